From an optimization exercise on the open Yosys and OpenROAD flow, aimed at small area; shortcuts taken in it are not production practice. RTL that was checked went through simulation tests only; none was proved equivalent to the original. Runs are listed by start time; runs that overlapped did not see each other's results, and the first one shown may already differ from the original design. Some runs may be left out. An edit can pass the tests and still lose a function that they never use. Function not checked in runs 2 to 4: the RTL went through the layout flow alone.

--- design/flow/constraint.sdc ---
create_clock -name core_clock -period 20.0 [get_ports {clk_50M}]
set_input_delay 4.0000 -clock core_clock [delete_from_list [all_inputs] [get_ports {clk_50M}]]
set_output_delay 4.0000 -clock core_clock [all_outputs]
set_load 0.01 [all_outputs]
--- design/flow/config.mk ---
export PLATFORM = sky130hd
export DESIGN_NAME = ov5640_cfg_top
export DESIGN_NICKNAME = ov5640_cfg_top
export VERILOG_FILES = /design/flow/design.v
export SDC_FILE = /design/flow/constraint.sdc
export NUM_CORES = 4
export LEC_CHECK = 0
export CAP_MARGIN = 20
export CORE_MARGIN = 2
export CORE_UTILIZATION = 40
export SLEW_MARGIN = 20
--- design/flow/design.v ---
module ov5640_powerup(
    input               sysclk      ,        
    input               rst_n       ,
    output              cmos_pwdn   ,
    output              cmos_reset  ,
    output              done        
);
localparam      delay_6ms   =   300_000     ;
localparam      delay_2ms   =   100_000     ;
localparam      delay_21ms  =   1_050_000   ;
reg     [20:0]  delay_cnt   ;
always @(posedge sysclk or negedge rst_n) begin
    if (rst_n == 1'b0) begin
        delay_cnt   <=  1'b0    ;
    end else if (delay_cnt == delay_21ms+delay_2ms+delay_6ms-1) begin
        delay_cnt   <=  delay_cnt   ;
    end else begin
        delay_cnt   <=  delay_cnt + 1'b1    ;
    end
end
assign cmos_pwdn    = (delay_cnt < delay_6ms) ? 1'b1 : 1'b0             ;
assign cmos_reset   = (delay_cnt < delay_6ms+delay_2ms) ? 1'b0 : 1'b1   ;
assign done         = (delay_cnt < delay_21ms+delay_2ms+delay_6ms-2) ? 1'b0 : 1'b1;
endmodule
`timescale 1ns/1ns
module ov5640_sccb(
    input                   sysclk      ,    
    input                   rst_n       ,
    input                   srst        ,    
    input                   ce_pos      ,    
    input                   ce_neg      ,    
    input                   start       ,
    input       [31:0]      cfg_data    ,
    output reg  [ 7:0]      rd_data     ,
    output reg              busy        ,
    output reg              done        ,
    output reg              cmos_sclk   ,
    output                  cmos_sdat_o ,
    output                  cmos_sdat_oe,
    input                   cmos_sdat_i 
);
localparam                  READ_JUMP_FROM  =   55  ;
localparam                  READ_JUMP_TO    =   76  ;
localparam                  WRITE_END_CNT   =   75  ;
localparam                  READ_END_CNT    =   117 ;
reg         [6:0]           cnt         ;
wire                        read        ;
reg                         cmos_sdat_r ;
reg         [31:0]          cfg_data_r  ;
reg                         sdat_dir    ;    
always @(posedge sysclk or negedge rst_n) begin
    if (rst_n == 1'b0) begin
        cfg_data_r <=  32'd0 ;
    end else if (srst == 1'b1) begin
        cfg_data_r <=  32'd0 ;
    end else if (ce_pos == 1'b1) begin
        if (start == 1'b1) begin
            cfg_data_r <=  cfg_data ;
        end
    end
end
always @(posedge sysclk or negedge rst_n) begin
    if (rst_n == 1'b0) begin
        busy    <=  1'b0    ;
    end else if (srst == 1'b1) begin
        busy    <=  1'b0    ;
    end else if (ce_pos == 1'b1) begin
        if (start == 1'b1) begin
            busy    <=  1'b1    ;
        end else if (cnt == WRITE_END_CNT || cnt == READ_END_CNT) begin
            busy    <=  1'b0    ;
        end
    end
end
always @(posedge sysclk or negedge rst_n) begin
    if (rst_n == 1'b0) begin
        done    <=  1'b0    ;
    end else if (srst == 1'b1) begin
        done    <=  1'b0    ;
    end else if (ce_pos == 1'b1) begin
        if (cnt == WRITE_END_CNT || cnt == READ_END_CNT) begin
            done    <=  1'b1    ;
        end else begin
            done    <=  1'b0    ;
        end
    end
end
always @(posedge sysclk or negedge rst_n) begin
    if (rst_n == 1'b0) begin
        cnt     <=  7'd0    ;
    end else if (srst == 1'b1) begin
        cnt     <=  7'd0    ;
    end else if (ce_pos == 1'b1) begin
        if (cnt == WRITE_END_CNT || cnt == READ_END_CNT) begin
            cnt     <=  7'd0    ;
        end else if (read == 1'b1 && cnt == READ_JUMP_FROM) begin
            cnt     <=  READ_JUMP_TO    ;
        end else if (busy   == 1'b1) begin
            cnt     <=  cnt + 1'd1  ;
        end
    end
end
assign read = cfg_data_r[24] ;
always @(posedge sysclk or negedge rst_n) begin
    if (rst_n == 1'b0) begin
        cmos_sclk   <=  1'b1    ;
    end else if (srst == 1'b1) begin
        cmos_sclk   <=  1'b1    ;
    end else if (ce_neg == 1'b1) begin
        if (cnt >= READ_JUMP_TO+1 && cnt <= READ_JUMP_TO + 3) begin
            cmos_sclk   <=  1'b1    ;
        end else if (cnt >= 2) begin
            cmos_sclk   <=  ~cmos_sclk  ;
        end else begin
            cmos_sclk   <=  1'b1    ;
        end
    end
end
always @(posedge sysclk or negedge rst_n) begin
    if (rst_n == 1'b0) begin
        cmos_sdat_r   <=  1'b1    ;
    end else if (srst == 1'b1) begin
        cmos_sdat_r   <=  1'b1    ;
    end else if (ce_pos == 1'b1) begin
        if (busy == 1'b1) begin
            case (cnt[6:1])
                  0:    cmos_sdat_r     <=  ~cnt[0]     ;   
                  1:    cmos_sdat_r     <=  cfg_data_r[31] ;   
                  2:    cmos_sdat_r     <=  cfg_data_r[30] ; 
                  3:    cmos_sdat_r     <=  cfg_data_r[29] ; 
                  4:    cmos_sdat_r     <=  cfg_data_r[28] ; 
                  5:    cmos_sdat_r     <=  cfg_data_r[27] ; 
                  6:    cmos_sdat_r     <=  cfg_data_r[26] ; 
                  7:    cmos_sdat_r     <=  cfg_data_r[25] ; 
                  8:    cmos_sdat_r     <=  1'b0        ; 
                 10:    cmos_sdat_r     <=  cfg_data_r[23] ;   
                 11:    cmos_sdat_r     <=  cfg_data_r[22] ; 
                 12:    cmos_sdat_r     <=  cfg_data_r[21] ; 
                 13:    cmos_sdat_r     <=  cfg_data_r[20] ; 
                 14:    cmos_sdat_r     <=  cfg_data_r[19] ; 
                 15:    cmos_sdat_r     <=  cfg_data_r[18] ; 
                 16:    cmos_sdat_r     <=  cfg_data_r[17] ; 
                 17:    cmos_sdat_r     <=  cfg_data_r[16] ; 
                 19:    cmos_sdat_r     <=  cfg_data_r[15] ;   
                 20:    cmos_sdat_r     <=  cfg_data_r[14] ; 
                 21:    cmos_sdat_r     <=  cfg_data_r[13] ; 
                 22:    cmos_sdat_r     <=  cfg_data_r[12] ; 
                 23:    cmos_sdat_r     <=  cfg_data_r[11] ; 
                 24:    cmos_sdat_r     <=  cfg_data_r[10] ; 
                 25:    cmos_sdat_r     <=  cfg_data_r[09] ; 
                 26:    cmos_sdat_r     <=  cfg_data_r[08] ; 
                 28:    cmos_sdat_r     <=  cfg_data_r[07] ;   
                 29:    cmos_sdat_r     <=  cfg_data_r[06] ; 
                 30:    cmos_sdat_r     <=  cfg_data_r[05] ; 
                 31:    cmos_sdat_r     <=  cfg_data_r[04] ; 
                 32:    cmos_sdat_r     <=  cfg_data_r[03] ; 
                 33:    cmos_sdat_r     <=  cfg_data_r[02] ; 
                 34:    cmos_sdat_r     <=  cfg_data_r[01] ; 
                 35:    cmos_sdat_r     <=  cfg_data_r[00] ; 
                 37:    cmos_sdat_r     <=  cnt[0]      ;   
                 38:    cmos_sdat_r     <=  cnt[0]      ;   
                 39:    cmos_sdat_r     <=  ~cnt[0]     ;   
                 40:    cmos_sdat_r     <=  cfg_data_r[31] ;   
                 41:    cmos_sdat_r     <=  cfg_data_r[30] ; 
                 42:    cmos_sdat_r     <=  cfg_data_r[29] ; 
                 43:    cmos_sdat_r     <=  cfg_data_r[28] ; 
                 44:    cmos_sdat_r     <=  cfg_data_r[27] ; 
                 45:    cmos_sdat_r     <=  cfg_data_r[26] ; 
                 46:    cmos_sdat_r     <=  cfg_data_r[25] ; 
                 47:    cmos_sdat_r     <=  1'b1        ; 
                 58:    cmos_sdat_r     <=  cnt[0]      ;   
                default: cmos_sdat_r    <=  1'b1        ;
            endcase
        end else begin
            cmos_sdat_r <=  1'b1    ;
        end
    end
end
always @(posedge sysclk or negedge rst_n) begin
    if (rst_n == 1'b0) begin
        sdat_dir    <=  1'b0    ;
    end else if (srst == 1'b1) begin
        sdat_dir    <=  1'b0    ;
    end else if (ce_pos == 1'b1) begin
        begin
            case (cnt[6:1])
                9, 18, 27, 36, 48, 49, 50, 51, 52, 53, 54, 55, 56:   sdat_dir    <=  1'b1    ; 
                default: sdat_dir   <=  1'b0    ;
            endcase
        end
    end
end
assign cmos_sdat_o  = cmos_sdat_r  ;
assign cmos_sdat_oe = ~sdat_dir    ;
always @(posedge sysclk or negedge rst_n) begin
    if (rst_n == 1'b0) begin
        rd_data <=  8'd0    ;
    end else if (srst == 1'b1) begin
        rd_data <=  8'd0    ;
    end else if (ce_pos == 1'b1) begin
        if (sdat_dir == 1'b1 && cmos_sclk == 1'b1) begin
            rd_data <=  {rd_data[6:0], cmos_sdat_i} ;
        end
    end
end
endmodule
`timescale 1ns/1ns
module ov5640_cfg(
    input                   sysclk          ,   
    input                   rst_n           ,
    input                   srst            ,   
    input                   ce_pos          ,   
    input                   ce_neg          ,   
    output                  cmos_sclk       ,
    output                  cmos_sdat_o     ,
    output                  cmos_sdat_oe    ,
    input                   cmos_sdat_i     ,
    output reg              cfg_done        ,
    output      [7:0]       rd_data         
);
localparam          CFG_REG_NUM =   304 ;
wire    [31:0]      cfg_reg[0:CFG_REG_NUM-1]    ;
reg     [ 8:0]      cfg_reg_addr                ;
wire                busy    ;
reg                 busy_r  ;
wire                done    ;
reg                 start   ;
always @(posedge sysclk) begin
    if (ce_pos == 1'b1)
        busy_r  <=  busy    ;
end
always @(posedge sysclk or negedge rst_n) begin
    if (rst_n == 1'b0) begin
        start   <=  1'b0    ;
    end else if (srst == 1'b1) begin
        start   <=  1'b0    ;
    end else if (ce_pos == 1'b1) begin
        if (busy_r == 1'b0 && cfg_done == 1'b0) begin
            start   <=  1'b1    ;
        end else begin
            start   <=  1'b0    ;
        end
    end
end
always @(posedge sysclk or negedge rst_n) begin
    if (rst_n == 1'b0) begin
        cfg_reg_addr    <=  9'd0    ;
    end else if (srst == 1'b1) begin
        cfg_reg_addr    <=  9'd0    ;
    end else if (ce_pos == 1'b1) begin
        if (cfg_reg_addr == CFG_REG_NUM-1) begin
            cfg_reg_addr    <=  cfg_reg_addr    ;
        end else if (done == 1'b1) begin
            cfg_reg_addr    <=  cfg_reg_addr + 9'd1 ;
        end
    end
end
always @(posedge sysclk or negedge rst_n) begin
    if (rst_n == 1'b0) begin
        cfg_done    <=  1'b0    ;
    end else if (srst == 1'b1) begin
        cfg_done    <=  1'b0    ;
    end else if (ce_pos == 1'b1) begin
        if (cfg_reg_addr == CFG_REG_NUM-1 && done == 1'b1) begin
            cfg_done    <=  1'b1    ;
        end
    end
end
ov5640_sccb u_ov5640_sccb(
    .sysclk                 (   sysclk                      ),
    .rst_n                  (   rst_n                       ),
    .srst                   (   srst                        ),
    .ce_pos                 (   ce_pos                      ),
    .ce_neg                 (   ce_neg                      ),
    .start                  (   start                       ),
    .cfg_data               (   cfg_reg[cfg_reg_addr]       ),
    .cmos_sclk              (   cmos_sclk                   ),
    .cmos_sdat_o            (   cmos_sdat_o                 ),
    .cmos_sdat_oe           (   cmos_sdat_oe                ),
    .cmos_sdat_i            (   cmos_sdat_i                 ),
    .done                   (   done                        ),
    .busy                   (   busy                        ),
    .rd_data                (   rd_data                     ) 
);
assign  cfg_reg[000]  =       {8'h78, 16'h3103, 8'h11};
assign  cfg_reg[001]  =       {8'h78, 16'h3008, 8'h82};
assign  cfg_reg[002]  =       {8'h78, 16'h3008, 8'h42};
assign  cfg_reg[003]  =       {8'h78, 16'h3103, 8'h03};
assign  cfg_reg[004]  =       {8'h78, 16'h3017, 8'hff};
assign  cfg_reg[005]  =       {8'h78, 16'h3018, 8'hff};
assign  cfg_reg[006]  =       {8'h78, 16'h3034, 8'h1A};
assign  cfg_reg[007]  =       {8'h78, 16'h3037, 8'h13};        
assign  cfg_reg[008]  =       {8'h78, 16'h3108, 8'h01};        
assign  cfg_reg[009]  =       {8'h78, 16'h3630, 8'h36};
assign  cfg_reg[010]  =       {8'h78, 16'h3631, 8'h0e};
assign  cfg_reg[011]  =       {8'h78, 16'h3632, 8'he2};
assign  cfg_reg[012]  =       {8'h78, 16'h3633, 8'h12};
assign  cfg_reg[013]  =       {8'h78, 16'h3621, 8'he0};
assign  cfg_reg[014]  =       {8'h78, 16'h3704, 8'ha0};
assign  cfg_reg[015]  =       {8'h78, 16'h3703, 8'h5a};
assign  cfg_reg[016]  =       {8'h78, 16'h3715, 8'h78};
assign  cfg_reg[017]  =       {8'h78, 16'h3717, 8'h01};
assign  cfg_reg[018]  =       {8'h78, 16'h370b, 8'h60};
assign  cfg_reg[019]  =       {8'h78, 16'h3705, 8'h1a};
assign  cfg_reg[020]  =       {8'h78, 16'h3905, 8'h02};
assign  cfg_reg[021]  =       {8'h78, 16'h3906, 8'h10};
assign  cfg_reg[022]  =       {8'h78, 16'h3901, 8'h0a};
assign  cfg_reg[023]  =       {8'h78, 16'h3731, 8'h12};
assign  cfg_reg[024]  =       {8'h78, 16'h3600, 8'h08};
assign  cfg_reg[025]  =       {8'h78, 16'h3601, 8'h33};
assign  cfg_reg[026]  =       {8'h78, 16'h302d, 8'h60};
assign  cfg_reg[027]  =       {8'h78, 16'h3620, 8'h52};
assign  cfg_reg[028]  =       {8'h78, 16'h371b, 8'h20};
assign  cfg_reg[029]  =       {8'h78, 16'h471c, 8'h50};
assign  cfg_reg[030]  =       {8'h78, 16'h3a13, 8'h43};
assign  cfg_reg[031]  =       {8'h78, 16'h3a18, 8'h00};
assign  cfg_reg[032]  =       {8'h78, 16'h3a19, 8'hf8};
assign  cfg_reg[033]  =       {8'h78, 16'h3635, 8'h13};
assign  cfg_reg[034]  =       {8'h78, 16'h3636, 8'h03};
assign  cfg_reg[035]  =       {8'h78, 16'h3634, 8'h40};
assign  cfg_reg[036]  =       {8'h78, 16'h3622, 8'h01};
assign  cfg_reg[037]  =       {8'h78, 16'h3c01, 8'h34};
assign  cfg_reg[038]  =       {8'h78, 16'h3c04, 8'h28};
assign  cfg_reg[039]  =       {8'h78, 16'h3c05, 8'h98};     
assign  cfg_reg[040]  =       {8'h78, 16'h3c06, 8'h00};
assign  cfg_reg[041]  =       {8'h78, 16'h3c07, 8'h08};
assign  cfg_reg[042]  =       {8'h78, 16'h3c08, 8'h00};
assign  cfg_reg[043]  =       {8'h78, 16'h3c09, 8'h1c};
assign  cfg_reg[044]  =       {8'h78, 16'h3c0a, 8'h9c};
assign  cfg_reg[045]  =       {8'h78, 16'h3c0b, 8'h40};
assign  cfg_reg[046]  =       {8'h78, 16'h3810, 8'h00};
assign  cfg_reg[047]  =       {8'h78, 16'h3811, 8'h10};
assign  cfg_reg[048]  =       {8'h78, 16'h3812, 8'h00};
assign  cfg_reg[049]  =       {8'h78, 16'h3708, 8'h64};
assign  cfg_reg[050]  =       {8'h78, 16'h4001, 8'h02};
assign  cfg_reg[051]  =       {8'h78, 16'h4005, 8'h1a};
assign  cfg_reg[052]  =       {8'h78, 16'h3000, 8'h00};
assign  cfg_reg[053]  =       {8'h78, 16'h3004, 8'hff};
assign  cfg_reg[054]  =       {8'h78, 16'h300e, 8'h58};
assign  cfg_reg[055]  =       {8'h78, 16'h302e, 8'h00};
assign  cfg_reg[056]  =       {8'h78, 16'h4300, 8'h61};   
assign  cfg_reg[057]  =       {8'h78, 16'h501f, 8'h01};
assign  cfg_reg[058]  =       {8'h78, 16'h440e, 8'h00};
assign  cfg_reg[059]  =       {8'h78, 16'h5000, 8'ha7};    
assign  cfg_reg[060]  =       {8'h78, 16'h3a0f, 8'h30};
assign  cfg_reg[061]  =       {8'h78, 16'h3a10, 8'h28};
assign  cfg_reg[062]  =       {8'h78, 16'h3a1b, 8'h30};
assign  cfg_reg[063]  =       {8'h78, 16'h3a1e, 8'h26};
assign  cfg_reg[064]  =       {8'h78, 16'h3a11, 8'h60};
assign  cfg_reg[065]  =       {8'h78, 16'h3a1f, 8'h14};
assign  cfg_reg[066]  =       {8'h78, 16'h5800, 8'h23};
assign  cfg_reg[067]  =       {8'h78, 16'h5801, 8'h14};
assign  cfg_reg[068]  =       {8'h78, 16'h5802, 8'h0f};
assign  cfg_reg[069]  =       {8'h78, 16'h5803, 8'h0f};  
assign  cfg_reg[070]  =       {8'h78, 16'h5804, 8'h12};
assign  cfg_reg[071]  =       {8'h78, 16'h5805, 8'h26};
assign  cfg_reg[072]  =       {8'h78, 16'h5806, 8'h0c};
assign  cfg_reg[073]  =       {8'h78, 16'h5807, 8'h08};
assign  cfg_reg[074]  =       {8'h78, 16'h5808, 8'h05};
assign  cfg_reg[075]  =       {8'h78, 16'h5809, 8'h05};
assign  cfg_reg[076]  =       {8'h78, 16'h580a, 8'h08};
assign  cfg_reg[077]  =       {8'h78, 16'h580b, 8'h0d};
assign  cfg_reg[078]  =       {8'h78, 16'h580c, 8'h08};
assign  cfg_reg[079]  =       {8'h78, 16'h580d, 8'h03};    
assign  cfg_reg[080]  =       {8'h78, 16'h580e, 8'h00};
assign  cfg_reg[081]  =       {8'h78, 16'h580f, 8'h00};
assign  cfg_reg[082]  =       {8'h78, 16'h5810, 8'h03};
assign  cfg_reg[083]  =       {8'h78, 16'h5811, 8'h09};
assign  cfg_reg[084]  =       {8'h78, 16'h5812, 8'h07};
assign  cfg_reg[085]  =       {8'h78, 16'h5813, 8'h03};
assign  cfg_reg[086]  =       {8'h78, 16'h5814, 8'h00};
assign  cfg_reg[087]  =       {8'h78, 16'h5815, 8'h01};
assign  cfg_reg[088]  =       {8'h78, 16'h5816, 8'h03};
assign  cfg_reg[089]  =       {8'h78, 16'h5817, 8'h08};  
assign  cfg_reg[090]  =       {8'h78, 16'h5818, 8'h0d};
assign  cfg_reg[091]  =       {8'h78, 16'h5819, 8'h08};
assign  cfg_reg[092]  =       {8'h78, 16'h581a, 8'h05};
assign  cfg_reg[093]  =       {8'h78, 16'h581b, 8'h06};
assign  cfg_reg[094]  =       {8'h78, 16'h581c, 8'h08};
assign  cfg_reg[095]  =       {8'h78, 16'h581d, 8'h0e};
assign  cfg_reg[096]  =       {8'h78, 16'h581e, 8'h29};
assign  cfg_reg[097]  =       {8'h78, 16'h581f, 8'h17};
assign  cfg_reg[098]  =       {8'h78, 16'h5820, 8'h11};
assign  cfg_reg[099]  =       {8'h78, 16'h5821, 8'h11};     
assign  cfg_reg[100]  =       {8'h78, 16'h5822, 8'h15};
assign  cfg_reg[101]  =       {8'h78, 16'h5823, 8'h28};
assign  cfg_reg[102]  =       {8'h78, 16'h5824, 8'h46};
assign  cfg_reg[103]  =       {8'h78, 16'h5825, 8'h26};
assign  cfg_reg[104]  =       {8'h78, 16'h5826, 8'h08};
assign  cfg_reg[105]  =       {8'h78, 16'h5827, 8'h26};
assign  cfg_reg[106]  =       {8'h78, 16'h5828, 8'h64};
assign  cfg_reg[107]  =       {8'h78, 16'h5829, 8'h26};
assign  cfg_reg[108]  =       {8'h78, 16'h582a, 8'h24};
assign  cfg_reg[109]  =       {8'h78, 16'h582b, 8'h22};       
assign  cfg_reg[110]  =       {8'h78, 16'h582c, 8'h24};
assign  cfg_reg[111]  =       {8'h78, 16'h582d, 8'h24};
assign  cfg_reg[112]  =       {8'h78, 16'h582e, 8'h06};
assign  cfg_reg[113]  =       {8'h78, 16'h582f, 8'h22};
assign  cfg_reg[114]  =       {8'h78, 16'h5830, 8'h40};
assign  cfg_reg[115]  =       {8'h78, 16'h5831, 8'h42};
assign  cfg_reg[116]  =       {8'h78, 16'h5832, 8'h24};
assign  cfg_reg[117]  =       {8'h78, 16'h5833, 8'h26};
assign  cfg_reg[118]  =       {8'h78, 16'h5834, 8'h24};
assign  cfg_reg[119]  =       {8'h78, 16'h5835, 8'h22};        
assign  cfg_reg[120]  =       {8'h78, 16'h5836, 8'h22};
assign  cfg_reg[121]  =       {8'h78, 16'h5837, 8'h26};
assign  cfg_reg[122]  =       {8'h78, 16'h5838, 8'h44};
assign  cfg_reg[123]  =       {8'h78, 16'h5839, 8'h24};
assign  cfg_reg[124]  =       {8'h78, 16'h583a, 8'h26};
assign  cfg_reg[125]  =       {8'h78, 16'h583b, 8'h28};
assign  cfg_reg[126]  =       {8'h78, 16'h583c, 8'h42};
assign  cfg_reg[127]  =       {8'h78, 16'h583d, 8'hce};
assign  cfg_reg[128]  =       {8'h78, 16'h5180, 8'hff};
assign  cfg_reg[129]  =       {8'h78, 16'h5181, 8'hf2};   
assign  cfg_reg[130]  =       {8'h78, 16'h5182, 8'h00};
assign  cfg_reg[131]  =       {8'h78, 16'h5183, 8'h14};
assign  cfg_reg[132]  =       {8'h78, 16'h5184, 8'h25};
assign  cfg_reg[133]  =       {8'h78, 16'h5185, 8'h24};
assign  cfg_reg[134]  =       {8'h78, 16'h5186, 8'h09};
assign  cfg_reg[135]  =       {8'h78, 16'h5187, 8'h09};
assign  cfg_reg[136]  =       {8'h78, 16'h5188, 8'h09};
assign  cfg_reg[137]  =       {8'h78, 16'h5189, 8'h75};
assign  cfg_reg[138]  =       {8'h78, 16'h518a, 8'h54};
assign  cfg_reg[139]  =       {8'h78, 16'h518b, 8'he0};   
assign  cfg_reg[140]  =       {8'h78, 16'h518c, 8'hb2};
assign  cfg_reg[141]  =       {8'h78, 16'h518d, 8'h42};
assign  cfg_reg[142]  =       {8'h78, 16'h518e, 8'h3d};
assign  cfg_reg[143]  =       {8'h78, 16'h518f, 8'h56};
assign  cfg_reg[144]  =       {8'h78, 16'h5190, 8'h46};
assign  cfg_reg[145]  =       {8'h78, 16'h5191, 8'hf8};
assign  cfg_reg[146]  =       {8'h78, 16'h5192, 8'h04};
assign  cfg_reg[147]  =       {8'h78, 16'h5193, 8'h70};
assign  cfg_reg[148]  =       {8'h78, 16'h5194, 8'hf0};
assign  cfg_reg[149]  =       {8'h78, 16'h5195, 8'hf0};   
assign  cfg_reg[150]  =       {8'h78, 16'h5196, 8'h03};
assign  cfg_reg[151]  =       {8'h78, 16'h5197, 8'h01};
assign  cfg_reg[152]  =       {8'h78, 16'h5198, 8'h04};
assign  cfg_reg[153]  =       {8'h78, 16'h5199, 8'h12};
assign  cfg_reg[154]  =       {8'h78, 16'h519a, 8'h04};
assign  cfg_reg[155]  =       {8'h78, 16'h519b, 8'h00};
assign  cfg_reg[156]  =       {8'h78, 16'h519c, 8'h06};
assign  cfg_reg[157]  =       {8'h78, 16'h519d, 8'h82};
assign  cfg_reg[158]  =       {8'h78, 16'h519e, 8'h38};
assign  cfg_reg[159]  =       {8'h78, 16'h5480, 8'h01};   
assign  cfg_reg[160]  =       {8'h78, 16'h5481, 8'h08};
assign  cfg_reg[161]  =       {8'h78, 16'h5482, 8'h14};
assign  cfg_reg[162]  =       {8'h78, 16'h5483, 8'h28};
assign  cfg_reg[163]  =       {8'h78, 16'h5484, 8'h51};
assign  cfg_reg[164]  =       {8'h78, 16'h5485, 8'h65};
assign  cfg_reg[165]  =       {8'h78, 16'h5486, 8'h71};
assign  cfg_reg[166]  =       {8'h78, 16'h5487, 8'h7d};
assign  cfg_reg[167]  =       {8'h78, 16'h5488, 8'h87};
assign  cfg_reg[168]  =       {8'h78, 16'h5489, 8'h91};
assign  cfg_reg[169]  =       {8'h78, 16'h548a, 8'h9a};   
assign  cfg_reg[170]  =       {8'h78, 16'h548b, 8'haa};
assign  cfg_reg[171]  =       {8'h78, 16'h548c, 8'hb8};
assign  cfg_reg[172]  =       {8'h78, 16'h548d, 8'hcd};
assign  cfg_reg[173]  =       {8'h78, 16'h548e, 8'hdd};
assign  cfg_reg[174]  =       {8'h78, 16'h548f, 8'hea};
assign  cfg_reg[175]  =       {8'h78, 16'h5490, 8'h1d};
assign  cfg_reg[176]  =       {8'h78, 16'h5381, 8'h1e};
assign  cfg_reg[177]  =       {8'h78, 16'h5382, 8'h5b};
assign  cfg_reg[178]  =       {8'h78, 16'h5383, 8'h08};
assign  cfg_reg[179]  =       {8'h78, 16'h5384, 8'h0a};  
assign  cfg_reg[180]  =       {8'h78, 16'h5385, 8'h7e};
assign  cfg_reg[181]  =       {8'h78, 16'h5386, 8'h88};
assign  cfg_reg[182]  =       {8'h78, 16'h5387, 8'h7c};
assign  cfg_reg[183]  =       {8'h78, 16'h5388, 8'h6c};
assign  cfg_reg[184]  =       {8'h78, 16'h5389, 8'h10};
assign  cfg_reg[185]  =       {8'h78, 16'h538a, 8'h01};
assign  cfg_reg[186]  =       {8'h78, 16'h538b, 8'h98};
assign  cfg_reg[187]  =       {8'h78, 16'h5580, 8'h06};
assign  cfg_reg[188]  =       {8'h78, 16'h5583, 8'h40};
assign  cfg_reg[189]  =       {8'h78, 16'h5584, 8'h10};  
assign  cfg_reg[190]  =       {8'h78, 16'h5589, 8'h10};
assign  cfg_reg[191]  =       {8'h78, 16'h558a, 8'h00};
assign  cfg_reg[192]  =       {8'h78, 16'h558b, 8'hf8};
assign  cfg_reg[193]  =       {8'h78, 16'h501d, 8'h40};
assign  cfg_reg[194]  =       {8'h78, 16'h5300, 8'h08};
assign  cfg_reg[195]  =       {8'h78, 16'h5301, 8'h30};
assign  cfg_reg[196]  =       {8'h78, 16'h5302, 8'h10};
assign  cfg_reg[197]  =       {8'h78, 16'h5303, 8'h00};
assign  cfg_reg[198]  =       {8'h78, 16'h5304, 8'h08};
assign  cfg_reg[199]  =       {8'h78, 16'h5305, 8'h30};  
assign  cfg_reg[200]  =       {8'h78, 16'h5306, 8'h08};
assign  cfg_reg[201]  =       {8'h78, 16'h5307, 8'h16};
assign  cfg_reg[202]  =       {8'h78, 16'h5309, 8'h08};
assign  cfg_reg[203]  =       {8'h78, 16'h530a, 8'h30};
assign  cfg_reg[204]  =       {8'h78, 16'h530b, 8'h04};
assign  cfg_reg[205]  =       {8'h78, 16'h530c, 8'h06};
assign  cfg_reg[206]  =       {8'h78, 16'h5025, 8'h00};
assign  cfg_reg[207]  =       {8'h78, 16'h3008, 8'h02};
assign  cfg_reg[208]  =       {8'h78, 16'h3035, 8'h11};
assign  cfg_reg[209]  =       {8'h78, 16'h3036, 8'h46}; 
assign  cfg_reg[210]  =       {8'h78, 16'h3c07, 8'h08};
assign  cfg_reg[211]  =       {8'h78, 16'h3820, 8'h41};
assign  cfg_reg[212]  =       {8'h78, 16'h3821, 8'h07};
assign  cfg_reg[213]  =       {8'h78, 16'h3814, 8'h31};
assign  cfg_reg[214]  =       {8'h78, 16'h3815, 8'h31};
assign  cfg_reg[215]  =       {8'h78, 16'h3800, 8'h00};
assign  cfg_reg[216]  =       {8'h78, 16'h3801, 8'h00};
assign  cfg_reg[217]  =       {8'h78, 16'h3802, 8'h00};
assign  cfg_reg[218]  =       {8'h78, 16'h3803, 8'h04};
assign  cfg_reg[219]  =       {8'h78, 16'h3804, 8'h0a};  
assign  cfg_reg[220]  =       {8'h78, 16'h3805, 8'h3f};
assign  cfg_reg[221]  =       {8'h78, 16'h3806, 8'h07};
assign  cfg_reg[222]  =       {8'h78, 16'h3807, 8'h9b};
assign  cfg_reg[223]  =       {8'h78, 16'h3808, 8'h03};
assign  cfg_reg[224]  =       {8'h78, 16'h3809, 8'h20};
assign  cfg_reg[225]  =       {8'h78, 16'h380a, 8'h02};
assign  cfg_reg[226]  =       {8'h78, 16'h380b, 8'h58};
assign  cfg_reg[227]  =       {8'h78, 16'h380c, 8'h07};
assign  cfg_reg[228]  =       {8'h78, 16'h380d, 8'h68};
assign  cfg_reg[229]  =       {8'h78, 16'h380e, 8'h03}; 
assign  cfg_reg[230]  =       {8'h78, 16'h380f, 8'hd8};
assign  cfg_reg[231]  =       {8'h78, 16'h3813, 8'h06};
assign  cfg_reg[232]  =       {8'h78, 16'h3618, 8'h00};
assign  cfg_reg[233]  =       {8'h78, 16'h3612, 8'h29};
assign  cfg_reg[234]  =       {8'h78, 16'h3709, 8'h52};
assign  cfg_reg[235]  =       {8'h78, 16'h370c, 8'h03};
assign  cfg_reg[236]  =       {8'h78, 16'h3a02, 8'h17};
assign  cfg_reg[237]  =       {8'h78, 16'h3a03, 8'h10};
assign  cfg_reg[238]  =       {8'h78, 16'h3a14, 8'h17};
assign  cfg_reg[239]  =       {8'h78, 16'h3a15, 8'h10}; 
assign  cfg_reg[240]  =       {8'h78, 16'h4004, 8'h02};
assign  cfg_reg[241]  =       {8'h78, 16'h3002, 8'h1c};
assign  cfg_reg[242]  =       {8'h78, 16'h3006, 8'hc3};
assign  cfg_reg[243]  =       {8'h78, 16'h4713, 8'h03};
assign  cfg_reg[244]  =       {8'h78, 16'h4407, 8'h04};
assign  cfg_reg[245]  =       {8'h78, 16'h460b, 8'h35};
assign  cfg_reg[246]  =       {8'h78, 16'h460c, 8'h22};
assign  cfg_reg[247]  =       {8'h78, 16'h4837, 8'h22};
assign  cfg_reg[248]  =       {8'h78, 16'h3824, 8'h02}; 
assign  cfg_reg[249]  =       {8'h78, 16'h5001, 8'ha3}; 
assign  cfg_reg[250]  =       {8'h78, 16'h3503, 8'h00};
assign  cfg_reg[251]  =       {8'h78, 16'h3035, 8'h41};        
assign  cfg_reg[252]  =       {8'h78, 16'h3036, 8'h69};
assign  cfg_reg[253]  =       {8'h78, 16'h3c07, 8'h07};
assign  cfg_reg[254]  =       {8'h78, 16'h3820, 8'h47};
assign  cfg_reg[255]  =       {8'h78, 16'h3821, 8'h07};
assign  cfg_reg[256]  =       {8'h78, 16'h3814, 8'h31};
assign  cfg_reg[257]  =       {8'h78, 16'h3815, 8'h31};
assign  cfg_reg[258]  =       {8'h78, 16'h3800, 8'h00};        
assign  cfg_reg[259]  =       {8'h78, 16'h3801, 8'h00};        
assign  cfg_reg[260]  =       {8'h78, 16'h3802, 8'h00};        
assign  cfg_reg[261]  =       {8'h78, 16'h3803, 8'hfa};        
assign  cfg_reg[262]  =       {8'h78, 16'h3804, 8'h0a};        
assign  cfg_reg[263]  =       {8'h78, 16'h3805, 8'h3f};        
assign  cfg_reg[264]  =       {8'h78, 16'h3806, 8'h06};        
assign  cfg_reg[265]  =       {8'h78, 16'h3807, 8'ha9};        
assign  cfg_reg[266]  =       {8'h78, 16'h3808, 8'h04};        
assign  cfg_reg[267]  =       {8'h78, 16'h3809, 8'h00};        
assign  cfg_reg[268]  =       {8'h78, 16'h380a, 8'h02};        
assign  cfg_reg[269]  =       {8'h78, 16'h380b, 8'hd0};        
assign  cfg_reg[270]  =       {8'h78, 16'h380c, 8'h07};        
assign  cfg_reg[271]  =       {8'h78, 16'h380d, 8'h64};        
assign  cfg_reg[272]  =       {8'h78, 16'h380e, 8'h02};        
assign  cfg_reg[273]  =       {8'h78, 16'h380f, 8'he4};        
assign  cfg_reg[274]  =       {8'h78, 16'h3813, 8'h04};        
assign  cfg_reg[275]  =       {8'h78, 16'h3618, 8'h00};
assign  cfg_reg[276]  =       {8'h78, 16'h3612, 8'h29};
assign  cfg_reg[277]  =       {8'h78, 16'h3709, 8'h52};
assign  cfg_reg[278]  =       {8'h78, 16'h370c, 8'h03};
assign  cfg_reg[279]  =       {8'h78, 16'h3a02, 8'h02}; 
assign  cfg_reg[280]  =       {8'h78, 16'h3a03, 8'he0};
assign  cfg_reg[281]  =       {8'h78, 16'h3a08, 8'h00};
assign  cfg_reg[282]  =       {8'h78, 16'h3a09, 8'h6f};
assign  cfg_reg[283]  =       {8'h78, 16'h3a0a, 8'h00};
assign  cfg_reg[284]  =       {8'h78, 16'h3a0b, 8'h5c};
assign  cfg_reg[285]  =       {8'h78, 16'h3a0e, 8'h06};
assign  cfg_reg[286]  =       {8'h78, 16'h3a0d, 8'h08};
assign  cfg_reg[287]  =       {8'h78, 16'h3a14, 8'h02};
assign  cfg_reg[288]  =       {8'h78, 16'h3a15, 8'he0};
assign  cfg_reg[289]  =       {8'h78, 16'h4004, 8'h02}; 
assign  cfg_reg[290]  =       {8'h78, 16'h3002, 8'h1c};
assign  cfg_reg[291]  =       {8'h78, 16'h3006, 8'hc3};
assign  cfg_reg[292]  =       {8'h78, 16'h4713, 8'h03};
assign  cfg_reg[293]  =       {8'h78, 16'h4407, 8'h04};
assign  cfg_reg[294]  =       {8'h78, 16'h460b, 8'h37};
assign  cfg_reg[295]  =       {8'h78, 16'h460c, 8'h20};
assign  cfg_reg[296]  =       {8'h78, 16'h4837, 8'h16};
assign  cfg_reg[297]  =       {8'h78, 16'h3824, 8'h04};        
assign  cfg_reg[298]  =       {8'h78, 16'h5001, 8'h83};
assign  cfg_reg[299]  =       {8'h78, 16'h3503, 8'h00}; 
assign  cfg_reg[300]  =       {8'h78, 16'h3016, 8'h02};
assign  cfg_reg[301]  =       {8'h78, 16'h3b07, 8'h0a};
assign  cfg_reg[302]  =       {8'h78, 16'h3b00, 8'h83};
assign  cfg_reg[303]  =       {8'h78, 16'h3b00, 8'h00};
endmodule
`timescale 1ns/1ns
module ov5640_cfg_top(
    input               clk_50M     ,
    input               rst_n       ,
    output              cmos_reset  ,
    output              cmos_pwdn   ,
    output              cmos_sclk   ,
    output              cmos_sdat_o ,
    output              cmos_sdat_oe,
    output              cfg_done    
);
wire            pwup_done   ;
wire            ce_pos      ;    
wire            ce_neg      ;    
reg     [8:0]   cnt         ;
always @(posedge clk_50M or negedge rst_n) begin
    if (rst_n == 1'b0) begin
        cnt     <=  'd0     ;
    end else begin
        cnt     <=  cnt + 1'd1  ;
    end
end
assign ce_pos = (cnt == 9'd255) ? 1'b1 : 1'b0 ;
assign ce_neg = (cnt == 9'd511) ? 1'b1 : 1'b0 ;
ov5640_powerup ov5640_powerup_inst(
    .sysclk                         (   clk_50M     ),        
    .rst_n                          (   rst_n       ),
    .cmos_pwdn                      (   cmos_pwdn   ),
    .cmos_reset                     (   cmos_reset  ),
    .done                           (   pwup_done   )
);
ov5640_cfg ov5640_cfg_inst(
    .sysclk                         (   clk_50M                 ),
    .rst_n                          (   rst_n                   ),
    .srst                           (   ~pwup_done              ),   
    .ce_pos                         (   ce_pos                  ),   
    .ce_neg                         (   ce_neg                  ),
    .cmos_sclk                      (   cmos_sclk               ),
    .cmos_sdat_o                    (   cmos_sdat_o             ),
    .cmos_sdat_oe                   (   cmos_sdat_oe            ),
    .cmos_sdat_i                    (   1'b1                    ),
    .cfg_done                       (   cfg_done                ),
    .rd_data                        (                           )
);
endmodule
--- design/flow/run.sh ---
#!/bin/bash
# synth_recipe.tcl (not shown) runs the flow's synth.tcl, then flattens the netlist and writes it again
# the make line also repeats each setting of config.mk as NAME=value (left out here)
make -C /OpenROAD-flow-scripts/flow DESIGN_CONFIG=/design/flow/config.mk WORK_HOME=/design/flow/orfs CLKGATE_MAP_FILE= SYNTH_SCRIPT=/design/flow/synth_recipe.tcl finish
==> metrics.md, run 1 <==
| Metric | Value |
|---|---|
| Slew margin rel. | 12.0% |
| Area share of fa/ha/maj cells after synthesis | 1.63% |
| Root buf cell | clkbuf_16 |
| Clock skew | 8.55 ps |
| Largest family of logic cells by synthesized area | simple AND/OR/NAND/NOR gates |
| R2r endpoint | ov5640_cfg_inst.u_ov5640_sccb.cfg_data_r[4] |
| Drt wl/cell | 41.8 um |
| Max FO, Critical Path | 5 |
| R2r setup slk | 14970 ps |
| DRT iter0 DRCs | 3428 |
| Fmax | 0.149 GHz |
| Post-synth EDFFs | 1 |
| Via count | 13500 |
| Fin crit share | 33.5% |
| CTS tree | yes |
| Post-synth top flop | dfrtp_1 |
| CTS max path bufs | 2 |
| Aggregate global-route resource usage | 53.6% |
| Die width | 156 um |
| DRC viols | 0 |
| Status | timing/DRC/antenna clean |
| Hold-fix buffers at CTS | 0 |
| Total CTS buffers | 9 |
| Number of port buffers | 7 |
| Net count, final | 1305 |
| First-pass GRT wire length | 92.1 mm |
| Hold path depth | 1 |
| Clock latency at the later pin of the worst-skew pair | 340 ps |
| Crit end category | output pin |
| GR Overflow Total | 0 |
| Mux share of post-synthesis cell area | 1.15% |
| Synth area leaders | dfrtp_1 20%, nor2_1 6.4%, a21oi_1 6.1%, nand2_1 5.8%, o21ai_0 4.8% |
| Max-slew violation count | 0 |
| R2r startpoint | ov5640_cfg_inst.cfg_reg_addr[2] |
| Crit path kind | reg -> out |
| Mapped Area | 0.00923 mm^2 |
| Final hold vios | 0 |
| Initial antenna violation count | 6 |
| Setup-failing EPs final | 0 |
| Critical Path Start Type | register |
| Core Rows | 55 |
| # IOs | 8 |
| Layout cells sized above 1 | 9.03% |
| Maximum number of pins on one net before global-route repair | 77 |
| Core Footprint | 0.0226 mm^2 |
| # H-tree levels | 3 |
| RSZ-0062 raised after global routing | no |
| Slew @ Worst Pin | 1310 ps |
| Vias in the first global route | 12400 |
| Synth area leader | dfrtp_1 |
| TritonRoute pass-1 iters | 20 |
| Die ar. | 0.0243 mm^2 |
| R2R depth | 8 |
| Seq/Total Area, Yosys | 21.0% |
| Share of the synthesized area in the top cell type | 20.1% |
| Post_cts resized | 0 |
| Hold Path Class | reg -> reg |
| Max-Cap Viols | 0 |
| Worst Path Arrival | 2710 ps |
| ANT nets after route | 0 |
| DP Wirelength | 45.5 mm |
| Hold endpoint | cnt[7] |
| Final min period | 6710 ps |
| YS warnings | 4 |
| Simple-gate share of the synthesized area | 34.8% |
| Synth Area in XOR/XNOR | 3.42% |
| Synth Register Bits | 77 |
| Die Y | 156 um |
| Distinct cells, synth | 90 |
| Vias/cell | 8.51 |
| Worst-path clk slew | 60 ps |
| Compound-Gate Fraction of Synth Area | 31.7% |
| Critical Path RT | 16000 ps |
| Fill cell count | 2323 |
| Gpl congestion | 1.20 |
| # clock sinks | 77 |
| Initial Util | 40.8% |
| Setup TNS | 0 ps |
| Post-CTS setup repair buffer count | 0 |
| Async S/R FF share, synth | 98.7% |
| Hold Crit Start | cnt[7] |
| Mean Syn Cell Area | 6.86 um^2 |
| Layout area overhead | 8.01% |
| Syn Inst Count | 1345 |
| Syn_nets | 1359 |
| Final wirelength | 66.3 mm |
-- final cells by class --
class | count | area [um^2] | area share, %
Timing Repair Buffer | 60 | 465 | 4.67
Multi-Input combinational cell | 1126 | 6800 | 68.2
Sequential cell | 77 | 1940 | 19.4
Clock buffer | 10 | 239 | 2.40
Inverter | 17 | 63.8 | 0.640
Clock inverter | 6 | 93.8 | 0.941
Antenna cell | 7 | 17.5 | 0.176
Tap cell | 285 | 357 | 3.58
-- worst max-delay path by stage --
stage	start	endpoint	slack (ps)	depth (start not counted)
4_1_cts	ov5640_powerup_inst.delay_cnt[5]	cmos_pwdn	13300	7
2_1_floorplan	ov5640_powerup_inst.delay_cnt[5]	cmos_pwdn	14250	6
3_3_place_gp	ov5640_powerup_inst.delay_cnt[5]	cmos_pwdn	13750	7
5_1_grt	ov5640_powerup_inst.delay_cnt[5]	cmos_pwdn	13210	7
3_5_place_dp	ov5640_powerup_inst.delay_cnt[5]	cmos_pwdn	13710	7
6_report	ov5640_powerup_inst.delay_cnt[5]	cmos_pwdn	13290	7
-- state kept, by name, indices dropped and copies added, names as in the netlist --
register / count
cnt: 9
ov5640_cfg_inst.busy_r: 1
ov5640_cfg_inst.cfg_done: 1
ov5640_cfg_inst.cfg_reg_addr: 9
ov5640_cfg_inst.start: 1
ov5640_cfg_inst.u_ov5640_sccb.busy: 1
ov5640_cfg_inst.u_ov5640_sccb.cfg_data_r: 23
ov5640_cfg_inst.u_ov5640_sccb.cmos_sclk: 1
ov5640_cfg_inst.u_ov5640_sccb.cmos_sdat_r: 1
ov5640_cfg_inst.u_ov5640_sccb.cnt: 7
ov5640_cfg_inst.u_ov5640_sccb.done: 1
ov5640_cfg_inst.u_ov5640_sccb.sdat_dir: 1
ov5640_powerup_inst.delay_cnt: 21
-- cell families after synthesis --
kind of cell    Yosys count
fa+ha+maj                12
compound gates          446
xor+xnor                 36
flops                    77
simple gates            622
buf+inv                 142
mux                      10
-- Yosys cell counts, types with 13 or more instances --
cell and n:
nor2_1 158, nand2_1 142, a21oi_1 113, clkbuf_1 93
o21ai_0 88, dfrtp_1 74, nor3_1 58, nand3_1 56
o22ai_1 40, a31oi_1 29, nor4_1 29, nand4_1 27
a22oi_1 21, and3_1 20, xnor2_1 20, nor2b_1 19
inv_1 17, a211oi_1 16, a311oi_1 16, xor2_1 16
and2_1 15, o221ai_1 15, a221oi_1 13, buf_1 13
-- layout by cell type, fill, tap and decap left out, types with 19 or more instances in the layout --
master	count
dfrtp_1	73
nand4_1	27
nor2_1	156
buf_4	54
nor2b_1	19
a22oi_1	21
o22ai_1	40
a31oi_1	29
nor3_1	55
and3_1	20
nand3_1	56
nand2_1	142
xnor2_1	20
nor4_1	27
o21ai_0	87
a21oi_1	113
-- critical path, cell delays in order (launching register included) --
cell	delay [ps]
dfrtp_1	420
and3_1	230
and3_1	220
o31a_1	260
o31a_1	240
o31a_1	250
nor3_1	170
clkdlybuf4s50_1	580
-- per-layer routing --
layer | vias to the layer above | wire, um | part of all wire, % | global-route usage (%)
met5 | - | 176 | 0.27 | 2.07
met4 | 10 | 6690 | 10 | 33.8
met3 | 594 | 12700 | 19 | 35.2
met2 | 1634 | 24000 | 36 | 70.1
met1 | 6234 | 22800 | 34 | 63.5
li1 | 5040 | - | - | -
-- through the flow --
step / instance area [um^2] / cells / utilization (%) / setup slack (ps) / hold slack [ps]
after floorplan: 9230 / 1345 / - / 14250 / 423
after global placement: 9600 / 1565 / 42.4 / 13750 / 456
after detailed placement: 9600 / 1565 / 42.4 / 13710 / 463
after CTS: 9940 / 1581 / 43.9 / 13300 / 474
after global routing: 9950 / 1581 / 44.0 / 13210 / 477
final: 9970 / 1588 / 44.0 / 13290 / 476
Power of run 1 is not shown: the default activity estimate is doubtful for this run.
==> run 2, diff against run 1 <==
==> design/flow/design.v (replaced) <==
module ov5640_cfg(
    input       [8:0]   a   ,
    output reg  [23:0]  q   
);
always @(*) begin
    case (a)
        9'd0: q = 24'h310311;
        9'd1: q = 24'h300882;
        9'd2: q = 24'h300842;
        9'd3: q = 24'h310303;
        9'd4: q = 24'h3017ff;
        9'd5: q = 24'h3018ff;
        9'd6: q = 24'h30341a;
        9'd7: q = 24'h303713;
        9'd8: q = 24'h310801;
        9'd9: q = 24'h363036;
        9'd10: q = 24'h36310e;
        9'd11: q = 24'h3632e2;
        9'd12: q = 24'h363312;
        9'd13: q = 24'h3621e0;
        9'd14: q = 24'h3704a0;
        9'd15: q = 24'h37035a;
        9'd16: q = 24'h371578;
        9'd17: q = 24'h371701;
        9'd18: q = 24'h370b60;
        9'd19: q = 24'h37051a;
        9'd20: q = 24'h390502;
        9'd21: q = 24'h390610;
        9'd22: q = 24'h39010a;
        9'd23: q = 24'h373112;
        9'd24: q = 24'h360008;
        9'd25: q = 24'h360133;
        9'd26: q = 24'h302d60;
        9'd27: q = 24'h362052;
        9'd28: q = 24'h371b20;
        9'd29: q = 24'h471c50;
        9'd30: q = 24'h3a1343;
        9'd31: q = 24'h3a1800;
        9'd32: q = 24'h3a19f8;
        9'd33: q = 24'h363513;
        9'd34: q = 24'h363603;
        9'd35: q = 24'h363440;
        9'd36: q = 24'h362201;
        9'd37: q = 24'h3c0134;
        9'd38: q = 24'h3c0428;
        9'd39: q = 24'h3c0598;
        9'd40: q = 24'h3c0600;
        9'd41: q = 24'h3c0708;
        9'd42: q = 24'h3c0800;
        9'd43: q = 24'h3c091c;
        9'd44: q = 24'h3c0a9c;
        9'd45: q = 24'h3c0b40;
        9'd46: q = 24'h381000;
        9'd47: q = 24'h381110;
        9'd48: q = 24'h381200;
        9'd49: q = 24'h370864;
        9'd50: q = 24'h400102;
        9'd51: q = 24'h40051a;
        9'd52: q = 24'h300000;
        9'd53: q = 24'h3004ff;
        9'd54: q = 24'h300e58;
        9'd55: q = 24'h302e00;
        9'd56: q = 24'h430061;
        9'd57: q = 24'h501f01;
        9'd58: q = 24'h440e00;
        9'd59: q = 24'h5000a7;
        9'd60: q = 24'h3a0f30;
        9'd61: q = 24'h3a1028;
        9'd62: q = 24'h3a1b30;
        9'd63: q = 24'h3a1e26;
        9'd64: q = 24'h3a1160;
        9'd65: q = 24'h3a1f14;
        9'd66: q = 24'h580023;
        9'd67: q = 24'h580114;
        9'd68: q = 24'h58020f;
        9'd69: q = 24'h58030f;
        9'd70: q = 24'h580412;
        9'd71: q = 24'h580526;
        9'd72: q = 24'h58060c;
        9'd73: q = 24'h580708;
        9'd74: q = 24'h580805;
        9'd75: q = 24'h580905;
        9'd76: q = 24'h580a08;
        9'd77: q = 24'h580b0d;
        9'd78: q = 24'h580c08;
        9'd79: q = 24'h580d03;
        9'd80: q = 24'h580e00;
        9'd81: q = 24'h580f00;
        9'd82: q = 24'h581003;
        9'd83: q = 24'h581109;
        9'd84: q = 24'h581207;
        9'd85: q = 24'h581303;
        9'd86: q = 24'h581400;
        9'd87: q = 24'h581501;
        9'd88: q = 24'h581603;
        9'd89: q = 24'h581708;
        9'd90: q = 24'h58180d;
        9'd91: q = 24'h581908;
        9'd92: q = 24'h581a05;
        9'd93: q = 24'h581b06;
        9'd94: q = 24'h581c08;
        9'd95: q = 24'h581d0e;
        9'd96: q = 24'h581e29;
        9'd97: q = 24'h581f17;
        9'd98: q = 24'h582011;
        9'd99: q = 24'h582111;
        9'd100: q = 24'h582215;
        9'd101: q = 24'h582328;
        9'd102: q = 24'h582446;
        9'd103: q = 24'h582526;
        9'd104: q = 24'h582608;
        9'd105: q = 24'h582726;
        9'd106: q = 24'h582864;
        9'd107: q = 24'h582926;
        9'd108: q = 24'h582a24;
        9'd109: q = 24'h582b22;
        9'd110: q = 24'h582c24;
        9'd111: q = 24'h582d24;
        9'd112: q = 24'h582e06;
        9'd113: q = 24'h582f22;
        9'd114: q = 24'h583040;
        9'd115: q = 24'h583142;
        9'd116: q = 24'h583224;
        9'd117: q = 24'h583326;
        9'd118: q = 24'h583424;
        9'd119: q = 24'h583522;
        9'd120: q = 24'h583622;
        9'd121: q = 24'h583726;
        9'd122: q = 24'h583844;
        9'd123: q = 24'h583924;
        9'd124: q = 24'h583a26;
        9'd125: q = 24'h583b28;
        9'd126: q = 24'h583c42;
        9'd127: q = 24'h583dce;
        9'd128: q = 24'h5180ff;
        9'd129: q = 24'h5181f2;
        9'd130: q = 24'h518200;
        9'd131: q = 24'h518314;
        9'd132: q = 24'h518425;
        9'd133: q = 24'h518524;
        9'd134: q = 24'h518609;
        9'd135: q = 24'h518709;
        9'd136: q = 24'h518809;
        9'd137: q = 24'h518975;
        9'd138: q = 24'h518a54;
        9'd139: q = 24'h518be0;
        9'd140: q = 24'h518cb2;
        9'd141: q = 24'h518d42;
        9'd142: q = 24'h518e3d;
        9'd143: q = 24'h518f56;
        9'd144: q = 24'h519046;
        9'd145: q = 24'h5191f8;
        9'd146: q = 24'h519204;
        9'd147: q = 24'h519370;
        9'd148: q = 24'h5194f0;
        9'd149: q = 24'h5195f0;
        9'd150: q = 24'h519603;
        9'd151: q = 24'h519701;
        9'd152: q = 24'h519804;
        9'd153: q = 24'h519912;
        9'd154: q = 24'h519a04;
        9'd155: q = 24'h519b00;
        9'd156: q = 24'h519c06;
        9'd157: q = 24'h519d82;
        9'd158: q = 24'h519e38;
        9'd159: q = 24'h548001;
        9'd160: q = 24'h548108;
        9'd161: q = 24'h548214;
        9'd162: q = 24'h548328;
        9'd163: q = 24'h548451;
        9'd164: q = 24'h548565;
        9'd165: q = 24'h548671;
        9'd166: q = 24'h54877d;
        9'd167: q = 24'h548887;
        9'd168: q = 24'h548991;
        9'd169: q = 24'h548a9a;
        9'd170: q = 24'h548baa;
        9'd171: q = 24'h548cb8;
        9'd172: q = 24'h548dcd;
        9'd173: q = 24'h548edd;
        9'd174: q = 24'h548fea;
        9'd175: q = 24'h54901d;
        9'd176: q = 24'h53811e;
        9'd177: q = 24'h53825b;
        9'd178: q = 24'h538308;
        9'd179: q = 24'h53840a;
        9'd180: q = 24'h53857e;
        9'd181: q = 24'h538688;
        9'd182: q = 24'h53877c;
        9'd183: q = 24'h53886c;
        9'd184: q = 24'h538910;
        9'd185: q = 24'h538a01;
        9'd186: q = 24'h538b98;
        9'd187: q = 24'h558006;
        9'd188: q = 24'h558340;
        9'd189: q = 24'h558410;
        9'd190: q = 24'h558910;
        9'd191: q = 24'h558a00;
        9'd192: q = 24'h558bf8;
        9'd193: q = 24'h501d40;
        9'd194: q = 24'h530008;
        9'd195: q = 24'h530130;
        9'd196: q = 24'h530210;
        9'd197: q = 24'h530300;
        9'd198: q = 24'h530408;
        9'd199: q = 24'h530530;
        9'd200: q = 24'h530608;
        9'd201: q = 24'h530716;
        9'd202: q = 24'h530908;
        9'd203: q = 24'h530a30;
        9'd204: q = 24'h530b04;
        9'd205: q = 24'h530c06;
        9'd206: q = 24'h502500;
        9'd207: q = 24'h300802;
        9'd208: q = 24'h303511;
        9'd209: q = 24'h303646;
        9'd210: q = 24'h3c0708;
        9'd211: q = 24'h382041;
        9'd212: q = 24'h382107;
        9'd213: q = 24'h381431;
        9'd214: q = 24'h381531;
        9'd215: q = 24'h380000;
        9'd216: q = 24'h380100;
        9'd217: q = 24'h380200;
        9'd218: q = 24'h380304;
        9'd219: q = 24'h38040a;
        9'd220: q = 24'h38053f;
        9'd221: q = 24'h380607;
        9'd222: q = 24'h38079b;
        9'd223: q = 24'h380803;
        9'd224: q = 24'h380920;
        9'd225: q = 24'h380a02;
        9'd226: q = 24'h380b58;
        9'd227: q = 24'h380c07;
        9'd228: q = 24'h380d68;
        9'd229: q = 24'h380e03;
        9'd230: q = 24'h380fd8;
        9'd231: q = 24'h381306;
        9'd232: q = 24'h361800;
        9'd233: q = 24'h361229;
        9'd234: q = 24'h370952;
        9'd235: q = 24'h370c03;
        9'd236: q = 24'h3a0217;
        9'd237: q = 24'h3a0310;
        9'd238: q = 24'h3a1417;
        9'd239: q = 24'h3a1510;
        9'd240: q = 24'h400402;
        9'd241: q = 24'h30021c;
        9'd242: q = 24'h3006c3;
        9'd243: q = 24'h471303;
        9'd244: q = 24'h440704;
        9'd245: q = 24'h460b35;
        9'd246: q = 24'h460c22;
        9'd247: q = 24'h483722;
        9'd248: q = 24'h382402;
        9'd249: q = 24'h5001a3;
        9'd250: q = 24'h350300;
        9'd251: q = 24'h303541;
        9'd252: q = 24'h303669;
        9'd253: q = 24'h3c0707;
        9'd254: q = 24'h382047;
        9'd255: q = 24'h382107;
        9'd256: q = 24'h381431;
        9'd257: q = 24'h381531;
        9'd258: q = 24'h380000;
        9'd259: q = 24'h380100;
        9'd260: q = 24'h380200;
        9'd261: q = 24'h3803fa;
        9'd262: q = 24'h38040a;
        9'd263: q = 24'h38053f;
        9'd264: q = 24'h380606;
        9'd265: q = 24'h3807a9;
        9'd266: q = 24'h380804;
        9'd267: q = 24'h380900;
        9'd268: q = 24'h380a02;
        9'd269: q = 24'h380bd0;
        9'd270: q = 24'h380c07;
        9'd271: q = 24'h380d64;
        9'd272: q = 24'h380e02;
        9'd273: q = 24'h380fe4;
        9'd274: q = 24'h381304;
        9'd275: q = 24'h361800;
        9'd276: q = 24'h361229;
        9'd277: q = 24'h370952;
        9'd278: q = 24'h370c03;
        9'd279: q = 24'h3a0202;
        9'd280: q = 24'h3a03e0;
        9'd281: q = 24'h3a0800;
        9'd282: q = 24'h3a096f;
        9'd283: q = 24'h3a0a00;
        9'd284: q = 24'h3a0b5c;
        9'd285: q = 24'h3a0e06;
        9'd286: q = 24'h3a0d08;
        9'd287: q = 24'h3a1402;
        9'd288: q = 24'h3a15e0;
        9'd289: q = 24'h400402;
        9'd290: q = 24'h30021c;
        9'd291: q = 24'h3006c3;
        9'd292: q = 24'h471303;
        9'd293: q = 24'h440704;
        9'd294: q = 24'h460b37;
        9'd295: q = 24'h460c20;
        9'd296: q = 24'h483716;
        9'd297: q = 24'h382404;
        9'd298: q = 24'h500183;
        9'd299: q = 24'h350300;
        9'd300: q = 24'h301602;
        9'd301: q = 24'h3b070a;
        9'd302: q = 24'h3b0083;
        9'd303: q = 24'h3b0000;
        default: q = 24'hxxxxxx;
    endcase
end
endmodule
`timescale 1ns/1ns
module ov5640_cfg_top(
    input               clk_50M     ,
    input               rst_n       ,
    output              cmos_reset  ,
    output              cmos_pwdn   ,
    output              cmos_sclk   ,
    output              cmos_sdat_o ,
    output              cmos_sdat_oe,
    output              cfg_done    
);
reg     [8:0]   c   ;
reg     [6:0]   t   ;
reg     [8:0]   x   ;
wire            pu   = x[8] & x[7]                  ;    
wire            fin  = x[8] & ~x[7] & x[5] & x[4]   ;    
wire            tick = &c                           ;
always @(posedge clk_50M or negedge rst_n) begin
    if (rst_n == 1'b0) begin
        c   <=  9'd256  ;
        t   <=  7'd12   ;
        x   <=  9'd476  ;
    end else begin
        c   <=  c + 1'd1    ;
        if (tick && !fin) begin
            if (t == 7'd78) begin
                t   <=  7'd0        ;
                x   <=  x + 1'd1    ;
            end else begin
                t   <=  t + 1'd1    ;
            end
        end
    end
end
wire    [24:0]  v = {x, t, c} ;
assign cmos_pwdn  = pu & (v < {9'd483, 7'd45, 9'd224}) ;
assign cmos_reset = ~(pu & (v < {9'd486, 7'd3, 9'd384})) ;
wire    [23:0]  q   ;
ov5640_cfg u_cfg (.a(x), .q(q)) ;
wire            hi  = c[8] ;     
wire    [6:0]   u   = t - 7'd3 ;             
reg             sd  ;
always @(*) begin
    case (u[6:1])
        6'd0 :  sd  =   ~u[0]   ;    
        6'd1 :  sd  =   1'b0    ;    
        6'd2 :  sd  =   1'b1    ;
        6'd3 :  sd  =   1'b1    ;
        6'd4 :  sd  =   1'b1    ;
        6'd5 :  sd  =   1'b1    ;
        6'd6 :  sd  =   1'b0    ;
        6'd7 :  sd  =   1'b0    ;
        6'd8 :  sd  =   1'b0    ;    
        6'd10:  sd  =   q[23]   ;
        6'd11:  sd  =   q[22]   ;
        6'd12:  sd  =   q[21]   ;
        6'd13:  sd  =   q[20]   ;
        6'd14:  sd  =   q[19]   ;
        6'd15:  sd  =   q[18]   ;
        6'd16:  sd  =   q[17]   ;
        6'd17:  sd  =   q[16]   ;
        6'd19:  sd  =   q[15]   ;
        6'd20:  sd  =   q[14]   ;
        6'd21:  sd  =   q[13]   ;
        6'd22:  sd  =   q[12]   ;
        6'd23:  sd  =   q[11]   ;
        6'd24:  sd  =   q[10]   ;
        6'd25:  sd  =   q[ 9]   ;
        6'd26:  sd  =   q[ 8]   ;
        6'd28:  sd  =   q[ 7]   ;
        6'd29:  sd  =   q[ 6]   ;
        6'd30:  sd  =   q[ 5]   ;
        6'd31:  sd  =   q[ 4]   ;
        6'd32:  sd  =   q[ 3]   ;
        6'd33:  sd  =   q[ 2]   ;
        6'd34:  sd  =   q[ 1]   ;
        6'd35:  sd  =   q[ 0]   ;
        6'd37:  sd  =   u[0]    ;    
        default: sd =   1'b1    ;
    endcase
end
wire            act = ~pu & (t >= 7'd3) & (t <= 7'd77) ;
assign cmos_sdat_o  = ~act | sd ;
assign cmos_sdat_oe = pu | ~(t == 7'd21 || t == 7'd22 || t == 7'd39 || t == 7'd40 ||
                             t == 7'd57 || t == 7'd58 || t == 7'd75 || t == 7'd76) ;
assign cmos_sclk    = pu | (hi ? ((t < 7'd4) | (t == 7'd78) | t[0])
                               : ((t < 7'd5) | ~t[0])) ;
assign cfg_done     = fin ;
endmodule
==> run 2 against run 1 <==
Against the previous run:
- the flow now stops in synthesis
==> metrics.md, run 2 <==
| Metric | Value |
|---|---|
| Status | stopped before the end (was timing/DRC/antenna clean) |
| Stop stage | synthesis |
| Error message | ERROR: TCL interpreter returned an error: Source files actually used in the design: |
| YS warnings | 2 (was 4) |
==> run 3, diff against run 2 <==
--- a/design/flow/config.mk
+++ b/design/flow/config.mk
@@ -5,6 +5,7 @@
 export SDC_FILE = /design/flow/constraint.sdc
 export NUM_CORES = 4
 export LEC_CHECK = 0
+export ABC_AREA = 1
 export CAP_MARGIN = 20
 export CORE_MARGIN = 2
 export CORE_UTILIZATION = 40
==> run 3 against run 2 <==
Against the previous run:
- the flow again stops in synthesis
==> metrics.md, run 3 <==
| Metric | Value |
|---|---|
| Error message | ERROR: TCL interpreter returned an error: Source files actually used in the design: (unchanged) |
| Status | stopped before the end (unchanged) |
| Stop stage | synthesis (unchanged) |
| YS warnings | 2 (unchanged) |
==> run 4, diff against run 3 <==
--- a/design/flow/config.mk
+++ b/design/flow/config.mk
@@ -10,3 +10,4 @@
 export CORE_MARGIN = 2
 export CORE_UTILIZATION = 40
 export SLEW_MARGIN = 20
+export SYNTH_MEMORY_MAX_BITS = 16384
==> run 4 against run 3 <==
Against the previous run:
- now clean on timing, DRC and antenna
==> metrics.md, run 4 <==
| Metric | Value |
|---|---|
| Post-CTS setup repair buffer count | 0 |
| Die width | 136 um |
| Mean Syn Cell Area | 4.90 um^2 |
| Area of the multi-input gates | 0.00557 mm^2 |
| Initial antenna violation count | 2 |
| Die Y | 136 um |
| Aggregate global-route resource usage | 47.2% |
| Root buf cell | clkbuf_16 |
| Synth Register Bits | 25 |
| Max-Cap Viols | 0 |
| Seq/Total Area, Yosys | 9.11% |
| # H-tree levels | 1 |
| Distinct cells, synth | 38 |
| Core Rows | 48 |
| Syn_nets | 1458 |
| Post-synth top flop | dfrtp_1 |
| YS warnings | 2 (unchanged) |
| Sequential cell area | 641 um^2 |
| Setup-failing EPs final | 0 |
| Biggest regs | c: 9 flops, x: 9 flops, t: 7 flops |
| GR Overflow Total | 0 |
| Initial Util | 40.7% |
| Post_cts resized | 0 |
| Number of port buffers | 7 |
| Mux share of post-synthesis cell area | 0% |
| Mapped Area | 0.00699 mm^2 |
| Fin crit share | 46.2% |
| Highest metal used | met4 |
| Synth area leader | nand2_1 |
| R2r startpoint | x[4] |
| Commonest non-fill, non-tap cells in the layout | 615 x nand2_1, 183 x nand3_1, 141 x nor2_1 |
| Via count | 10800 |
| End point of the critical path | cmos_sdat_o |
| Routed met3 length | 7.78 mm |
| Compound-Gate Fraction of Synth Area | 14.2% |
| CTS max path bufs | 2 |
| CTS tree | yes |
| Total CTS buffers | 3 |
| Post-synth EDFFs | 0 |
| Max FO, Critical Path | 16 |
| Fmax | 0.108 GHz |
| Crit path kind | reg -> out |
| Gpl congestion | 1.17 |
| Status | timing/DRC/antenna clean (was stopped before the end) |
| Area share of fa/ha/maj cells after synthesis | 5.19% |
| Async S/R FF share, synth | 100% |
| Max-slew violation count | 0 |
| Synth Area in XOR/XNOR | 1.75% |
| ANT nets after route | 0 |
| Layout area overhead | 2.61% |
| Clock latency at the later pin of the worst-skew pair | 260 ps |
| Largest family of logic cells by synthesized area | simple AND/OR/NAND/NOR gates |
| R2R depth | 8 |
| Net count, final | 1413 |
| DP Wirelength | 31.6 mm |
| Core Footprint | 0.0172 mm^2 |
| Layout cells sized above 1 | 3.84% |
| Most frequent cell after synthesis | nand2_1 |
| R2r endpoint | x[7] |
| Hold Crit Start | c[0] |
| Final hold vios | 0 |
| Commonest non-fill, non-tap cell in the layout | nand2_1 |
| First-pass GRT wire length | 63.3 mm |
| Final wirelength | 44.1 mm |
| DRT iter0 DRCs | 2591 |
| Setup TNS | 0 ps |
| Clock skew | 4.16 ps |
| RSZ-0062 raised after global routing | no |
| Crit end category | output pin |
| Vias/cell | 6.68 |
| Slew @ Worst Pin | 1080 ps |
| Fill cell count | 2067 |
| DRC viols | 0 |
| R2r setup slk | 16810 ps |
| Hold Path Class | reg -> reg |
| Share of the synthesized area in the top cell type | 33.0% |
| M1 wire length | 16.2 mm |
| Critical Path Start Type | register |
| Final min period | 9230 ps |
| Hold-fix buffers at CTS | 0 |
| Worst Setup SP | x[0] |
| Maximum number of pins on one net before global-route repair | 78 |
| Routed met2 length | 16.3 mm |
| Vias in the first global route | 9604 |
| Die ar. | 0.0185 mm^2 |
| Simple-gate share of the synthesized area | 58.5% |
| # clock sinks | 25 |
| TritonRoute pass-1 iters | 11 |
| Worst-path clk slew | 70 ps |
| # IOs | 8 |
| Critical Path RT | 16000 ps |
| Syn Inst Count | 1427 |
| Slew margin rel. | 27.6% |
| Worst Path Arrival | 5230 ps |
| Drt wl/cell | 27.4 um |
| Top post-synthesis cells by count | 615 x nand2_1, 183 x nand3_1, 141 x nor2_1 |
| Synth area leaders | nand2_1 33%, nand3_1 13%, nor2_1 7.6%, o21ai_0 6.4%, dfrtp_1 5.7% |
[run 4: layout make-up]
cell class                 instances  area share, %
multi-input combinational       1219           77.7
sequential                        25           8.93
inverter                         115           6.02
tap                              225           3.92
timing repair buffer              18           2.13
clock buffer                       3           1.05
antenna                            4          0.140
clock inverter                     1          0.105
[run 4: worst min path at each step]
| stage | cells after the start | end |
|---|---|---|
| finish | 1 | c[0] |
| global route | 1 | c[0] |
| CTS | 1 | c[0] |
| detailed placement | 1 | c[0] |
| global placement | 1 | c[0] |
| floorplan | 1 | c[0] |
[run 4: cells by family (layout without fill, tap and decap cells)]
logic type / count (synthesis) / after routing
adder cells (fa/ha/maj): 29 / 29
buffers and inverters: 183 / 137
flip-flops: 25 / 25
AO/OA/AOI/OAI: 184 / 184
AND/OR/NAND/NOR: 992 / 992
XOR/XNOR: 14 / 14
other: 0 / 4
[run 4: metal layers]
layer  vias up  track usage (%)
met5         -                0
met4         0             26.7
met2      1119             63.5
met3       292             20.2
li1       4522                -
met1      4825             62.1
[run 4: metrics by stage]
| stage | util (%) | setup WS [ps] | cell area, um^2 | hold WS, ps | std cells |
|---|---|---|---|---|---|
| after detailed placement | 41.2 | 11410 | 7080 | 447 | 1602 |
| after CTS | 41.7 | 11110 | 7160 | 458 | 1606 |
| after floorplan | - | 13480 | 6990 | 422 | 1427 |
| after global routing | 41.7 | 10780 | 7160 | 480 | 1606 |
| after global placement | 41.2 | 11430 | 7080 | 442 | 1602 |
| final | 41.8 | 10770 | 7170 | 459 | 1610 |
[run 4: worst max-delay path, cell delays in order, from the launching register on]
cell and delay (ps):
dfrtp_1 890, clkinv_1 690, ha_1 580, nand2_1 500, nand2_1 420, nand2_1 210, nand2_1 80, nand2_1 140
nand3b_1 130, nand2_1 50, nand2_1 70, nand3_1 170, nand2_1 180, nand2_1 70, inv_1 50, nand2_1 50
nor2_1 140, nand2_1 70, clkdlybuf4s50_1 470
Power of run 4 is not shown: the default activity estimate is doubtful for this run.
==> run 5, diff against run 4 <==
--- a/design/flow/design.v
+++ b/design/flow/design.v
@@ -335,66 +335,117 @@
         t   <=  7'd12   ;
         x   <=  9'd476  ;
     end else begin
-        c   <=  c + 1'd1    ;
+        c   <=  c ^ {&c[7:0], &c[6:0], &c[5:0], &c[4:0], &c[3:0], &c[2:0], &c[1:0], c[0], 1'b1} ;
         if (tick && !fin) begin
             if (t == 7'd78) begin
                 t   <=  7'd0        ;
-                x   <=  x + 1'd1    ;
+                x   <=  x ^ {&x[7:0], &x[6:0], &x[5:0], &x[4:0], &x[3:0], &x[2:0], &x[1:0], x[0], 1'b1} ;
             end else begin
-                t   <=  t + 1'd1    ;
+                t   <=  t ^ {&t[5:0], &t[4:0], &t[3:0], &t[2:0], &t[1:0], t[0], 1'b1} ;
             end
         end
     end
 end
 wire    [24:0]  v = {x, t, c} ;
-assign cmos_pwdn  = pu & (v < {9'd483, 7'd45, 9'd224}) ;
-assign cmos_reset = ~(pu & (v < {9'd486, 7'd3, 9'd384})) ;
+function lt25;
+    input   [24:0]  a   ;
+    input   [24:0]  k   ;
+    integer         i   ;
+    reg             r   ;
+    begin
+        r   =   1'b0    ;
+        for (i = 0; i < 25; i = i + 1)
+            r   =   k[i] ? (~a[i] | r) : (~a[i] & r) ;
+        lt25    =   r   ;
+    end
+endfunction
+assign cmos_pwdn  = pu & lt25(v, {9'd483, 7'd45, 9'd224}) ;
+assign cmos_reset = ~(pu & lt25(v, {9'd486, 7'd3, 9'd384})) ;
 wire    [23:0]  q   ;
 ov5640_cfg u_cfg (.a(x), .q(q)) ;
 wire            hi  = c[8] ;     
-wire    [6:0]   u   = t - 7'd3 ;             
 reg             sd  ;
 always @(*) begin
-    case (u[6:1])
-        6'd0 :  sd  =   ~u[0]   ;    
-        6'd1 :  sd  =   1'b0    ;    
-        6'd2 :  sd  =   1'b1    ;
-        6'd3 :  sd  =   1'b1    ;
-        6'd4 :  sd  =   1'b1    ;
-        6'd5 :  sd  =   1'b1    ;
-        6'd6 :  sd  =   1'b0    ;
-        6'd7 :  sd  =   1'b0    ;
-        6'd8 :  sd  =   1'b0    ;    
-        6'd10:  sd  =   q[23]   ;
-        6'd11:  sd  =   q[22]   ;
-        6'd12:  sd  =   q[21]   ;
-        6'd13:  sd  =   q[20]   ;
-        6'd14:  sd  =   q[19]   ;
-        6'd15:  sd  =   q[18]   ;
-        6'd16:  sd  =   q[17]   ;
-        6'd17:  sd  =   q[16]   ;
-        6'd19:  sd  =   q[15]   ;
-        6'd20:  sd  =   q[14]   ;
-        6'd21:  sd  =   q[13]   ;
-        6'd22:  sd  =   q[12]   ;
-        6'd23:  sd  =   q[11]   ;
-        6'd24:  sd  =   q[10]   ;
-        6'd25:  sd  =   q[ 9]   ;
-        6'd26:  sd  =   q[ 8]   ;
-        6'd28:  sd  =   q[ 7]   ;
-        6'd29:  sd  =   q[ 6]   ;
-        6'd30:  sd  =   q[ 5]   ;
-        6'd31:  sd  =   q[ 4]   ;
-        6'd32:  sd  =   q[ 3]   ;
-        6'd33:  sd  =   q[ 2]   ;
-        6'd34:  sd  =   q[ 1]   ;
-        6'd35:  sd  =   q[ 0]   ;
-        6'd37:  sd  =   u[0]    ;    
-        default: sd =   1'b1    ;
+    case (t)
+        7'd3: sd = 1'b1 ;
+        7'd4: sd = 1'b0 ;
+        7'd5: sd = 1'b0 ;
+        7'd6: sd = 1'b0 ;
+        7'd7: sd = 1'b1 ;
+        7'd8: sd = 1'b1 ;
+        7'd9: sd = 1'b1 ;
+        7'd10: sd = 1'b1 ;
+        7'd11: sd = 1'b1 ;
+        7'd12: sd = 1'b1 ;
+        7'd13: sd = 1'b1 ;
+        7'd14: sd = 1'b1 ;
+        7'd15: sd = 1'b0 ;
+        7'd16: sd = 1'b0 ;
+        7'd17: sd = 1'b0 ;
+        7'd18: sd = 1'b0 ;
+        7'd19: sd = 1'b0 ;
+        7'd20: sd = 1'b0 ;
+        7'd21: sd = 1'b1 ;
+        7'd22: sd = 1'b1 ;
+        7'd23: sd = q[23] ;
+        7'd24: sd = q[23] ;
+        7'd25: sd = q[22] ;
+        7'd26: sd = q[22] ;
+        7'd27: sd = q[21] ;
+        7'd28: sd = q[21] ;
+        7'd29: sd = q[20] ;
+        7'd30: sd = q[20] ;
+        7'd31: sd = q[19] ;
+        7'd32: sd = q[19] ;
+        7'd33: sd = q[18] ;
+        7'd34: sd = q[18] ;
+        7'd35: sd = q[17] ;
+        7'd36: sd = q[17] ;
+        7'd37: sd = q[16] ;
+        7'd38: sd = q[16] ;
+        7'd39: sd = 1'b1 ;
+        7'd40: sd = 1'b1 ;
+        7'd41: sd = q[15] ;
+        7'd42: sd = q[15] ;
+        7'd43: sd = q[14] ;
+        7'd44: sd = q[14] ;
+        7'd45: sd = q[13] ;
+        7'd46: sd = q[13] ;
+        7'd47: sd = q[12] ;
+        7'd48: sd = q[12] ;
+        7'd49: sd = q[11] ;
+        7'd50: sd = q[11] ;
+        7'd51: sd = q[10] ;
+        7'd52: sd = q[10] ;
+        7'd53: sd = q[9] ;
+        7'd54: sd = q[9] ;
+        7'd55: sd = q[8] ;
+        7'd56: sd = q[8] ;
+        7'd57: sd = 1'b1 ;
+        7'd58: sd = 1'b1 ;
+        7'd59: sd = q[7] ;
+        7'd60: sd = q[7] ;
+        7'd61: sd = q[6] ;
+        7'd62: sd = q[6] ;
+        7'd63: sd = q[5] ;
+        7'd64: sd = q[5] ;
+        7'd65: sd = q[4] ;
+        7'd66: sd = q[4] ;
+        7'd67: sd = q[3] ;
+        7'd68: sd = q[3] ;
+        7'd69: sd = q[2] ;
+        7'd70: sd = q[2] ;
+        7'd71: sd = q[1] ;
+        7'd72: sd = q[1] ;
+        7'd73: sd = q[0] ;
+        7'd74: sd = q[0] ;
+        7'd75: sd = 1'b1 ;
+        7'd76: sd = 1'b1 ;
+        7'd77: sd = 1'b0 ;
+        default: sd = 1'b1 ;
     endcase
 end
-wire            act = ~pu & (t >= 7'd3) & (t <= 7'd77) ;
-assign cmos_sdat_o  = ~act | sd ;
+assign cmos_sdat_o  = pu | sd ;
 assign cmos_sdat_oe = pu | ~(t == 7'd21 || t == 7'd22 || t == 7'd39 || t == 7'd40 ||
                              t == 7'd57 || t == 7'd58 || t == 7'd75 || t == 7'd76) ;
 assign cmos_sclk    = pu | (hi ? ((t < 7'd4) | (t == 7'd78) | t[0])
==> design/flow/flow/run.sh (new file) <==
#!/bin/bash
# Standard layout, except that the combinational logic of the standard
# synthesis is re-mapped for area before floorplanning: flow/resyn.tcl runs
# four ABC scripts (flow/resyn*.abc, different seeds) on the standard
# netlist, keeping its flip-flops, and the smallest result is laid out.
set -euo pipefail
W=$(pwd)
R=$W/orfs/results/sky130hd/ov5640_cfg_top/base
bash standard.sh synth > $W/synth_std.log 2>&1
cp $R/1_2_yosys.v $W/1_2_yosys_std.v
for s in 0 1 2 3; do
  RESYN_LIB=$FLOW_HOME/platforms/sky130hd/lib/sky130_fd_sc_hd__tt_025C_1v80.lib \
  RESYN_IN=$W/1_2_yosys_std.v RESYN_OUT=$W/1_2_yosys_resyn$s.v \
  RESYN_DONTUSE=$W/flow/dontuse.txt RESYN_ABC=$W/flow/resyn$s.abc \
    yosys -c $W/flow/resyn.tcl > $W/resyn$s.log 2>&1 &
done
wait
best=$(for s in 0 1 2 3; do
  a=$(grep 'Chip area' $W/1_2_yosys_resyn$s.v.stat | awk '{print $NF}') && echo "$a $s"
done | sort -g | head -1 | awk '{print $2}')
echo "areas:"; grep -H 'Chip area' $W/1_2_yosys_resyn*.v.stat; echo "using resyn$best"
cp $W/1_2_yosys_resyn$best.v $R/1_2_yosys.v
rm -f $R/1_synth.odb $R/1_synth.sdc
bash standard.sh synth > $W/synth_odb.log 2>&1
bash standard.sh finish > $W/finish.log 2>&1
==> design/flow/flow/dontuse.txt (new file) <==
sky130_fd_sc_hd__probe_p_8 sky130_fd_sc_hd__probec_p_8 sky130_fd_sc_hd__lpflow_bleeder_1 sky130_fd_sc_hd__lpflow_clkbufkapwr_1 sky130_fd_sc_hd__lpflow_clkbufkapwr_16 sky130_fd_sc_hd__lpflow_clkbufkapwr_2 sky130_fd_sc_hd__lpflow_clkbufkapwr_4 sky130_fd_sc_hd__lpflow_clkbufkapwr_8 sky130_fd_sc_hd__lpflow_clkinvkapwr_1 sky130_fd_sc_hd__lpflow_clkinvkapwr_16 sky130_fd_sc_hd__lpflow_clkinvkapwr_2 sky130_fd_sc_hd__lpflow_clkinvkapwr_4 sky130_fd_sc_hd__lpflow_clkinvkapwr_8 sky130_fd_sc_hd__lpflow_decapkapwr_12 sky130_fd_sc_hd__lpflow_decapkapwr_3 sky130_fd_sc_hd__lpflow_decapkapwr_4 sky130_fd_sc_hd__lpflow_decapkapwr_6 sky130_fd_sc_hd__lpflow_decapkapwr_8 sky130_fd_sc_hd__lpflow_inputiso0n_1 sky130_fd_sc_hd__lpflow_inputiso0p_1 sky130_fd_sc_hd__lpflow_inputiso1n_1 sky130_fd_sc_hd__lpflow_inputiso1p_1 sky130_fd_sc_hd__lpflow_inputisolatch_1 sky130_fd_sc_hd__lpflow_isobufsrc_1 sky130_fd_sc_hd__lpflow_isobufsrc_16 sky130_fd_sc_hd__lpflow_isobufsrc_2 sky130_fd_sc_hd__lpflow_isobufsrc_4 sky130_fd_sc_hd__lpflow_isobufsrc_8 sky130_fd_sc_hd__lpflow_isobufsrckapwr_16 sky130_fd_sc_hd__lpflow_lsbuf_lh_hl_isowell_tap_1 sky130_fd_sc_hd__lpflow_lsbuf_lh_hl_isowell_tap_2 sky130_fd_sc_hd__lpflow_lsbuf_lh_hl_isowell_tap_4 sky130_fd_sc_hd__lpflow_lsbuf_lh_isowell_4 sky130_fd_sc_hd__lpflow_lsbuf_lh_isowell_tap_1 sky130_fd_sc_hd__lpflow_lsbuf_lh_isowell_tap_2 sky130_fd_sc_hd__lpflow_lsbuf_lh_isowell_tap_4
==> design/flow/flow/resyn.tcl (new file) <==
# Re-map the combinational logic of the standard synthesis netlist with a
# stronger ABC script. Flip-flops (and tie cells) are kept as they are, with
# their instance names, cell types and connections.
yosys -import
set lib $::env(RESYN_LIB)
read_liberty -overwrite -setattr liberty_cell -ignore_miss_func $lib
read_verilog $::env(RESYN_IN)
hierarchy -top $::env(FLOW_TOP)
foreach m [split [string trim [tee -q -s result.string select -list-mod =A:liberty_cell]] "\n"] {
  if {[string match "*__df*" $m] || [string match "*__conb*" $m]} { setattr -mod -set blackbox 1 $m }
}
flatten
opt_clean
set du ""
set f [open $::env(RESYN_DONTUSE)]
foreach c [split [string trim [read $f]] " "] { append du " -dont_use $c" }
close $f
eval abc -liberty $lib $du -script $::env(RESYN_ABC)
opt_clean -purge
read_liberty -overwrite -lib $lib
hilomap -singleton -hicell sky130_fd_sc_hd__conb_1 HI -locell sky130_fd_sc_hd__conb_1 LO
splitnets
opt_clean -purge
insbuf -buf sky130_fd_sc_hd__buf_4 A X
check -assert
tee -o $::env(RESYN_OUT).stat stat -liberty $lib
write_verilog -noattr -nohex -nodec $::env(RESYN_OUT)
==> design/flow/flow/resyn0.abc (new file) <==
strash
&get -n
&deepsyn -T 60 -S 0
&dch -f
&nf -R 1000 -F 8 -A 4
&put
strash
&get -n
&dch -f
&nf -R 1000 -F 8 -A 4
&put
strash
&get -n
&dch -f
&nf -R 1000 -F 8 -A 4
&put
topo
==> design/flow/flow/resyn1.abc (new file) <==
strash
&get -n
&deepsyn -T 60 -S 1
&dch -f
&nf -R 1000 -F 8 -A 4
&put
strash
&get -n
&dch -f
&nf -R 1000 -F 8 -A 4
&put
strash
&get -n
&dch -f
&nf -R 1000 -F 8 -A 4
&put
topo
==> design/flow/flow/resyn2.abc (new file) <==
strash
&get -n
&deepsyn -T 60 -S 2
&dch -f
&nf -R 1000 -F 8 -A 4
&put
strash
&get -n
&dch -f
&nf -R 1000 -F 8 -A 4
&put
strash
&get -n
&dch -f
&nf -R 1000 -F 8 -A 4
&put
topo
==> design/flow/flow/resyn3.abc (new file) <==
strash
&get -n
&deepsyn -T 60 -S 3
&dch -f
&nf -R 1000 -F 8 -A 4
&put
strash
&get -n
&dch -f
&nf -R 1000 -F 8 -A 4
&put
strash
&get -n
&dch -f
&nf -R 1000 -F 8 -A 4
&put
topo
==> design/flow/standard.sh (new file) <==
#!/bin/bash
# synth_recipe.tcl (not shown) runs the flow's synth.tcl, then flattens the netlist and writes it again
# the make line also repeats each setting of config.mk as NAME=value (left out here)
make -C /OpenROAD-flow-scripts/flow DESIGN_CONFIG=/design/flow/config.mk WORK_HOME=/design/flow/orfs CLKGATE_MAP_FILE= SYNTH_SCRIPT=/design/flow/synth_recipe.tcl "${@:-finish}"
--- a/design/flow/config.mk
+++ b/design/flow/config.mk
@@ -7,7 +7,11 @@
 export LEC_CHECK = 0
 export ABC_AREA = 1
 export CAP_MARGIN = 20
+export CELL_PAD_IN_SITES_DETAIL_PLACEMENT = 1
+export CELL_PAD_IN_SITES_GLOBAL_PLACEMENT = 1
 export CORE_MARGIN = 2
-export CORE_UTILIZATION = 40
+export CORE_UTILIZATION = 30
+export GPL_TIMING_DRIVEN = 0
+export PLACE_DENSITY = 0.45
 export SLEW_MARGIN = 20
 export SYNTH_MEMORY_MAX_BITS = 16384
removed: design/flow/run.sh
==> run 5 against run 4 <==
Against the previous run:
- core utilization fell by 8.4 points
- flip-flop and latch count unchanged
- die area is 12% lower
- count of clock-buffer cells in the layout rose by 1
- non-clock buffer count down 9
- via count shrank 28%
- setup slack got worse by 1600 ps
- critical path depth shrank 5
- synthesized area fell by 34%
- global-route usage decreased by 4.6 points
- final area fell by 30%
- hold slack gained 29 ps
- critical endpoint unchanged
- highest routed layer unchanged
==> metrics.md, run 5 <==
| Metric | Value |
|---|---|
| Die width | 128 um (was 136 um) |
| ANT nets after route | 0 (unchanged) |
| Critical Path RT | 16000 ps (about the same) |
| Sequential cell area | 643 um^2 (was 641 um^2) |
| Syn Inst Count | 766 (was 1427) |
| Worst Path Arrival | 6840 ps (was 5230 ps) |
| Post_cts resized | 0 (unchanged) |
| Slew margin rel. | 8.45% (was 27.6%) |
| DP Wirelength | 24.3 mm (was 31.6 mm) |
| Mean Syn Cell Area | 5.98 um^2 (was 4.90 um^2) |
| Clock skew | 2.70 ps (was 4.16 ps) |
| Total CTS buffers | 3 (unchanged) |
| Post-CTS setup repair buffer count | 0 (unchanged) |
| Layout area overhead | 9.93% (was 2.61%) |
| YS warnings | 2 (unchanged) |
| Aggregate global-route resource usage | 42.5% (was 47.2%) |
| Setup-failing EPs final | 0 (unchanged) |
| Mapped Area | 0.00458 mm^2 (was 0.00699 mm^2) |
| Gpl congestion | 1.10 (was 1.17) |
| Slew @ Worst Pin | 1360 ps (was 1080 ps) |
| Crit end category | output pin (unchanged) |
| Initial antenna violation count | 2 (unchanged) |
| Hold-fix buffers at CTS | 0 (unchanged) |
| Max-Cap Viols | 0 (unchanged) |
| Status | timing/DRC/antenna clean (unchanged) |
| Total placed instance area | 0.00496 mm^2 (was 0.00708 mm^2) |
| Final core utilization | 33.4% (was 41.8%) |
| Hold Path Class | reg -> reg (unchanged) |
| Crit path kind | reg -> out (unchanged) |
| Final min period | 10840 ps (was 9230 ps) |
| Vias in the first global route | 7287 (was 9604) |
| Commonest non-fill, non-tap cells in the layout | 117 x nand2_1, 109 x o21ai_0, 106 x nor2_1 (was 615 x nand2_1, 183 x nand3_1, 141 x nor2_1) |
| Max FO, Critical Path | 25 (was 16) |
| Drt wl/cell | 36.8 um (was 27.4 um) |
| Fin crit share | 54.2% (was 46.2%) |
| Max-slew violation count | 0 (unchanged) |
| CTS tree | yes (unchanged) |
| Critical Path Start Type | register (unchanged) |
| Clock latency at the later pin of the worst-skew pair | 270 ps (was 260 ps) |
| Maximum number of pins on one net before global-route repair | 79 (was 78) |
| TritonRoute pass-1 iters | 7 (was 11) |
| Fill cell count | 2014 (was 2067) |
| Biggest regs | c: 9 flops, x: 9 flops, t: 7 flops (unchanged) |
| Root buf cell | clkbuf_16 (unchanged) |
| # clock sinks | 25 (unchanged) |
| CTS max path bufs | 2 (unchanged) |
| Via count | 7765 (was 10800) |
| Area of the multi-input gates | 0.00394 mm^2 (was 0.00557 mm^2) |
| Core Rows | 45 (was 48) |
| Core Footprint | 0.0151 mm^2 (was 0.0172 mm^2) |
| Final wirelength | 35.6 mm (was 44.1 mm) |
| DRC viols | 0 (unchanged) |
| RSZ-0062 raised after global routing | no (unchanged) |
| Number of port buffers | 7 (unchanged) |
| First-pass GRT wire length | 50.8 mm (was 63.3 mm) |
| Fmax | 0.0922 GHz (was 0.108 GHz) |
| Worst-path clk slew | 70 ps (about the same) |
| Vias/cell | 8.02 (was 6.68) |
| # H-tree levels | 1 (unchanged) |
| Die ar. | 0.0163 mm^2 (was 0.0185 mm^2) |
| Setup TNS | 0 ps (unchanged) |
| DRT iter0 DRCs | 1759 (was 2591) |
| Layout cells sized above 1 | 3.08% (was 3.84%) |
| Initial Util | 30.4% (was 40.7%) |
| # IOs | 8 (unchanged) |
| Final hold vios | 0 (unchanged) |
| Commonest non-fill, non-tap cell in the layout | nand2_1 (unchanged) |
| Syn_nets | 768 (was 1458) |
| GR Overflow Total | 0 (unchanged) |
| Net count, final | 782 (was 1413) |
| Die Y | 128 um (was 136 um) |
| Design area | 0.00504 mm^2 (was 0.00717 mm^2) |
## run 5: final cells by class
type                            instances  share of cell area [%]
Clock buffer                            4                    1.56
Timing Repair Buffer                    9                    1.99
Antenna cell                            1                  0.0497
Sequential cell                        25                    12.8
Inverter                               10                   0.745
Tap cell                              188                    4.67
Multi-Input combinational cell        731                    78.2
## run 5: per-layer routing
layer	GRT usage [%]	share of wire, %
met1	54.1	37
met2	57.6	37
met3	20.5	17
met4	25.2	8.6
met5	0	0
## run 5: worst max-delay path, cell delays in order, from the launching register on
cell             delay [ps]
dfrtp_1                1120
clkinv_1                730
nor2_2                  900
nor2_1                  370
nor2_1                  720
nor3_1                  100
o21ai_0                 230
a31oi_1                 190
nor4_1                  930
a21oi_1                 190
o22ai_1                 200
a21oi_1                  80
o21ai_0                 200
clkdlybuf4s50_1         570
## run 5: final timing paths
| path | from | endpoint | slack (ps) | cells past startpoint |
|---|---|---|---|---|
| worst max-delay path | x[1] | cmos_sdat_o | 9160 | 13 |
| worst min-delay path | c[1] | c[1] | 490 | 1 |
| worst max register to register | x[4] | x[4] | 16020 | 11 |
| worst min register to register | c[1] | c[1] | 490 | 1 |
| max in group asynchronous | rst_n | x[5] | 15840 | 1 |
| min in group asynchronous | rst_n | c[4] | 3730 | 1 |
## run 5: stage by stage
stage | hold WS [ps] | worst slack (ps) | std cells
final | 488 | 9160 | 968
after global routing | 504 | 9140 | 967
after CTS | 495 | 9700 | 967
after detailed placement | 481 | 10000 | 963
after global placement | 469 | 8760 | 961
after floorplan | 454 | 12160 | 766
Power of run 5 is not shown: the default activity estimate is doubtful for this run.
==> run 6, diff against run 5 <==
==> design/flow/flow/run.sh (replaced) <==
#!/bin/bash
# Standard layout, except that the combinational logic of the standard
# synthesis is re-mapped for area before floorplanning. flow/resyn.tcl runs
# an ABC script on a netlist, keeping its flip-flops (names, cells and
# connections) as they are. Eight scripts (flow/resyn*.abc, deepsyn with
# different seeds) run on the standard netlist; four more (flow/refine*.abc)
# run on the smallest result; the smallest of all is laid out.
set -euo pipefail
W=$(pwd)
R=$W/orfs/results/sky130hd/ov5640_cfg_top/base
LIB=$FLOW_HOME/platforms/sky130hd/lib/sky130_fd_sc_hd__tt_025C_1v80.lib
bash standard.sh synth > $W/synth_std.log 2>&1
cp $R/1_2_yosys.v $W/1_2_yosys_std.v
resyn() {  # input netlist, output name, abc script
  RESYN_LIB=$LIB RESYN_IN=$1 RESYN_OUT=$W/$2.v RESYN_DONTUSE=$W/flow/dontuse.txt \
  RESYN_ABC=$3 yosys -c $W/flow/resyn.tcl > $W/$2.log 2>&1 || true
}
smallest() {  # names -> the one with the smallest area
  for n in "$@"; do
    a=$(grep 'Chip area' $W/$n.v.stat 2>/dev/null | awk '{print $NF}') && [ -n "$a" ] && echo "$a $n"
  done | sort -g | head -1 | awk '{print $2}'
}
for s in 0 1 2 3; do resyn $W/1_2_yosys_std.v resyn$s $W/flow/resyn$s.abc & done; wait
for s in 4 5 6 7; do resyn $W/1_2_yosys_std.v resyn$s $W/flow/resyn$s.abc & done; wait
b1=$(smallest resyn0 resyn1 resyn2 resyn3 resyn4 resyn5 resyn6 resyn7)
for s in 0 1 2 3; do resyn $W/$b1.v refine$s $W/flow/refine$s.abc & done; wait
best=$(smallest $b1 refine0 refine1 refine2 refine3)
grep -H 'Chip area' $W/*.v.stat > $W/resyn_areas.txt
echo "using $best" >> $W/resyn_areas.txt
cp $W/$best.v $R/1_2_yosys.v
rm -f $R/1_synth.odb $R/1_synth.sdc
bash standard.sh synth > $W/synth_odb.log 2>&1
bash standard.sh finish > $W/finish.log 2>&1
==> design/flow/flow/refine0.abc (new file) <==
strash
&get -n
&deepsyn -T 60 -S 20
&dch -f
&nf -R 1000 -F 8 -A 4
&put
strash
&get -n
&dch -f
&nf -R 1000 -F 8 -A 4
&put
strash
&get -n
&dch -f
&nf -R 1000 -F 8 -A 4
&put
topo
==> design/flow/flow/refine1.abc (new file) <==
strash
&get -n
&deepsyn -T 60 -S 21
&dch -f
&nf -R 1000 -F 8 -A 4
&put
strash
&get -n
&dch -f
&nf -R 1000 -F 8 -A 4
&put
strash
&get -n
&dch -f
&nf -R 1000 -F 8 -A 4
&put
topo
==> design/flow/flow/refine2.abc (new file) <==
strash
&get -n
&deepsyn -T 60 -S 22
&dch -f
&nf -R 1000 -F 8 -A 4
&put
strash
&get -n
&dch -f
&nf -R 1000 -F 8 -A 4
&put
strash
&get -n
&dch -f
&nf -R 1000 -F 8 -A 4
&put
topo
==> design/flow/flow/refine3.abc (new file) <==
strash
&get -n
&deepsyn -T 60 -S 23
&dch -f
&nf -R 1000 -F 8 -A 4
&put
strash
&get -n
&dch -f
&nf -R 1000 -F 8 -A 4
&put
strash
&get -n
&dch -f
&nf -R 1000 -F 8 -A 4
&put
topo
==> design/flow/flow/resyn4.abc (new file) <==
strash
&get -n
&deepsyn -T 60 -S 4
&dch -f
&nf -R 1000 -F 8 -A 4
&put
strash
&get -n
&dch -f
&nf -R 1000 -F 8 -A 4
&put
strash
&get -n
&dch -f
&nf -R 1000 -F 8 -A 4
&put
topo
==> design/flow/flow/resyn5.abc (new file) <==
strash
&get -n
&deepsyn -T 60 -S 5
&dch -f
&nf -R 1000 -F 8 -A 4
&put
strash
&get -n
&dch -f
&nf -R 1000 -F 8 -A 4
&put
strash
&get -n
&dch -f
&nf -R 1000 -F 8 -A 4
&put
topo
==> design/flow/flow/resyn6.abc (new file) <==
strash
&get -n
&deepsyn -T 60 -S 6
&dch -f
&nf -R 1000 -F 8 -A 4
&put
strash
&get -n
&dch -f
&nf -R 1000 -F 8 -A 4
&put
strash
&get -n
&dch -f
&nf -R 1000 -F 8 -A 4
&put
topo
==> design/flow/flow/resyn7.abc (new file) <==
strash
&get -n
&deepsyn -T 60 -S 7
&dch -f
&nf -R 1000 -F 8 -A 4
&put
strash
&get -n
&dch -f
&nf -R 1000 -F 8 -A 4
&put
strash
&get -n
&dch -f
&nf -R 1000 -F 8 -A 4
&put
topo
--- a/design/flow/config.mk
+++ b/design/flow/config.mk
@@ -11,6 +11,7 @@
 export CELL_PAD_IN_SITES_GLOBAL_PLACEMENT = 1
 export CORE_MARGIN = 2
 export CORE_UTILIZATION = 30
+export CTS_BUF_LIST = sky130_fd_sc_hd__clkbuf_4 sky130_fd_sc_hd__clkbuf_8
 export GPL_TIMING_DRIVEN = 0
 export PLACE_DENSITY = 0.45
 export SLEW_MARGIN = 20
==> run 6 against run 5 <==
Against the previous run:
- highest routed layer unchanged
- register-to-register slack worse by 20 ps
- synthesized cell count unchanged
- via count up 0.53%
- critical endpoint unchanged
- first-iteration DRC count down 3.4%
- die area unchanged
- cell count unchanged
- setup slack better by 27 ps
- global-route usage down 0.079 points
==> metrics.md, run 6 <==
| Metric | Value |
|---|---|
| Final min period | 10810 ps (was 10840 ps) |
| Mean Syn Cell Area | 5.98 um^2 (unchanged) |
| Slew margin rel. | 5.75% (was 8.45%) |
| Vias in the first global route | 7277 (was 7287) |
| Worst-path clk slew | 90 ps (was 70 ps) |
| Clock latency at the later pin of the worst-skew pair | 280 ps (was 270 ps) |
| Critical path's largest stage delay | 1130 ps (was 1120 ps) |
| Worst path slowest cell | dfrtp_1 (unchanged) |
| Syn Inst Count | 766 (unchanged) |
| Max-slew violation count | 0 (unchanged) |
| Crit-path cells | clkinv_1 -> nor2_2 -> nor2_1 -> nor2_1 -> nor3_1 -> o21ai_0 -> a31oi_1 -> nor4_1 -> a21oi_1 -> o22ai_1 -> a21oi_1 -> o21ai_0 -> clkdlybuf4s50_1 (unchanged) |
| Post_cts resized | 0 (unchanged) |
| TritonRoute pass-1 iters | 6 (was 7) |
| Critical Path RT | 16000 ps (about the same) |
| Die width | 128 um (unchanged) |
| Initial antenna violation count | 2 (unchanged) |
| Crit end category | output pin (unchanged) |
| Total CTS buffers | 3 (unchanged) |
| Status | timing/DRC/antenna clean (unchanged) |
| Maximum number of pins on one net before global-route repair | 79 (unchanged) |
| # clock sinks | 25 (unchanged) |
| Fmax | 0.0925 GHz (was 0.0922 GHz) |
| Syn_nets | 768 (unchanged) |
| Post-CTS setup repair buffer count | 0 (unchanged) |
| Crit path kind | reg -> out (unchanged) |
| Layout area overhead | 9.28% (was 9.93%) |
| CP delay by family, top | simple AND/OR/NAND/NOR gates (unchanged) |
| # IOs | 8 (unchanged) |
| Fin crit share | 54.1% (was 54.2%) |
| Vias/cell | 8.06 (was 8.02) |
| Hold-fix buffers at CTS | 0 (unchanged) |
| DRT iter0 DRCs | 1699 (was 1759) |
| Critical Path Start Type | register (unchanged) |
| Worst Path Arrival | 6810 ps (was 6840 ps) |
| Mapped Area | 0.00458 mm^2 (unchanged) |
| Hold Path Class | reg -> reg (unchanged) |
| Buf/Inv on CP | 2 (unchanged) |
| Biggest regs | c: 9 flops, x: 9 flops, t: 7 flops (unchanged) |
| Setup TNS | 0 ps (unchanged) |
| YS warnings | 2 (unchanged) |
| Initial Util | 30.4% (unchanged) |
| Setup-failing EPs final | 0 (unchanged) |
| Clock skew | 3.50 ps (was 2.70 ps) |
| Via count | 7806 (was 7765) |
| Gpl congestion | 1.10 (unchanged) |
| Final wirelength | 35.6 mm (about the same) |
| # H-tree levels | 1 (unchanged) |
| First-pass GRT wire length | 50.8 mm (about the same) |
| Max FO, Critical Path | 25 (unchanged) |
| Root buf cell | clkbuf_8 (was clkbuf_16) |
| Commonest non-fill, non-tap cell in the layout | nand2_1 (unchanged) |
| Layout cells sized above 1 | 3.21% (was 3.08%) |
| Core Footprint | 0.0151 mm^2 (unchanged) |
| Max-Cap Viols | 0 (unchanged) |
| Drt wl/cell | 36.8 um (about the same) |
| DP Wirelength | 24.3 mm (unchanged) |
| Aggregate global-route resource usage | 42.5% (about the same) |
| Slew @ Worst Pin | 1400 ps (was 1360 ps) |
| Core Rows | 45 (unchanged) |
| CTS tree | yes (unchanged) |
| RSZ-0062 raised after global routing | no (unchanged) |
| Die ar. | 0.0163 mm^2 (unchanged) |
| Net count, final | 782 (unchanged) |
| Commonest non-fill, non-tap cells in the layout | 117 x nand2_1, 109 x o21ai_0, 106 x nor2_1 (unchanged) |
| ANT nets after route | 0 (unchanged) |
| DRC viols | 0 (unchanged) |
| Die Y | 128 um (unchanged) |
| CTS max path bufs | 2 (unchanged) |
| Number of port buffers | 7 (unchanged) |
| GR Overflow Total | 0 (unchanged) |
| Final hold vios | 0 (unchanged) |
## run 6: layout make-up
| type | count | area [um^2] |
|---|---|---|
| antenna | 1 | 2.50 |
| clock buffer | 4 | 48.8 |
| fill | 2010 | 10100 |
| inverter | 10 | 37.5 |
| multi-input combinational | 731 | 3940 |
| sequential | 25 | 643 |
| tap | 188 | 235 |
| timing repair buffer | 9 | 100 |
## run 6: path summary, 6_finish.rpt
check                            from           to  slack, ps  depth (start not counted)
worst min-delay path             c[1]         c[1]        490                          1
worst max-delay path             x[1]  cmos_sdat_o       9190                         13
max in group asynchronous       rst_n         x[5]      15860                          1
worst max register to register   x[4]         x[4]      16000                         11
min in group asynchronous       rst_n         c[4]       3710                          1
worst min register to register   c[1]         c[1]        490                          1
## run 6: routing by layer
layer	share of wire, %	track usage [%]
met2	37	58.0
met5	0	0
met3	16	19.6
met4	9.0	25.5
met1	38	54.0
## run 6: metrics by stage
stage | instances | hold WS [ps] | setup WS, ps | util (%) | instance area (um^2)
after global routing | 967 | 509 | 9180 | 33.2 | 5010
final | 968 | 491 | 9190 | 33.2 | 5010
after floorplan | 766 | 454 | 12160 | - | 4580
after CTS | 967 | 499 | 9680 | 33.2 | 5010
after global placement | 961 | 469 | 8760 | 32.4 | 4890
after detailed placement | 963 | 481 | 10000 | 32.9 | 4960
Power of run 6 is not shown: the default activity estimate is doubtful for this run.
==> run 7, diff against run 6 <==
--- a/design/flow/flow/resyn.tcl
+++ b/design/flow/flow/resyn.tcl
@@ -21,7 +21,7 @@
 hilomap -singleton -hicell sky130_fd_sc_hd__conb_1 HI -locell sky130_fd_sc_hd__conb_1 LO
 splitnets
 opt_clean -purge
-insbuf -buf sky130_fd_sc_hd__buf_4 A X
+insbuf -buf sky130_fd_sc_hd__buf_1 A X
 check -assert
 tee -o $::env(RESYN_OUT).stat stat -liberty $lib
 write_verilog -noattr -nohex -nodec $::env(RESYN_OUT)
--- a/design/flow/config.mk
+++ b/design/flow/config.mk
@@ -10,9 +10,9 @@
 export CELL_PAD_IN_SITES_DETAIL_PLACEMENT = 1
 export CELL_PAD_IN_SITES_GLOBAL_PLACEMENT = 1
 export CORE_MARGIN = 2
-export CORE_UTILIZATION = 30
+export CORE_UTILIZATION = 36
 export CTS_BUF_LIST = sky130_fd_sc_hd__clkbuf_4 sky130_fd_sc_hd__clkbuf_8
 export GPL_TIMING_DRIVEN = 0
-export PLACE_DENSITY = 0.45
+export PLACE_DENSITY = 0.5
 export SLEW_MARGIN = 20
 export SYNTH_MEMORY_MAX_BITS = 16384
==> run 7 against run 6 <==
Against the previous run:
- non-clock buffer count is 5 higher
- register-to-register slack gained 300 ps
- synthesized cell count unchanged
- maximum frequency up 0.95%
- global-route usage is 8.2 points higher
- largest cell class unchanged
- critical path depth rose by 2
==> metrics.md, run 7 <==
| Metric | Value |
|---|---|
| DRC viols | 0 (unchanged) |
| Slew @ Worst Pin | 1310 ps (was 1400 ps) |
| Number of port buffers | 7 (unchanged) |
| Worst Setup SP | x[1] (unchanged) |
| Dpl ws | 10450 ps (was 10000 ps) |
| Gpl congestion | 1.11 (was 1.10) |
| Critical Path RT | 16000 ps (about the same) |
| Net count, final | 787 (was 782) |
| DRT iter0 DRCs | 1639 (was 1699) |
| CTS tree | yes (unchanged) |
| Worst path slowest cell | dfrtp_1 (unchanged) |
| Fill cell count | 1754 (was 2010) |
| Critical path's largest stage delay | 1080 ps (was 1130 ps) |
| Total CTS buffers | 3 (unchanged) |
| TritonRoute pass-1 iters | 7 (was 6) |
| Die width | 117 um (was 128 um) |
| First-pass GRT wire length | 49.8 mm (was 50.8 mm) |
| Initial antenna violation count | 0 (was 2) |
| Syn_nets | 768 (unchanged) |
| Setup TNS | 0 ps (unchanged) |
| Biggest regs | c: 9 flops, x: 9 flops, t: 7 flops (unchanged) |
| Fmax | 0.0934 GHz (was 0.0925 GHz) |
| Via count | 7818 (was 7806) |
| Commonest non-fill, non-tap cell in the layout | nand2_1 (unchanged) |
| Layout area overhead | 10.3% (was 9.28%) |
| YS warnings | 2 (unchanged) |
| Crit-path cells | clkinv_1 -> nor2_2 -> nand2_1 -> nand2_1 -> nand2_1 -> a21oi_1 -> a31oi_1 -> nor3_1 -> o21ai_0 -> o21ai_0 -> a21oi_1 -> nand4_1 -> a311oi_1 -> o21ai_0 -> clkdlybuf4s50_1 (was clkinv_1 -> nor2_2 -> nor2_1 -> nor2_1 -> nor3_1 -> o21ai_0 -> a31oi_1 -> nor4_1 -> a21oi_1 -> o22ai_1 -> a21oi_1 -> o21ai_0 -> clkdlybuf4s50_1) |
| Crit path kind | reg -> out (unchanged) |
| Crit end category | output pin (unchanged) |
| Syn Inst Count | 766 (unchanged) |
| Hold WS | 495 ps (was 491 ps) |
| Fin crit share | 53.6% (was 54.1%) |
| ANT nets after route | 0 (unchanged) |
| Slew margin rel. | 12.6% (was 5.75%) |
| Max FO, Critical Path | 25 (unchanged) |
| Mapped Area | 0.00458 mm^2 (unchanged) |
| Post_cts resized | 0 (unchanged) |
| Die ar. | 0.0137 mm^2 (was 0.0163 mm^2) |
| Max-slew violation count | 0 (unchanged) |
| GR Overflow Total | 0 (unchanged) |
| Layout cells sized above 1 | 3.83% (was 3.21%) |
| Design area | 0.00506 mm^2 (was 0.00501 mm^2) |
| # clock sinks | 25 (unchanged) |
| Max-Cap Viols | 0 (unchanged) |
| R2r startpoint | x[4] (unchanged) |
| Root buf cell | clkbuf_8 (unchanged) |
| Drt wl/cell | 36.3 um (was 36.8 um) |
| Clock latency at the later pin of the worst-skew pair | 280 ps (about the same) |
| # IOs | 8 (unchanged) |
| Vias/cell | 8.17 (was 8.06) |
| CTS max path bufs | 2 (unchanged) |
| Aggregate global-route resource usage | 50.7% (was 42.5%) |
| Final hold vios | 0 (unchanged) |
| Setup-failing EPs final | 0 (unchanged) |
| Commonest non-fill, non-tap cells in the layout | 117 x nand2_1, 108 x o21ai_0, 107 x nor2_1 (was 117 x nand2_1, 109 x o21ai_0, 106 x nor2_1) |
| Maximum number of pins on one net before global-route repair | 79 (unchanged) |
| Final min period | 10710 ps (was 10810 ps) |
| Final wirelength | 34.7 mm (was 35.6 mm) |
| Clock skew | 1.47 ps (was 3.50 ps) |
| Mean Syn Cell Area | 5.98 um^2 (unchanged) |
| Vias in the first global route | 7215 (was 7277) |
| Hold Path Class | reg -> reg (unchanged) |
| Initial Util | 36.6% (was 30.4%) |
| Status | timing/DRC/antenna clean (unchanged) |
| DP Wirelength | 23.4 mm (was 24.3 mm) |
| Hold-fix buffers at CTS | 0 (unchanged) |
| Worst-path clk slew | 90 ps (about the same) |
| Hold Crit Start | c[3] (was c[1]) |
| # H-tree levels | 1 (unchanged) |
| Post-CTS setup repair buffer count | 0 (unchanged) |
| Core Footprint | 0.0125 mm^2 (was 0.0151 mm^2) |
| RSZ-0062 raised after global routing | no (unchanged) |
| Core Rows | 41 (was 45) |
| Critical Path Start Type | register (unchanged) |
| Total placed instance area | 0.00495 mm^2 (was 0.00496 mm^2) |
| Final worst slack | 9290 ps (was 9190 ps) |
| Die Y | 117 um (was 128 um) |
| Worst Path Arrival | 6710 ps (was 6810 ps) |
==> run 7: final timing paths <==
kind	endpoint	slack, ps	depth (start not counted)
setup / recovery	cmos_sdat_o	9290	15
hold / removal	c[3]	500	1
setup reg to reg	x[4]	16300	11
hold reg to reg	c[3]	500	1
max in group asynchronous	x[5]	15880	1
min in group asynchronous	c[3]	3700	1
==> run 7: stage by stage <==
stage | cells | util [%]
final | 957 | 40.4
after global routing | 956 | 40.4
after CTS | 953 | 40.0
after detailed placement | 949 | 39.6
after global placement | 945 | 38.9
after floorplan | 766 | -
==> run 7: layout make-up <==
type                       instances  area [um^2]  share of cell area (%)
sequential                        25          643                    12.7
timing repair buffer              14          173                    3.41
tap                              172          215                    4.26
clock buffer                       4         48.8                   0.965
inverter                          10         37.5                   0.742
antenna                            1         2.50                  0.0495
multi-input combinational        731         3940                    77.9
==> run 7: routing by layer <==
layer | routed length [um] | vias to the layer above | GRT usage [%]
li1 | - | 3060 | -
met1 | 12800 | 3654 | 65.0
met2 | 12900 | 836 | 68.0
met3 | 6060 | 266 | 27.2
met4 | 2940 | 2 | 26.1
met5 | 39 | - | 0
==> run 7: critical path: cells and delay by family (launching register included) <==
| kind | cells | cell delay, ps |
|---|---|---|
| and+or+nand+nor | 6 | 2530 |
| buffers and inverters | 2 | 1300 |
| AOI/OAI and AO/OA | 7 | 1490 |
| DFF | 1 | 1080 |
Power of run 7 is not shown: the default activity estimate is doubtful for this run.
==> run 8, diff against run 7 <==
--- a/design/flow/config.mk
+++ b/design/flow/config.mk
@@ -10,9 +10,9 @@
 export CELL_PAD_IN_SITES_DETAIL_PLACEMENT = 1
 export CELL_PAD_IN_SITES_GLOBAL_PLACEMENT = 1
 export CORE_MARGIN = 2
-export CORE_UTILIZATION = 36
+export CORE_UTILIZATION = 25
 export CTS_BUF_LIST = sky130_fd_sc_hd__clkbuf_4 sky130_fd_sc_hd__clkbuf_8
 export GPL_TIMING_DRIVEN = 0
-export PLACE_DENSITY = 0.5
+export PLACE_DENSITY = 0.4
 export SLEW_MARGIN = 20
 export SYNTH_MEMORY_MAX_BITS = 16384
==> run 8 against run 7 <==
Against the previous run:
- clock skew up 2.9 ps
- count of clock-buffer cells in the layout unchanged
- critical path depth unchanged
- die area up 42%
- non-clock buffer count down 2
- still clean on timing, DRC and antenna
- flip-flop and latch count unchanged
- first-iteration DRC count down 8.9%
==> metrics.md, run 8 <==
| Metric | Value |
|---|---|
| Slew @ Worst Pin | 1220 ps (was 1310 ps) |
| Worst Path Arrival | 6160 ps (was 6710 ps) |
| Area of the multi-input gates | 0.00394 mm^2 (about the same) |
| Number of port buffers | 7 (unchanged) |
| Mapped Area | 0.00458 mm^2 (unchanged) |
| Via count | 7622 (was 7818) |
| R2r endpoint | x[4] (unchanged) |
| CTS max path bufs | 2 (unchanged) |
| Fill cell count | 2363 (was 1754) |
| RSZ-0062 raised after global routing | no (unchanged) |
| Die ar. | 0.0194 mm^2 (was 0.0137 mm^2) |
| Layout cells sized above 1 | 3.58% (was 3.83%) |
| Status | timing/DRC/antenna clean (unchanged) |
| Cells after DPL | 1007 (was 949) |
| Setup TNS | 0 ps (unchanged) |
| Clock latency at the later pin of the worst-skew pair | 280 ps (about the same) |
| Net count, final | 785 (was 787) |
| # H-tree levels | 1 (unchanged) |
| Root buf cell | clkbuf_8 (unchanged) |
| Crit-path cells | clkinv_1 -> nor2_2 -> nor2_1 -> nor3_1 -> a31oi_1 -> nor2_1 -> nor2_1 -> nor4_1 -> a31oi_1 -> nor3_1 -> a21oi_1 -> o2111ai_1 -> a311oi_1 -> o21ai_0 -> clkdlybuf4s50_1 (was clkinv_1 -> nor2_2 -> nand2_1 -> nand2_1 -> nand2_1 -> a21oi_1 -> a31oi_1 -> nor3_1 -> o21ai_0 -> o21ai_0 -> a21oi_1 -> nand4_1 -> a311oi_1 -> o21ai_0 -> clkdlybuf4s50_1) |
| Mean Syn Cell Area | 5.98 um^2 (unchanged) |
| Total CTS buffers | 3 (unchanged) |
| Setup-failing EPs final | 0 (unchanged) |
| Die Y | 139 um (was 117 um) |
| Final min period | 10160 ps (was 10710 ps) |
| Final wirelength | 36.5 mm (was 34.7 mm) |
| Cell mode on critical path | nor2_1 |
| DRC viols | 0 (unchanged) |
| Initial Util | 25.5% (was 36.6%) |
| # IOs | 8 (unchanged) |
| Vias in the first global route | 7201 (was 7215) |
| Biggest regs | c: 9 flops, x: 9 flops, t: 7 flops (unchanged) |
| Critical Path RT | 16000 ps (about the same) |
| Core Footprint | 0.0180 mm^2 (was 0.0125 mm^2) |
| Critical Path Start Type | register (unchanged) |
| Hold Crit Start | c[3] (unchanged) |
| Commonest non-fill, non-tap cell in the layout | nand2_1 (unchanged) |
| Vias/cell | 7.53 (was 8.17) |
| Final hold vios | 0 (unchanged) |
| Fmax | 0.0985 GHz (was 0.0934 GHz) |
| Max-Cap Viols | 0 (unchanged) |
| Post_cts resized | 0 (unchanged) |
| Core Rows | 49 (was 41) |
| Hold-fix buffers at CTS | 0 (unchanged) |
| DRT iter0 DRCs | 1493 (was 1639) |
| Fin crit share | 50.8% (was 53.6%) |
| R2r setup slk | 16060 ps (was 16300 ps) |
| Critical path's largest stage delay | 940 ps (was 1080 ps) |
| Drt wl/cell | 36.1 um (was 36.3 um) |
| Hold Path Class | reg -> reg (unchanged) |
| DP Wirelength | 26.1 mm (was 23.4 mm) |
| Commonest non-fill, non-tap cells in the layout | 117 x nand2_1, 108 x o21ai_0, 106 x nor2_1 (was 117 x nand2_1, 108 x o21ai_0, 107 x nor2_1) |
| Initial antenna violation count | 0 (unchanged) |
| Maximum number of pins on one net before global-route repair | 76 (was 79) |
| Slew margin rel. | 18.5% (was 12.6%) |
| Crit end category | output pin (unchanged) |
| GR Overflow Total | 0 (unchanged) |
| Final core utilization | 28.6% (was 40.4%) |
| YS warnings | 2 (unchanged) |
| # clock sinks | 25 (unchanged) |
| CTS tree | yes (unchanged) |
| Clock skew | 4.41 ps (was 1.47 ps) |
| TritonRoute pass-1 iters | 6 (was 7) |
| R2r startpoint | x[4] (unchanged) |
| Max FO, Critical Path | 31 (was 25) |
| Crit path kind | reg -> out (unchanged) |
| Post-CTS setup repair buffer count | 0 (unchanged) |
| Final non-filler cell total | 1012 (was 957) |
| Sequential cell area | 643 um^2 (unchanged) |
| First-pass GRT wire length | 52.0 mm (was 49.8 mm) |
| Hold path depth | 1 (unchanged) |
| Total placed instance area | 0.00509 mm^2 (was 0.00495 mm^2) |
| Worst-path clk slew | 90 ps (about the same) |
| Gpl congestion | 1.01 (was 1.11) |
| Max-slew violation count | 0 (unchanged) |
| Hold endpoint | c[3] (unchanged) |
| Design area | 0.00514 mm^2 (was 0.00506 mm^2) |
| Aggregate global-route resource usage | 36.2% (was 50.7%) |
| R2R depth | 11 (unchanged) |
| Layout area overhead | 12.2% (was 10.3%) |
| Die width | 139 um (was 117 um) |
| Syn Inst Count | 766 (unchanged) |
| Worst path slowest cell | nor2_2 (was dfrtp_1) |
| ANT nets after route | 0 (unchanged) |
| Syn_nets | 768 (unchanged) |
-- run 8: cell type report --
class | count | area share, %
Timing Repair Buffer | 12 | 3.55
Clock buffer | 4 | 0.949
Antenna cell | 1 | 0.0486
Tap cell | 229 | 5.57
Sequential cell | 25 | 12.5
Inverter | 10 | 0.730
Multi-Input combinational cell | 731 | 76.6
-- run 8: how the worst max path moves through the flow --
stage	from	to	slack, ps
6_report	x[0]	cmos_sdat_o	9840
5_1_grt	x[0]	cmos_sdat_o	9880
4_1_cts	x[1]	cmos_sdat_o	10220
3_5_place_dp	x[1]	cmos_sdat_o	10550
3_3_place_gp	x[5]	cmos_sdat_o	8410
2_1_floorplan	x[5]	cmos_sdat_o	12160
-- run 8: critical path: cells and delay by family, from the launching register on --
family | cells | cell delay, ps
AOI/OAI and AO/OA | 6 | 700
buffers and inverters | 2 | 1500
and+or+nand+nor | 7 | 2750
DFF | 1 | 890
-- run 8: metal layers --
| layer | global-route usage [%] | up-vias | part of all wire [%] | wire length, um |
|---|---|---|---|---|
| li1 | - | 3041 | - | - |
| met1 | 49.0 | 3701 | 40 | 14400 |
| met2 | 50.6 | 715 | 40 | 14600 |
| met3 | 13.1 | 163 | 14 | 5170 |
| met4 | 16.6 | 2 | 6.2 | 2250 |
| met5 | 2.76 | - | 0.19 | 69 |
-- run 8: stage by stage --
| step | worst slack [ps] | hold WS [ps] |
|---|---|---|
| after floorplan | 12160 | 454 |
| after global routing | 9880 | 515 |
| after CTS | 10220 | 499 |
| after detailed placement | 10550 | 482 |
| after global placement | 8410 | 469 |
| final | 9840 | 500 |
Power of run 8 is not shown: the default activity estimate is doubtful for this run.

## afterwards: timing with drivers on the ports
How much do the figures lean on ideal ports? The routed layouts below were timed once more, with nothing changed but the port constraints.
Step 1, drivers: a clkbuf_16 drives clk_50M and a buf_2 each remaining input, both assumed.
Step 2 times the ports against the registers' clock, not the clock port: input delays grow and output delays shrink by t, the midpoint of the rising clock arrivals with the driver on.
Slacks: ideal / step 1 / step 2; pairs: ideal / step 1.
| run | t, ns | setup WS [ns] | hold WS [ns] | worst register clock-pin slew, ns |
|---|---|---|---|---|
| run 1 | 0.376 | 13.292 / 13.255 / 13.631 | 0.476 / 0.476 / 0.476 | 0.07 / 0.07 |
| run 4 | 0.285 | 10.769 / 10.741 / 11.026 | 0.459 / 0.459 / 0.459 | 0.07 / 0.07 |
| run 5 | 0.301 | 9.160 / 9.126 / 9.428 | 0.488 / 0.488 / 0.488 | 0.07 / 0.07 |
| run 6 | 0.312 | 9.187 / 9.156 / 9.469 | 0.491 / 0.491 / 0.491 | 0.09 / 0.09 |
| run 7 | 0.310 | 9.289 / 9.260 / 9.570 | 0.495 / 0.495 / 0.495 | 0.09 / 0.09 |
| run 8 | 0.305 | 9.843 / 9.813 / 10.118 | 0.500 / 0.500 / 0.500 | 0.09 / 0.09 |
After both steps every run listed still meets setup and hold.
